Context: an optimization exercise on an open-source flow, tuned for small area. The choices shown serve that exercise and are no tape-out recipe. RTL that was checked went through simulation tests only; none was proved equivalent to the original. Runs are listed by start time; runs that overlapped did not see each other's results, and the first one shown may already differ from the original design. Not every run is shown, and edits may drop behaviour that the tests do not exercise. No functional check of the RTL was part of runs 8 and 15. No activity file was given, so power comes from the tool's default toggle rates.

==> flow/design.v <==
`timescale 1ns / 1ps
module filter (i_clk, i_rst_n, i_data, o_data);
	parameter INPUT_WIDTH = 18;
	input i_clk, i_rst_n;
	input  	   signed [INPUT_WIDTH - 1 : 0] i_data;
	output reg signed [INPUT_WIDTH - 1 : 0] o_data;
	reg [3 : 0] counter_r;
	reg 		ctrl_comp;
	reg signed [INPUT_WIDTH - 1 : 0] pipeline_r [0 : 10];
	reg signed [INPUT_WIDTH + 4 - 1 : 0] mux_out, term;
	reg signed [INPUT_WIDTH + 7 - 1 : 0] acc_r;
	wire sync_reset;
	integer i;
assign  sync_reset = (counter_r == 4'b1111) ? 1'b0 : 1'b1;
always @(posedge i_clk, negedge i_rst_n)
	if(!i_rst_n)
		counter_r <= 4'b0;
	else
		counter_r <= counter_r + 1'b1;
always @(posedge i_clk, negedge i_rst_n)
    if(!i_rst_n)
		for(i = 0 ; i < 11; i = i + 1)
			pipeline_r[i] <= {INPUT_WIDTH{1'b0}};
    else if (!sync_reset) 
		begin
			pipeline_r[0] <= i_data;
			for(i = 0 ; i < 10; i = i + 1)
				pipeline_r [i + 1] <= pipeline_r[i];
	        end
always @(*) begin
    case (counter_r)
        4'd0  : 
                begin
                    mux_out = pipeline_r[0];
                    ctrl_comp = 1'b1;
                end
        4'd1  : 
                begin
                    mux_out = pipeline_r[0] << 1;
                    ctrl_comp = 1'b1;
                end
        4'd2  : 
                begin
                    mux_out = pipeline_r[1] << 3;
                    ctrl_comp = 1'b1;
                end
        4'd3  : 
                begin
                    mux_out = pipeline_r[2] << 3;
                    ctrl_comp = 1'b1;
                end
        4'd4  : 
                begin
                    mux_out = pipeline_r[4] << 3;
                    ctrl_comp = 1'b0;
                end
        4'd5  : 
                begin
                    mux_out = pipeline_r[4] << 1;
                    ctrl_comp = 1'b0;
                end
        4'd6  : 
                begin 
                    mux_out = pipeline_r[4];
                    ctrl_comp = 1'b0;
                end
        4'd7  : 
                begin
                    mux_out = pipeline_r[5] << 4;
                    ctrl_comp = 1'b0;
                end
        4'd8  :
                begin 
                    mux_out = pipeline_r[6] << 3;
                    ctrl_comp = 1'b0;
                end
        4'd9  : 
                begin
                    mux_out = pipeline_r[6] << 1;
                    ctrl_comp = 1'b0;
                end
        4'd10 : 
                begin
                    mux_out = pipeline_r[6];
                    ctrl_comp = 1'b0;
                end
        4'd11 :
                begin 
                    mux_out = pipeline_r[8] << 3;
                    ctrl_comp = 1'b1;
                end
        4'd12 : 
                begin
                mux_out = pipeline_r[9] << 3;
                ctrl_comp = 1'b1;
                end
        4'd13 : 
                begin
                    mux_out = pipeline_r[10];
                    ctrl_comp = 1'b1;
                end                                      
        4'd14 : 
                begin
                    mux_out = pipeline_r[10] << 1;
                    ctrl_comp = 1'b1;
                end
	default:
		begin
		    mux_out = {INPUT_WIDTH + 4 {1'b0}};
		    ctrl_comp = 1'b0;
		end
    endcase
end
always @(*)
	if (ctrl_comp)
		term = ~ mux_out + 1'b1; 
	else
		term = mux_out;
always @(posedge i_clk, negedge i_rst_n)
	if (!i_rst_n)
		acc_r <= {(INPUT_WIDTH + 7){1'b0}};
	else if (!sync_reset)
		acc_r <= {(INPUT_WIDTH + 7){1'b0}};
	else
		acc_r <= term + acc_r;
always @(posedge i_clk, negedge i_rst_n)
	if(!i_rst_n)
		o_data <= {(INPUT_WIDTH){1'b0}};
	else if(sync_reset == 1'b0)
		if(((~(|acc_r[24:22])) || (&acc_r[24:22])) && !((acc_r[22:5] == 18'h1FFFF) && acc_r[4]))
			o_data <= acc_r[22:5] + {acc_r[4]&&(|acc_r[3:0]||acc_r[5])};
		else if(acc_r[24]) 
			o_data <= 18'h20000;
		else 
			o_data <= 18'h1FFFF;
endmodule
==> flow/run.sh <==
#!/bin/bash
# synth_recipe.tcl (not shown) runs the flow's synth.tcl, then flattens the netlist and writes it again
# the make line also repeats each setting of config.mk as NAME=value (left out here)
make -C /OpenROAD-flow-scripts/flow DESIGN_CONFIG=/design/flow/config.mk WORK_HOME=/design/flow/orfs CLKGATE_MAP_FILE= SYNTH_SCRIPT=/design/flow/synth_recipe.tcl finish
==> flow/config.mk <==
export PLATFORM = sky130hd
export DESIGN_NAME = filter
export DESIGN_NICKNAME = filter
export VERILOG_FILES = /design/flow/design.v
export SDC_FILE = /design/flow/constraint.sdc
export NUM_CORES = 4
export LEC_CHECK = 0
export CAP_MARGIN = 20
export CORE_MARGIN = 2
export CORE_UTILIZATION = 40
export SLEW_MARGIN = 20
==> flow/constraint.sdc <==
create_clock -name core_clock -period 6.0 [get_ports {i_clk}]
set_input_delay 1.2000 -clock core_clock [delete_from_list [all_inputs] [get_ports {i_clk}]]
set_output_delay 1.2000 -clock core_clock [all_outputs]
set_load 0.01 [all_outputs]
==> results of run 1 <==
==> power groups by stage <==
stage | Combinational [mW] | Clock, mW | Sequential (mW)
detailed placement | 0.497 | 0 | 1.85
floorplan | 0.250 | 0 | 1.86
global placement | 0.489 | 0 | 1.84
finish | 0.493 | 1.66 | 1.82
CTS | 0.498 | 1.69 | 1.82
global route | 0.557 | 1.75 | 1.83
==> cells in the final DEF, fill, tap and decap left out, types with 12 or more instances in the layout <==
cell type / instances
nor2_1: 67
and3_1: 14
xnor2_1: 24
o21ai_0: 34
mux2i_1: 21
o22a_1: 17
buf_4: 18
a21o_1: 17
a221oi_1: 14
inv_1: 16
dfrtp_1: 243
xor2_1: 29
clkdlybuf4s50_1: 36
a22oi_1: 35
nand3_1: 33
a31oi_1: 12
ha_1: 28
nand2_1: 638
a21oi_1: 53
a222oi_1: 17
nor2b_1: 14
clkbuf_16: 27
==> cell type report <==
| cell class | count | area share |
|---|---|---|
| clock inverter | 12 | 0.00905 |
| inverter | 18 | 0.00457 |
| tap | 442 | 0.0374 |
| timing repair buffer | 58 | 0.0386 |
| sequential | 245 | 0.415 |
| clock buffer | 35 | 0.0504 |
| multi-input combinational | 1200 | 0.445 |
==> flip-flops by register name (all words and copies together) (netlist names) <==
name	count
acc_r	25
pipeline_r	198
counter_r	4
o_data	18
==> critical path, stage by stage, from the launching register on <==
cell,delay [ns]
dfrtp_1,0.39
inv_1,0.10
ha_2,0.38
buf_4,0.32
nor3_1,0.27
nor3_1,0.10
nor2_1,0.47
buf_4,0.26
nor2_1,0.05
a21oi_1,0.17
inv_1,0.09
fa_1,0.41
nor2b_1,0.19
o31ai_1,0.12
a21oi_1,0.23
a31oi_1,0.17
o21ai_0,0.52
a31oi_1,0.24
o21ai_0,0.24
xnor3_1,0.24
nor2_1,0.08
==> synthesized netlist by cell type, types with 5 or more instances <==
master / count / area [um^2]
a221oi_1: 14 / 123
mux2_2: 10 / 113
nand2_1: 638 / 2390
inv_1: 16 / 60.1
o2bb2ai_1: 6 / 52.6
nand2b_1: 11 / 68.8
a21o_1: 17 / 128
o22a_1: 17 / 149
and2_1: 6 / 37.5
o21a_1: 5 / 37.5
a21oi_1: 53 / 265
a31oi_1: 12 / 75.1
o22ai_1: 6 / 37.5
and3_1: 15 / 93.8
nand3_1: 34 / 170
dfrtp_1: 245 / 6130
xnor2_1: 24 / 210
buf_2: 17 / 85.1
a222oi_1: 17 / 170
a211oi_1: 6 / 45.0
o21ai_0: 34 / 170
buf_6: 13 / 146
mux2i_1: 21 / 210
a22oi_1: 35 / 263
nor3_1: 11 / 55.1
buf_1: 8 / 30.0
nor2_1: 67 / 251
ha_1: 31 / 388
clkbuf_1: 56 / 210
xor2_1: 29 / 254
nor2b_1: 14 / 87.6
==> per-stage QoR <==
stage	worst slack, ns	instance area, um^2	std cells	hold WS (ns)
floorplan	1.51	13300	1562	0.439
global placement	1.07	13900	1963	0.446
detailed placement	0.965	13900	1963	0.450
CTS	0.947	14800	2010	0.465
global route	0.320	14800	2010	0.488
finish	0.894	14800	2010	0.458
==> kinds of logic after synthesis <==
family | count (synthesis)
fa+ha+maj | 32
flops | 245
compound gates | 257
mux | 37
buf+inv | 117
simple gates | 820
xor+xnor | 54
==> path summary, 6_finish.rpt <==
| kind | startpoint | to | slack (ns) | cells past startpoint |
|---|---|---|---|---|
| setup / recovery | counter_r[0] | acc_r[24] | 0.89 | 20 |
| hold / removal | pipeline_r[7][3] | pipeline_r[8][3] | 0.46 | 2 |
| setup reg to reg | counter_r[0] | acc_r[24] | 0.89 | 20 |
| hold reg to reg | pipeline_r[7][3] | pipeline_r[8][3] | 0.46 | 2 |
| max in group asynchronous | i_rst_n | pipeline_r[0][11] | 4.15 | 2 |
| min in group asynchronous | i_rst_n | pipeline_r[0][0] | 0.71 | 1 |
==> metal layers <==
| layer | wire [um] | share of wire | vias to the layer above |
|---|---|---|---|
| li1 | - | - | 5249 |
| met1 | 16700 | 0.49 | 5180 |
| met2 | 14700 | 0.43 | 281 |
| met3 | 1650 | 0.049 | 59 |
| met4 | 901 | 0.027 | 0 |
| met5 | 0 | 0 | - |
==> reports/metrics.csv, run 1 <==
metric;value;unit
H-tree Lvls;1;
worst-skew pair later-pin latency;0.54;ns
vias in the first global route;10300;
synth unique cells;78;
GR Overflow Total;0;
Critical Path RT;6.47;ns
post_cts resized;0;
vias per cell;5.36;
nets;1602;
Worst Setup Path Type;reg2reg;
first-pass GRT wire length;55500;um
max_cap viols;0;
multiplexer area fraction after synthesis;0.0345;
largest family of logic cells by synthesized area;simple AND/OR/NAND/NOR gates;
Ports;38;
Worst Tran Pin Value;0.800;ns
critical path data arrival time;5.57;ns
Max clock buf depth;3;
total track usage;0.200;
clock share of power;0.418;
initial antenna violation count;0;
sequential share of power;0.458;
critical path startpoint category;flip-flop;
P&R area growth vs syn;11.3;%
Syn Inst Count;1562;
Internal Pwr Total;2.98;mW
fill count;3196;
largest net degree at the start of global routing;149;
WL final;33900;um
Synth Register Bits;245;
xor and xnor fraction of the mapped netlist area;0.0366;
die width;186;um
leakage;6.98;nW
Hold Fails Final Rpt;0;
clk_skew;0.00929;ns
clk root buf;clkbuf_16;
clock-pin transition on the worst setup and hold timing paths;0.06;ns
hold_buf cts;0;
Mapped Area;0.0133;mm^2
Synthesis Warnings;2;
Setup-failing EPs final;0;
Syn Nets;1614;
Max FO, Critical Path;30;
Fin Setup TNS;0;ns
Sw Share;0.249;
met3 GRT Util;0.0247;
Sink Count;245;
Sequential Area;0.00614;mm^2
Synth Area in Adders;0.0307;
area of the multi-input gates;0.00659;mm^2
Max Slew Vio Count;0;
Buffers on Ports;37;
Pwr Total;3.97;mW
cts bufs inserted;27;
Switch Pwr;988;uW
DRC;0;
worst vdd ir;204;uV
Layout Utilization;0.454;
fraction of registers with async set/reset;1.00;
outcome;finished clean;
gpl congestion;0.857;
PwrDens;268;mW/mm^2
Simple-Gate Fraction of Synth Area;0.254;
Compound-Gate Fraction of Synth Area;0.138;
RSZ-0062 raised after global routing;false;
Initial Utilization;0.407;
combinational share of power;0.124;
M1 GR Usage;0.296;
antenna-violating nets left;0;
crit end category;flip-flop;
main flop type after synthesis;dfrtp_1;
die area;0.0347;mm^2
initial drt markers;951;
row cnt;66;
busiest grt layer;met2;
sequential-to-total area share from yosys stat;0.461;
Tmin final;5.11;ns
layout cell share with drive strength beyond 1;0.0619;
Post-synth EDFFs;0;
hpwl dp;22700;um
met2 Resource Use GR;0.306;
wire per inst;16.9;um
routed vias;10800;
DIE HEIGHT;186;um
CTS tree;done;
Hold Crit Class;reg2reg;
CORE AREA;0.0326;mm^2
syn avg cell area;8.51;um^2
Antenna Cells;0;
Setup Buffers After CTS;0;
DRT Pass-1 Iters;9;
Slew headroom;0.467;
maximum clock frequency;196;MHz
fin crit share;0.851;
==> run 2: changes to the inputs <==
==> flow/design.v (replaced) <==
`timescale 1ns / 1ps
module filter (i_clk, i_rst_n, i_data, o_data);
	input i_clk, i_rst_n;
	input  signed [17:0] i_data;
	output reg signed [17:0] o_data;
	reg [3:0] cnt;
	reg started;
	reg [197:0] ring;
	reg [24:0] acc;
	wire ins = (cnt == 4'd15);
	wire [17:0] r10 = ring[197:180];
	wire [17:0] rd0 = ring[71:54];
	wire [17:0] rd1 = ring[143:126];
	wire [17:0] rd2 = ring[161:144];
	reg [2:0] sel;
	reg neg, dbl;
	always @(*) begin
		sel = 3'd0; neg = 1'b0; dbl = 1'b0;
		case (cnt)
			4'd15: begin sel[1] = 1'b1; end
			4'd0: begin sel[0] = 1'b1; end
			4'd1: begin sel[2] = 1'b1; neg = 1'b1; dbl = 1'b1; end
			4'd2: begin sel[0] = 1'b1; neg = 1'b1; end
			4'd3: begin sel[2] = 1'b1; neg = 1'b1; end
			4'd4: begin sel[0] = 1'b1; neg = 1'b1; end
			4'd5: begin sel[0] = 1'b1; end
			4'd6: begin sel[0] = 1'b1; neg = 1'b1; dbl = 1'b1; end
			4'd7: begin sel[1] = 1'b1; neg = 1'b1; end
			4'd8: begin sel[0] = 1'b1; neg = 1'b1; end
			4'd9: begin sel[1] = 1'b1; dbl = 1'b1; end
			4'd10: begin sel[2] = 1'b1; dbl = 1'b1; end
			4'd11: begin sel[2] = 1'b1; neg = 1'b1; end
			4'd13: begin sel[2] = 1'b1; end
			4'd14: begin sel[0] = 1'b1; end
			default: ;
		endcase
	end
	wire [17:0] word = ({18{sel[0]}} & rd0) | ({18{sel[1]}} & rd1) | ({18{sel[2]}} & rd2);
	wire [24:0] term = {{7{word[17]}}, word} ^ {25{neg}};
	wire [24:0] base = ins ? 25'd1 : (dbl ? {acc[23:0], 1'b0} : acc);
	wire [24:0] acc_nx = base + term + {24'd0, neg};
	wire ovf = ~((acc[24] == acc[23]) && (acc[24] == acc[22]));
	wire tie = ~|acc[4:0];
	wire [17:0] y = ovf ? {acc[24], {17{~acc[24]}}} : {acc[22:6], acc[5] & ~tie};
	always @(posedge i_clk, negedge i_rst_n)
		if (!i_rst_n) begin
			cnt <= 4'd0;
			started <= 1'b0;
			o_data <= 18'd0;
		end else begin
			cnt <= cnt + 4'd1;
			if (ins) started <= 1'b1;
			if (ins && started) o_data <= y;
		end
	always @(posedge i_clk) begin
		ring <= {ring[179:0], ins ? i_data : (started ? r10 : 18'd0)};
		acc <= acc_nx;
	end
endmodule
==> reports/metrics.csv, run 2 <==
metric;value;unit;change
sequential-to-total area share from yosys stat;0.624;;+0.163
cts bufs inserted;25;;-7.4%
P&R area growth vs syn;16.9;%;
Synthesis Warnings;1;;-1
critical path startpoint category;flip-flop;;
CORE AREA;0.0197;mm^2;-40%
routed vias;5138;;-52%
Max FO, Critical Path;18;;-40%
GR Overflow Total;0;;unchanged
share of the synthesized area in the top cell type;0.553;;+0.0916
die width;146;um;-22%
fin crit share;0.792;;-0.0589
Setup-failing EPs final;0;;unchanged
die area;0.0213;mm^2;-39%
Layout Utilization;0.480;;+0.0265
critical path data arrival time;5.21;ns;-0.36 ns
largest cells by area after synthesis;dfxtp_1 (55%), dfrtp_1 (7.1%), nand2_1 (6.9%), ha_1 (4.8%), o21ai_0 (3.8%);;
largest net degree at the start of global routing;37;;-75%
Max clock buf depth;3;;unchanged
setup slack after layout;1.25;ns;+0.354 ns
post-place setup slack;1.25;ns;+0.290 ns
post_cts resized;0;;unchanged
clk root buf;clkbuf_16;;
fraction of registers with async set/reset;0.0935;;-0.907
initial antenna violation count;0;;unchanged
antenna-violating nets left;0;;unchanged
Hold Crit Class;reg2reg;;
DIE HEIGHT;146;um;-22%
PwrDens;359;mW/mm^2;+34%
WL final;14500;um;-57%
Post-synth EDFFs;0;;unchanged
Fin Setup TNS;0;ns;unchanged
wire per inst;13.4;um;-20%
Antenna Cells;0;;unchanged
hold_buf cts;0;;unchanged
Syn Nets;822;;-49%
RSZ-0062 raised after global routing;false;;
Worst Setup Path Type;reg2reg;;
Slew headroom;0.318;;-0.149
Biggest register;ring;;
main flop type after synthesis;dfxtp_1;;
total track usage;0.138;;-0.0615
Initial Utilization;0.411;;+0.00341
Tmin final;4.75;ns;-0.354 ns
clock-pin transition on the worst setup and hold timing paths;0.06;ns;about the same
max FFs per register;198;;unchanged
gpl congestion;0.841;;-1.9%
vias in the first global route;4873;;-53%
vias per cell;4.74;;-11%
Mapped Area;0.00807;mm^2;-39%
nets;856;;-47%
first-pass GRT wire length;24500;um;-56%
Setup Buffers After CTS;0;;unchanged
Syn Inst Count;770;;-51%
most frequent cells after synthesis;dfxtp_1 (223), nand2_1 (148), o21ai_0 (62);;
maximum clock frequency;210;MHz;+7.4%
layout cell share with drive strength beyond 1;0.0697;;+0.00782
worst-skew pair later-pin latency;0.53;ns;about the same
clk_skew;0.0218;ns;+0.0125 ns
DRC;0;;unchanged
DRT Pass-1 Iters;5;;-4
Max Slew Vio Count;0;;unchanged
most instantiated library cell after synthesis;dfxtp_1;;
syn avg cell area;10.5;um^2;+23%
crit end category;flip-flop;;
Buffers on Ports;37;;unchanged
Hold Fails Final Rpt;0;;unchanged
max_cap viols;0;;unchanged
most common cell after layout, fill and taps aside;dfxtp_1;;
cell accounting for the most synthesized area;dfxtp_1;;
Ports;38;;unchanged
H-tree Lvls;1;;unchanged
most frequent cells in the layout;dfxtp_1 (222), nand2_1 (148), o21ai_0 (62);;
initial drt markers;325;;-66%
CTS tree;done;;
Sink Count;246;;+0.41%
outcome;finished clean;;
row cnt;51;;-23%
leakage;3.82;nW;-45%
Worst Tran Pin Value;1.02;ns;+0.222 ns
Critical Path RT;6.46;ns;about the same
synth unique cells;49;;-37%
Synth Register Bits;246;;+0.41%
worst vdd ir;192;uV;-5.5%
hpwl dp;9780;um;-57%
Regs by FF count;ring (198), acc (25), o_data (18);;
## run 2: report_power, final
| group | leakage [nW] | switching, mW | internal [mW] | total (mW) |
|---|---|---|---|---|
| Combinational | 1.34 | 0.0793 | 0.132 | 0.211 |
| Sequential | 2.11 | 0.0326 | 1.72 | 1.75 |
| Clock | 0.372 | 0.612 | 0.820 | 1.43 |
| Total | 3.82 | 0.724 | 2.67 | 3.39 |
## run 2: final timing paths
check / slack [ns] / depth (start not counted) / startpoint / end
worst max register to register: 1.25 / 14 / cnt[0] / acc[24]
min in group asynchronous: 0.65 / 1 / i_rst_n / cnt[3]
max in group asynchronous: 4.98 / 1 / i_rst_n / o_data[16]
worst min-delay path: 0.31 / 0 / ring[116] / ring[134]
worst min register to register: 0.31 / 0 / ring[116] / ring[134]
worst max-delay path: 1.25 / 14 / cnt[0] / acc[24]
## run 2: layer usage
metal	GRT usage	up-vias	part of all wire
met5	0	-	0
met4	0.0359	0	0.023
met3	0.0281	27	0.046
met2	0.206	103	0.41
met1	0.205	2322	0.52
li1	-	2686	-
## run 2: through the flow
stage	instance area (um^2)	hold WS, ns	power, mW	cells
final	9440	0.309	3.39	1083
after floorplan	8070	0.310	1.85	770
after global placement	8690	0.310	1.99	1042
after global routing	9440	0.326	3.54	1083
after detailed placement	8690	0.312	2.00	1042
after CTS	9440	0.316	3.44	1083
## run 2: logic make-up (layout without fill, tap and decap cells)
family / count (synthesis) / after routing / share of synthesized area
XOR/XNOR: 40 / 40 / 0.0434
AO/OA/AOI/OAI: 170 / 170 / 0.133
flip-flops: 246 / 246 / 0.624
multiplexers: 9 / 9 / 0.0133
buffers and inverters: 45 / 93 / 0.0211
AND/OR/NAND/NOR: 228 / 228 / 0.115
adder cells (fa/ha/maj): 32 / 32 / 0.0505
## run 2: area by class of cell
class                      count  area [um^2]
fill                        1855        10200
sequential                   246         5040
multi-input combinational    479         2870
clock buffer                  30          654
timing repair buffer          43          410
tap                          265          332
clock inverter                11          100
inverter                       9         33.8
## run 2: critical path: stages, from the launching register on
cell and delay (ns):
dfrtp_1 0.48, inv_2 0.10, ha_1 0.22, mux4_2 0.68, a222oi_1 0.69, mux2i_1 0.24
fa_1 0.46, a211oi_1 0.27, o21bai_1 0.18, a2111o_1 0.45, a31oi_1 0.21, nand3_1 0.14
a31o_2 0.25, a21oi_1 0.16, xor2_1 0.14
==> run 3: changes to the inputs <==
==> flow/design.v (replaced) <==
`timescale 1ns / 1ps
module filter (i_clk, i_rst_n, i_data, o_data);
	input i_clk, i_rst_n;
	input  signed [17:0] i_data;
	output reg signed [17:0] o_data;
	reg [3:0] cnt;           
	reg started;             
	reg [197:0] ring;        
	reg [9:0] lo;            
	reg [10:0] hi;            
	reg cy;                  
	reg z;                   
	wire ins = (cnt == 4'd15);
	wire keep = ~ins & started;
	wire [17:0] r10 = ring[197:180];
	wire [17:0] rd0 = ring[35:18];
	wire [17:0] rd1 = ring[107:90];
	wire [17:0] rd2 = ring[161:144];
	reg [2:0] sel_d;
	reg neg_d, sh_d;
	always @(*) begin
		sel_d = 3'd0; neg_d = 1'b0; sh_d = 1'b0;
		case (cnt + 4'd1)
			4'd15: begin sel_d[2] = 1'b1; end
			4'd0: begin sel_d[2] = 1'b1; end
			4'd1: begin sel_d[0] = 1'b1; neg_d = 1'b1; end
			4'd2: begin sel_d[2] = 1'b1; end
			4'd3: begin sel_d[0] = 1'b1; sh_d = 1'b1; end
			4'd4: begin sel_d[0] = 1'b1; end
			4'd5: begin sel_d[1] = 1'b1; neg_d = 1'b1; end
			4'd6: begin sel_d[0] = 1'b1; neg_d = 1'b1; sh_d = 1'b1; end
			4'd7: begin sel_d[2] = 1'b1; neg_d = 1'b1; sh_d = 1'b1; end
			4'd8: begin sel_d[1] = 1'b1; end
			4'd9: begin sel_d[2] = 1'b1; neg_d = 1'b1; end
			4'd10: begin sel_d[2] = 1'b1; end
			4'd11: begin sel_d[1] = 1'b1; neg_d = 1'b1; end
			4'd12: begin sel_d[2] = 1'b1; neg_d = 1'b1; end
			4'd13: begin sel_d[1] = 1'b1; sh_d = 1'b1; end
			default: ;
		endcase
	end
	reg [2:0] sel;
	reg neg, sh;
	always @(posedge i_clk) begin
		sel <= sel_d; neg <= neg_d; sh <= sh_d;
	end
	wire [17:0] word = ({18{sel[0]}} & rd0) | ({18{sel[1]}} & rd1) | ({18{sel[2]}} & rd2);
	wire [17:0] tw = word ^ {18{neg}};    
	wire ld = ins;
	wire hs = ~ins & sh;
	wire hp = ~ins & ~sh;
	wire [9:0] lo_b = ({10{hs}} & {hi[0] ^ cy, lo[9:1]}) | ({10{hp}} & lo) | {5'd0, ld, 4'd0};
	wire [10:0] hi_b = ({11{hs}} & {hi[10], hi[10:1]}) | ({11{hp}} & hi);
	wire hi_ci = (hs & hi[0] & cy) | (hp & cy);
	wire [9:0] lo_t = tw[9:0];
	wire [10:0] hi_t = {{3{tw[17]}}, tw[17:10]};
	wire [10:0] la_c;
	wire [9:0] la_s;
	assign la_c[0] = neg;
	genvar la_i;
	generate for (la_i = 0; la_i < 10; la_i = la_i + 1) begin : la_g
		assign la_s[la_i] = lo_b[la_i] ^ lo_t[la_i] ^ la_c[la_i];
		assign la_c[la_i + 1] = (lo_b[la_i] & lo_t[la_i]) | (la_c[la_i] & (lo_b[la_i] ^ lo_t[la_i]));
	end endgenerate
	wire [11:0] ha_c;
	wire [10:0] ha_s;
	assign ha_c[0] = hi_ci;
	genvar ha_i;
	generate for (ha_i = 0; ha_i < 11; ha_i = ha_i + 1) begin : ha_g
		assign ha_s[ha_i] = hi_b[ha_i] ^ hi_t[ha_i] ^ ha_c[ha_i];
		assign ha_c[ha_i + 1] = (hi_b[ha_i] & hi_t[ha_i]) | (ha_c[ha_i] & (hi_b[ha_i] ^ hi_t[ha_i]));
	end endgenerate
	wire [20:0] acc = {hi, lo};
	wire ovf = ~((acc[20] == acc[19]) && (acc[20] == acc[18]));
	wire tie = z & ~acc[0];
	wire en = ins & started;
	wire en_v = en & ~ovf;
	wire en_p = en & ovf & ~acc[20];    
	wire en_n = en & ovf & acc[20];     
	wire [17:0] val = {acc[18:2], acc[1] & ~tie};
	wire [17:0] o_nx = ({18{en_v}} & val) | {en_n, {17{en_p}}} | ({18{~en}} & o_data);
	always @(posedge i_clk, negedge i_rst_n)
		if (!i_rst_n) begin
			cnt <= 4'd0;
			started <= 1'b0;
			o_data <= 18'd0;
		end else begin
			cnt <= cnt + 4'd1;
			started <= started | ins;
			o_data <= o_nx;
		end
	always @(posedge i_clk) begin
		ring <= {ring[179:0], ({18{ins}} & i_data) | ({18{keep}} & r10)};
		lo <= la_s;
		cy <= la_c[10];
		hi <= ha_s;
		z <= ld | (z & ~(hs & lo[0]));
	end
endmodule
--- a/flow/config.mk
+++ b/flow/config.mk
@@ -8,4 +8,6 @@
 export CAP_MARGIN = 20
 export CORE_MARGIN = 2
 export CORE_UTILIZATION = 40
+export CTS_CLUSTER_DIAMETER = 60
+export CTS_CLUSTER_SIZE = 30
 export SLEW_MARGIN = 20
==> reports/metrics.csv, run 3 <==
metric;value;unit;change
outcome;finished clean;;
clk_skew;0.0162;ns;-0.00556 ns
first-pass GRT wire length;19300;um;-21%
clock-pin transition on the worst setup and hold timing paths;0.10;ns;+0.04 ns
Setup-failing EPs final;0;;unchanged
worst-skew pair later-pin latency;0.48;ns;-0.05 ns
max_cap viols;0;;unchanged
Max clock buf depth;3;;unchanged
routed vias;3710;;-28%
total track usage;0.132;;-0.00636
wire per inst;14.7;um;+9.2%
Worst Setup Path Type;reg2reg;;
initial antenna violation count;0;;unchanged
RSZ-0062 raised after global routing;false;;
post_cts resized;0;;unchanged
vias per cell;4.57;;-3.6%
R2R setup slack;0.23;ns;-1.02 ns
layout cell share with drive strength beyond 1;0.0836;;+0.0139
Hold Fails Final Rpt;0;;unchanged
syn avg cell area;13.1;um^2;+25%
Max Slew Vio Count;0;;unchanged
CORE AREA;0.0174;mm^2;-12%
gpl congestion;0.802;;-4.6%
maximum clock frequency;173;MHz;-18%
Mapped Area;0.00711;mm^2;-12%
critical path startpoint category;flip-flop;;
row cnt;48;;-5.9%
critical path data arrival time;6.14;ns;+0.93 ns
cts bufs inserted;14;;-44%
nets;621;;-27%
R2R Path Start;cnt[1];;
cell mode on critical path;fa_1;;
Initial Utilization;0.409;;-0.00135
Syn Inst Count;543;;-29%
largest net degree at the start of global routing;36;;-2.7%
DRC;0;;unchanged
fill count;1516;;-18%
critical path, cell by cell;ha_2 -> and3_4 -> nor2_1 -> fa_1 -> fa_1 -> fa_1 -> fa_1 -> fa_2 -> fa_2 -> fa_2 -> fa_1 -> fa_1 -> fa_1 -> xor3_1;;
hpwl dp;7970;um;-19%
max FFs per register;198;;unchanged
Sequential Area;0.00510;mm^2;+1.2%
Syn Nets;585;;-29%
Worst path max stage delay;0.47;ns;-0.22 ns
Biggest register;ring;;
Tmin final;5.77;ns;+1.02 ns
Max FO, Critical Path;7;;-11
most frequent cells after synthesis;dfxtp_1 (226), nand2_1 (61), o21ai_0 (40);;
CTS tree;done;;
GR Overflow Total;0;;unchanged
Setup Buffers After CTS;0;;unchanged
PwrDens;378;mW/mm^2;+5.1%
die width;137;um;-6.0%
fraction of registers with async set/reset;0.0924;;-0.00113
leakage;3.29;nW;-14%
Regs by FF count;ring (198), o_data (18), hi (11);;
Synth Register Bits;249;;+1.2%
r2r worst-path depth;14;;unchanged
clk root buf;clkbuf_16;;
most frequent cells in the layout;dfxtp_1 (226), nand2_1 (61), o21ai_0 (40);;
Worst path slowest cell;dfrtp_1;;
share of the synthesized area in the top cell type;0.637;;+0.0837
area of the multi-input gates;0.00184;mm^2;-36%
hold_sp;ring[63];;
P&R area growth vs syn;16.0;%;
cell accounting for the most synthesized area;dfxtp_1;;
DIE HEIGHT;137;um;-6.0%
most common cell after layout, fill and taps aside;dfxtp_1;;
Critical Path RT;6.37;ns;-0.09 ns
DRT Pass-1 Iters;5;;unchanged
Fin Setup TNS;0;ns;unchanged
hold depth;0;;unchanged
worst hold endpoint;ring[81];;
Slew headroom;0.593;;+0.275
initial drt markers;280;;-14%
Hold Crit Class;reg2reg;;
Buffers on Ports;37;;unchanged
worst vdd ir;182;uV;-5.5%
most instantiated library cell after synthesis;dfxtp_1;;
main flop type after synthesis;dfxtp_1;;
Worst Tran Pin Value;0.611;ns;-0.412 ns
Fin Hold WS;0.327;ns;+0.0185 ns
synth unique cells;38;;-22%
Sink Count;249;;+1.2%
vias in the first global route;3752;;-23%
hold_buf cts;0;;unchanged
largest cells by area after synthesis;dfxtp_1 (64%), dfrtp_1 (8.1%), fa_1 (5.4%), nand2_1 (3.2%), mux2i_1 (2.8%);;
Post-synth EDFFs;0;;unchanged
crit end category;flip-flop;;
sequential-to-total area share from yosys stat;0.718;;+0.0934
antenna-violating nets left;0;;unchanged
Reg-to-Reg End;hi[10];;
Ports;38;;unchanged
fin crit share;0.962;;+0.170
WL final;11900;um;-18%
Antenna Cells;0;;unchanged
H-tree Lvls;1;;unchanged
die area;0.0188;mm^2;-12%
Synthesis Warnings;1;;unchanged
run 3: per-stage QoR:
stage | setup slack, ns | utilization | std cells | power [mW] | instance area, um^2
4_1_cts | 0.194 | 0.475 | 811 | 3.15 | 8250
6_report | 0.225 | 0.475 | 811 | 3.11 | 8240
2_1_floorplan | 0.0336 | - | 543 | 1.90 | 7140
3_3_place_gp | 0.254 | 0.446 | 788 | 2.05 | 7730
3_5_place_dp | 0.201 | 0.446 | 788 | 2.06 | 7730
5_1_grt | 0.0286 | 0.475 | 811 | 3.25 | 8240
run 3: per-layer routing:
metal  GRT usage  vias up  wire [um]  part of all wire
met1       0.184     1749       5840              0.49
met5           0        -          0                 0
met2       0.207       85       5250              0.44
met4      0.0418        0        226             0.019
li1            -     1863          -                 -
met3      0.0261       13        577             0.049
run 3: worst max-delay path by stage:
stage | slack [ns] | end | from | depth (start not counted)
2_1_floorplan | 0.03 | hi[10] | cnt[1] | 16
3_3_place_gp | 0.25 | hi[10] | cnt[1] | 14
4_1_cts | 0.19 | hi[10] | cnt[1] | 14
6_report | 0.23 | hi[10] | cnt[1] | 14
5_1_grt | 0.03 | hi[10] | cnt[1] | 14
3_5_place_dp | 0.20 | hi[10] | cnt[1] | 14
run 3: logic make-up (layout without fill, tap and decap cells):
group / after synthesis / count (layout) / synth area share
AOI/OAI and AO/OA: 88 / 88 / 0.0796
buffers and inverters: 43 / 86 / 0.0261
adders and majority gates: 22 / 22 / 0.0588
muxes: 23 / 23 / 0.0329
DFF: 249 / 249 / 0.718
xor gates and xnor gates: 23 / 23 / 0.0305
and+or+nand+nor: 95 / 95 / 0.0546
run 3: worst max-delay path: cells and delay by family, from the launching register on:
kind	cells	cell delay (ns)
xor+xnor	1	0.35
fa+ha+maj	11	4.60
simple gates	2	0.25
flops	1	0.47
run 3: power breakdown:
group	leakage (nW)	internal, mW	switching [mW]
logic	0.916	0.145	0.0923
registers	2.13	1.73	0.0383
clock network	0.246	0.545	0.556
total	3.29	2.43	0.687
run 3: final cells by class:
cell class,instances,area share
Clock buffer,16,0.0472
Timing Repair Buffer,50,0.0562
Multi-Input combinational cell,251,0.223
Inverter,13,0.00592
Tap cell,225,0.0342
Clock inverter,7,0.0147
Sequential cell,249,0.619
==> run 4: changes to the inputs <==
--- a/flow/config.mk
+++ b/flow/config.mk
@@ -8,6 +8,6 @@
 export CAP_MARGIN = 20
 export CORE_MARGIN = 2
 export CORE_UTILIZATION = 40
-export CTS_CLUSTER_DIAMETER = 60
-export CTS_CLUSTER_SIZE = 30
+export CTS_CLUSTER_DIAMETER = 50
+export CTS_CLUSTER_SIZE = 20
 export SLEW_MARGIN = 20
==> reports/metrics.csv, run 4 <==
metric;value;unit;change
Buffers on Ports;37;;unchanged
sequential share of power;0.556;;-0.014
critical path data arrival time;6.10;ns;-0.04 ns
Initial Utilization;0.409;;unchanged
Slew headroom;0.576;;-0.0169
Max clock buf depth;3;;unchanged
Max Slew Vio Count;0;;unchanged
gpl congestion;0.802;;unchanged
sequential-to-total area share from yosys stat;0.718;;unchanged
Syn Inst Count;543;;unchanged
wire per inst;14.6;um;-0.38%
nets;625;;+0.64%
Tmin final;5.74;ns;-0.0308 ns
RSZ-0062 raised after global routing;false;;
routed vias;3704;;-0.16%
fin crit share;0.957;;-0.00513
vias per cell;4.54;;-0.77%
top sig layer;met4;;
largest cells by area after synthesis;dfxtp_1 (64%), dfrtp_1 (8.1%), fa_1 (5.4%), nand2_1 (3.2%), mux2i_1 (2.8%);;
Synth Register Bits;249;;unchanged
fraction of registers with async set/reset;0.0924;;unchanged
R2R setup slack;0.26;ns;+0.03 ns
clk_skew;0.0106;ns;-0.00559 ns
Worst path top cell family by delay;adder cells;;
met2 WL;5320;um;+1.4%
cts bufs inserted;18;;+4
CORE AREA;0.0174;mm^2;unchanged
Worst path max stage delay;0.47;ns;about the same
met1 WL;5880;um;+0.58%
cell accounting for the most synthesized area;dfxtp_1;;
max_cap viols;0;;unchanged
Final Instance Count excl. Fillers;816;;+0.62%
WL final;11900;um;+0.24%
Antenna Cells;0;;unchanged
PwrDens;384;mW/mm^2;+1.6%
metal3 WL;500;um;-13%
die area;0.0188;mm^2;unchanged
H-tree Lvls;1;;unchanged
clock share of power;0.369;;+0.015
GR Overflow Total;0;;unchanged
Syn Nets;585;;unchanged
Worst Setup Path Type;reg2reg;;
Setup-failing EPs final;0;;unchanged
max FFs per register;198;;unchanged
maximum clock frequency;174;MHz;+0.54%
critical path startpoint category;flip-flop;;
Internal Pwr Total;2.51;mW;+3.4%
Biggest register;ring;;
DRT Pass-1 Iters;7;;+2
P&R area growth vs syn;16.8;%;
DIE HEIGHT;137;um;unchanged
Fin Setup TNS;0;ns;unchanged
critical path, cell by cell;a222oi_1 -> xnor2_1 -> fa_1 -> fa_1 -> fa_1 -> fa_1 -> fa_2 -> fa_2 -> fa_2 -> fa_1 -> fa_1 -> fa_1 -> xor3_1;;
Hold Crit Class;reg2reg;;
most frequent cells after synthesis;dfxtp_1 (226), nand2_1 (61), o21ai_0 (40);;
Synthesis Warnings;1;;unchanged
Regs by FF count;ring (198), o_data (18), hi (11);;
share of the synthesized area in the top cell type;0.637;;unchanged
main flop type after synthesis;dfxtp_1;;
most frequent cells in the layout;dfxtp_1 (226), nand2_1 (61), o21ai_0 (40);;
hold_buf cts;0;;unchanged
Buf/Inv on CP;0;;unchanged
DRC;0;;unchanged
Critical Path RT;6.36;ns;about the same
layout cell share with drive strength beyond 1;0.0931;;+0.00944
first-pass GRT wire length;19300;um;+0.39%
most common cell after layout, fill and taps aside;dfxtp_1;;
worst vdd ir;196;uV;+8.0%
CTS tree;done;;
Hold Fails Final Rpt;0;;unchanged
clk root buf;clkbuf_16;;
Worst Tran Pin Value;0.636;ns;+0.0253 ns
Post-synth EDFFs;0;;unchanged
Sw Share;0.213;;-0.00735
Worst path slowest cell;fa_1;;
initial antenna violation count;0;;unchanged
row cnt;48;;unchanged
Ports;38;;unchanged
vias in the first global route;3756;;+0.11%
combinational share of power;0.075;;about the same
Mapped Area;0.00711;mm^2;unchanged
cell mode on critical path;fa_1;;
worst-skew pair later-pin latency;0.48;ns;about the same
clock-pin transition on the worst setup and hold timing paths;0.08;ns;-0.02 ns
DP Cell Count;788;;unchanged
initial drt markers;296;;+5.7%
crit end category;flip-flop;;
most instantiated library cell after synthesis;dfxtp_1;;
largest net degree at the start of global routing;36;;unchanged
die width;137;um;unchanged
leakage;3.33;nW;+0.98%
hpwl dp;7970;um;unchanged
syn avg cell area;13.1;um^2;unchanged
Switch Pwr;680;uW;-1.0%
antenna-violating nets left;0;;unchanged
Max FO, Critical Path;2;;-5
synth unique cells;38;;unchanged
outcome;finished clean;;
Sink Count;249;;unchanged
total track usage;0.132;;+0.000547
[run 4: cell counts after synthesis]
Identical to the previous run, type by type.
[run 4: repair_timing]
item | CTS | global route
setup buffers | 0 | 0
resized for setup | 0 | 1
setup endpoints to repair | 0 | 1
endpoints found under the hold margin | 0 | 0
[run 4: kinds of logic (layout without fill, tap and decap cells)]
kind of cell,Yosys count,after routing,synth area share
multiplexers,23,23,0.0329
AND/OR/NAND/NOR,95,95,0.0546
flip-flops,249,249,0.718
buffers and inverters,43,91,0.0261
adder cells (fa/ha/maj),22,22,0.0588
XOR/XNOR,23,23,0.0305
AO/OA/AOI/OAI,88,88,0.0796
[run 4: cell type report]
type,count,area [um^2]
Sequential cell,249,5100
Multi-Input combinational cell,251,1840
Tap cell,225,282
Clock buffer,19,475
Fill cell,1515,9050
Clock inverter,9,95.1
Inverter,13,48.8
Timing Repair Buffer,50,463
[run 4: worst paths after layout]
kind,start,end,depth (start not counted)
worst max register to register,ring[28],hi[10],13
max in group asynchronous,i_rst_n,cnt[1],1
worst max-delay path,ring[28],hi[10],13
worst min-delay path,ring[116],ring[134],0
min in group asynchronous,i_rst_n,o_data[4],1
worst min register to register,ring[116],ring[134],0
[run 4: per-layer routing]
layer	vias to the layer above	track usage
li1	1877	-
met1	1730	0.188
met2	81	0.208
met3	16	0.0232
met4	0	0.0389
met5	-	0
[run 4: through the flow]
stage	utilization	hold slack [ns]	total power, mW	setup slack (ns)	area (um^2)
after global routing	0.478	0.319	3.33	0.0666	8300
after global placement	0.446	0.310	2.05	0.254	7730
after floorplan	-	0.310	1.90	0.0336	7140
after CTS	0.479	0.323	3.23	0.188	8310
final	0.478	0.322	3.19	0.256	8300
after detailed placement	0.446	0.312	2.06	0.201	7730
[run 4: power groups by stage]
stage / Combinational (mW) / Sequential (mW) / Clock (mW)
6_report: 0.238 / 1.77 / 1.18
5_1_grt: 0.268 / 1.78 / 1.28
4_1_cts: 0.242 / 1.78 / 1.21
3_5_place_dp: 0.242 / 1.81 / 0
3_3_place_gp: 0.240 / 1.81 / 0
2_1_floorplan: 0.0592 / 1.84 / 0
==> run 5: changes to the inputs <==
==> flow/flow/run.sh (new file) <==
#!/bin/bash
# Own layout flow: the standard flow (standard synthesis unchanged), with
#  - the smallest buffer (buf_1) on the ports instead of the default choice,
#  - clock tree sink clusters sized for this design, without dummy loads,
#  - power recovery (downsizing of cells off the critical paths) after global
#    routing.
# The make output goes to standard.log in this folder; ORFS's own per-step
# logs are under orfs/logs.
set -euo pipefail
bash standard.sh \
  "BUFFER_PORTS_ARGS=-buffer_cell sky130_fd_sc_hd__buf_1" \
  "CTS_ARGS=-sink_clustering_enable -repair_clock_nets -dont_use_dummy_load -sink_clustering_size 30 -sink_clustering_max_diameter 60" \
  "RECOVER_POWER=100" \
  finish > standard.log 2>&1
==> flow/standard.sh (new file) <==
#!/bin/bash
# synth_recipe.tcl (not shown) runs the flow's synth.tcl, then flattens the netlist and writes it again
# the make line also repeats each setting of config.mk as NAME=value (left out here)
make -C /OpenROAD-flow-scripts/flow DESIGN_CONFIG=/design/flow/config.mk WORK_HOME=/design/flow/orfs CLKGATE_MAP_FILE= SYNTH_SCRIPT=/design/flow/synth_recipe.tcl "${@:-finish}"
--- a/flow/config.mk
+++ b/flow/config.mk
@@ -8,6 +8,6 @@
 export CAP_MARGIN = 20
 export CORE_MARGIN = 2
 export CORE_UTILIZATION = 40
-export CTS_CLUSTER_DIAMETER = 50
-export CTS_CLUSTER_SIZE = 20
+export CTS_CLUSTER_DIAMETER = 60
+export CTS_CLUSTER_SIZE = 30
 export SLEW_MARGIN = 20
removed: flow/run.sh
==> reports/metrics.csv, run 5 <==
metric;value;unit;change
worst-skew pair later-pin latency;0.50;ns;+0.02 ns
largest net degree at the start of global routing;36;;unchanged
Fin Setup TNS;0;ns;unchanged
r2r worst-path depth;14;;+1
area of the multi-input gates;0.00184;mm^2;unchanged
Hold Crit Class;reg2reg;;
worst hold endpoint;ring[56];;
WL final;11900;um;about the same
vias in the first global route;3779;;+0.61%
Mapped Area;0.00711;mm^2;unchanged
initial antenna violation count;0;;unchanged
cell accounting for the most synthesized area;dfxtp_1;;
R2R Path Start;cnt[1];;
Regs by FF count;ring (198), o_data (18), hi (11);;
Max FO, Critical Path;7;;+5
clock-pin transition on the worst setup and hold timing paths;0.10;ns;+0.02 ns
leakage;3.13;nW;-6.0%
gpl congestion;0.864;;+7.7%
Max Slew Vio Count;0;;unchanged
Syn Nets;585;;unchanged
Sink Count;249;;unchanged
sequential share of power;0.621;;+0.065
hold_sp;ring[38];;
H-tree Lvls;1;;unchanged
sequential-to-total area share from yosys stat;0.718;;unchanged
total track usage;0.133;;+0.000622
Antenna Cells;0;;unchanged
Syn Inst Count;543;;unchanged
first-pass GRT wire length;19500;um;+0.97%
most frequent cells in the layout;dfxtp_1 (226), nand2_1 (61), o21ai_0 (40);;
outcome;finished clean;;
Post-synth EDFFs;0;;unchanged
syn avg cell area;13.1;um^2;unchanged
PwrDens;362;mW/mm^2;-5.6%
fin crit share;0.956;;-0.00159
Buffers on Ports;37;;unchanged
clock share of power;0.324;;-0.045
die area;0.0188;mm^2;unchanged
maximum clock frequency;174;MHz;+0.17%
most instantiated library cell after synthesis;dfxtp_1;;
Worst Tran Pin Value;1.32;ns;+0.688 ns
Sequential Area;0.00510;mm^2;about the same
Critical Path RT;6.34;ns;-0.02 ns
most common cell after layout, fill and taps aside;dfxtp_1;;
Synth Register Bits;249;;unchanged
die width;137;um;unchanged
DRT Pass-1 Iters;5;;-2
DRC;0;;unchanged
Hold Fails Final Rpt;0;;unchanged
wire per inst;14.8;um;+1.4%
hold_buf cts;0;;unchanged
Switch Pwr;612;uW;-10%
clk_skew;0.0728;ns;+0.0621 ns
Tmin final;5.73;ns;-0.00954 ns
Sw Share;0.214;;+0.000949
GR Overflow Total;0;;unchanged
CORE AREA;0.0174;mm^2;unchanged
Reg-to-Reg End;hi[10];;
Synthesis Warnings;1;;unchanged
worst vdd ir;158;uV;-20%
synth unique cells;38;;unchanged
nets;624;;-0.16%
fraction of registers with async set/reset;0.0924;;unchanged
Setup Buffers After CTS;0;;unchanged
most frequent cells after synthesis;dfxtp_1 (226), nand2_1 (61), o21ai_0 (40);;
RSZ-0062 raised after global routing;false;;
largest cells by area after synthesis;dfxtp_1 (64%), dfrtp_1 (8.1%), fa_1 (5.4%), nand2_1 (3.2%), mux2i_1 (2.8%);;
hpwl dp;8040;um;+0.95%
antenna-violating nets left;0;;unchanged
Worst Setup Path Type;reg2reg;;
Pwr Total;2.85;mW;-10%
Ports;38;;unchanged
fill count;1518;;+0.20%
row cnt;48;;unchanged
share of the synthesized area in the top cell type;0.637;;unchanged
vias per cell;4.63;;+2.1%
CTS tree;done;;
main flop type after synthesis;dfxtp_1;;
Biggest register;ring;;
max FFs per register;198;;unchanged
clk root buf;clkbuf_16;;
hold depth;0;;unchanged
cts bufs inserted;15;;-3
P&R area growth vs syn;10.9;%;
R2R setup slack;0.27;ns;about the same
layout cell share with drive strength beyond 1;0.0655;;-0.0275
Max clock buf depth;3;;unchanged
Setup-failing EPs final;0;;unchanged
crit end category;flip-flop;;
DIE HEIGHT;137;um;unchanged
Internal Pwr Total;2.24;mW;-11%
post_cts resized;0;;unchanged
combinational share of power;0.054;;-0.021
critical path startpoint category;flip-flop;;
max_cap viols;0;;unchanged
routed vias;3730;;+0.70%
Slew headroom;0.118;;-0.458
Initial Utilization;0.409;;unchanged
critical path data arrival time;6.08;ns;-0.02 ns
initial drt markers;234;;-21%
[run 5: cell count changes in the layout (fill, tap and decap cells not counted), sizes merged]
cell           delta
buf              +34
clkinvlp          -1
inv               -2
clkinv            -5
bufinv            -1
clkdlybuf4s50    -36
[run 5: layout make-up]
cell class | instances | share of cell area
sequential | 249 | 0.647
multi-input combinational | 251 | 0.233
tap | 225 | 0.0357
timing repair buffer | 52 | 0.0300
clock buffer | 15 | 0.0476
inverter | 13 | 0.00619
[run 5: how the worst max path moves through the flow]
stage                       from     end
after detailed placement  cnt[1]  hi[10]
final                     cnt[1]  hi[10]
after global routing      cnt[1]  hi[10]
after global placement    cnt[1]  hi[10]
after CTS                 cnt[1]  hi[10]
after floorplan           cnt[1]  hi[10]
[run 5: power groups by stage]
stage	clock network, mW	registers [mW]	logic (mW)
global placement	0	1.81	0.159
CTS	0.957	1.78	0.161
global route	1.01	1.78	0.185
finish	0.925	1.77	0.155
floorplan	0	1.84	0.0592
detailed placement	0	1.81	0.161
[run 5: per-stage QoR]
stage / setup WS (ns) / cells / hold WS [ns] / cell area (um^2) / util
2_1_floorplan: 0.0336 / 543 / 0.310 / 7140 / -
3_3_place_gp: 0.229 / 790 / 0.310 / 7520 / 0.433
3_5_place_dp: 0.177 / 790 / 0.312 / 7520 / 0.433
4_1_cts: 0.151 / 805 / 0.273 / 7890 / 0.455
5_1_grt: 0.0232 / 805 / 0.278 / 7880 / 0.454
6_report: 0.266 / 805 / 0.275 / 7880 / 0.454
[run 5: critical path, stage by stage (launching register included)]
cell and delay (ns):
dfrtp_1 0.45, ha_1 0.20, and3_4 0.21, nor2_1 0.07, fa_2 0.41, fa_1 0.45, fa_1 0.46, fa_1 0.46
fa_2 0.41, fa_2 0.40, fa_2 0.40, fa_1 0.45, fa_1 0.45, fa_1 0.42, xor3_1 0.35
[run 5: logic make-up after synthesis]
family / Yosys count / share of synthesized area
XOR/XNOR: 23 / 0.0305
AND/OR/NAND/NOR: 95 / 0.0546
buffers and inverters: 43 / 0.0261
multiplexers: 23 / 0.0329
AO/OA/AOI/OAI: 88 / 0.0796
flip-flops: 249 / 0.718
adder cells (fa/ha/maj): 22 / 0.0588
[run 5: routing by layer]
layer / global-route usage / part of all wire / vias to the layer above
li1: - / - / 1855
met4: 0.0435 / 0.017 / 0
met3: 0.0213 / 0.051 / 18
met1: 0.183 / 0.48 / 1773
met5: 0 / 0 / -
met2: 0.215 / 0.45 / 84
==> run 6: changes to the inputs <==
==> flow/flow/run.sh (replaced) <==
#!/bin/bash
# Own layout flow: the standard flow (standard synthesis unchanged), with
#  - the smallest buffer (buf_1) on the ports instead of the default choice,
#  - clock tree of clkbuf_8 with sink clusters sized for this design, without dummy loads,
#  - power recovery (downsizing of cells off the critical paths) after global
#    routing.
# The make output goes to standard.log in this folder; ORFS's own per-step
# logs are under orfs/logs.
set -euo pipefail
bash standard.sh \
  "BUFFER_PORTS_ARGS=-buffer_cell sky130_fd_sc_hd__buf_1" \
  "CTS_ARGS=-sink_clustering_enable -repair_clock_nets -dont_use_dummy_load -buf_list sky130_fd_sc_hd__clkbuf_8 -sink_clustering_size 20 -sink_clustering_max_diameter 60" \
  "RECOVER_POWER=100" \
  finish > standard.log 2>&1
==> reports/metrics.csv, run 6 <==
metric;value;unit;change
outcome;finished clean;;
fraction of registers with async set/reset;0.0924;;unchanged
gpl congestion;0.864;;unchanged
main flop type after synthesis;dfxtp_1;;
Slew headroom;0.148;;+0.0303
CTS tree;done;;
hold depth;0;;unchanged
fill count;1541;;+1.5%
max FFs per register;198;;unchanged
initial drt markers;231;;-1.3%
Buf/Inv on CP;0;;unchanged
Setup-failing EPs final;0;;unchanged
crit end category;flip-flop;;
share of the synthesized area in the top cell type;0.637;;unchanged
post-place setup slack;0.177;ns;unchanged
clk root buf;clkbuf_8;;
wire per inst;14.7;um;-0.54%
antenna-violating nets left;0;;unchanged
r2r worst-path depth;14;;unchanged
die area;0.0188;mm^2;unchanged
R2R setup slack;0.25;ns;about the same
Sw Share;0.222;;+0.00737
hold_buf cts;0;;unchanged
vias in the first global route;3801;;+0.58%
Biggest register;ring;;
most common cell after layout, fill and taps aside;dfxtp_1;;
hold_sp;ring[54];;
critical path startpoint category;flip-flop;;
syn avg cell area;13.1;um^2;unchanged
GR Overflow Total;0;;unchanged
Initial Utilization;0.409;;unchanged
hpwl dp;8040;um;unchanged
cell mode on critical path;fa_1;;
combinational share of power;0.059;;+0.005
Antenna Cells;0;;unchanged
Post-synth EDFFs;0;;unchanged
nets;626;;+0.32%
critical path, cell by cell;ha_1 -> and3_4 -> nor2_1 -> fa_1 -> fa_1 -> fa_1 -> fa_1 -> fa_2 -> fa_2 -> fa_2 -> fa_1 -> fa_1 -> fa_1 -> xor3_1;;
clk_skew;0.0457;ns;-0.0271 ns
RSZ-0062 raised after global routing;false;;
sequential share of power;0.672;;+0.051
vias per cell;4.58;;-1.1%
Worst path max stage delay;0.46;ns;about the same
Max clock buf depth;3;;unchanged
H-tree Lvls;1;;unchanged
fin crit share;0.958;;+0.00186
clock-pin transition on the worst setup and hold timing paths;0.12;ns;+0.02 ns
R2R Path Start;cnt[1];;
Critical Path RT;6.37;ns;+0.03 ns
Tmin final;5.75;ns;+0.0112 ns
leakage;3.06;nW;-2.0%
clock share of power;0.269;;-0.055
PwrDens;341;mW/mm^2;-5.9%
Syn Nets;585;;unchanged
Synth Register Bits;249;;unchanged
total track usage;0.133;;-0.000168
Worst path slowest cell;fa_1;;
Switch Pwr;584;uW;-4.4%
Hold Fails Final Rpt;0;;unchanged
max_cap viols;0;;unchanged
Synthesis Warnings;1;;unchanged
Syn Inst Count;543;;unchanged
Internal Pwr Total;2.05;mW;-8.5%
Buffers on Ports;37;;unchanged
WL final;11900;um;-0.29%
DRT Pass-1 Iters;5;;unchanged
Regs by FF count;ring (198), o_data (18), hi (11);;
Hold Crit Class;reg2reg;;
worst vdd ir;128;uV;-19%
maximum clock frequency;174;MHz;-0.19%
routed vias;3698;;-0.86%
Worst Setup Path Type;reg2reg;;
most frequent cells in the layout;dfxtp_1 (226), nand2_1 (61), o21ai_0 (40);;
initial antenna violation count;0;;unchanged
Fin Setup TNS;0;ns;unchanged
Fin Hold WS;0.299;ns;+0.0236 ns
Max Slew Vio Count;0;;unchanged
layout cell share with drive strength beyond 1;0.0687;;+0.00321
first-pass GRT wire length;19500;um;unchanged
Final Instance Count excl. Fillers;807;;+0.25%
synth unique cells;38;;unchanged
DRC;0;;unchanged
Worst Tran Pin Value;1.28;ns;-0.0454 ns
Reg-to-Reg End;hi[10];;
critical path data arrival time;6.12;ns;+0.04 ns
worst hold endpoint;ring[72];;
Max FO, Critical Path;7;;unchanged
cts bufs inserted;17;;+2
most instantiated library cell after synthesis;dfxtp_1;;
row cnt;48;;unchanged
most frequent cells after synthesis;dfxtp_1 (226), nand2_1 (61), o21ai_0 (40);;
Layout Utilization;0.446;;-0.00822
Worst path top cell family by delay;adder cells;;
Sink Count;249;;unchanged
largest net degree at the start of global routing;36;;unchanged
cell accounting for the most synthesized area;dfxtp_1;;
Ports;38;;unchanged
worst-skew pair later-pin latency;0.50;ns;about the same
DIE HEIGHT;137;um;unchanged
sequential-to-total area share from yosys stat;0.718;;unchanged
setup slack after layout;0.254;ns;-0.0112 ns
CORE AREA;0.0174;mm^2;unchanged
die width;137;um;unchanged
P&R area growth vs syn;8.86;%;
DP Cell Count;790;;unchanged
Mapped Area;0.00711;mm^2;unchanged
largest cells by area after synthesis;dfxtp_1 (64%), dfrtp_1 (8.1%), fa_1 (5.4%), nand2_1 (3.2%), mux2i_1 (2.8%);;
run 6: cell families (layout without fill, tap and decap cells):
logic type / after synthesis / after routing / synth area share
flops: 249 / 249 / 0.718
simple gates: 95 / 95 / 0.0546
compound gates: 88 / 88 / 0.0796
buf+inv: 43 / 82 / 0.0261
xor+xnor: 23 / 23 / 0.0305
mux: 23 / 23 / 0.0329
fa+ha+maj: 22 / 22 / 0.0588
run 6: worst max path at each step:
stage / to / slack, ns / startpoint / depth (start not counted)
floorplan: hi[10] / 0.03 / cnt[1] / 16
global placement: hi[10] / 0.23 / cnt[1] / 14
detailed placement: hi[10] / 0.18 / cnt[1] / 14
CTS: hi[10] / 0.14 / cnt[1] / 14
global route: hi[10] / 0.007 / sel[0] / 13
finish: hi[10] / 0.25 / cnt[1] / 14
run 6: power by group through the flow:
stage	clock network (mW)	logic, mW	registers [mW]
detailed placement	0	0.161	1.81
CTS	0.745	0.161	1.78
finish	0.709	0.155	1.77
floorplan	0	0.0592	1.84
global placement	0	0.159	1.81
global route	0.800	0.184	1.78
run 6: layout make-up:
cell class	count	area (um^2)	area share
flip-flops and latches	249	5100	0.659
multi-input cells	251	1830	0.237
well taps	225	282	0.0364
repair buffers	52	236	0.0306
clock buffers	17	234	0.0302
inverters	13	48.8	0.00631
run 6: layer usage:
| layer | up-vias | track usage | wire (um) |
|---|---|---|---|
| met4 | 0 | 0.0424 | 208 |
| met2 | 64 | 0.214 | 5390 |
| met1 | 1758 | 0.184 | 5790 |
| met3 | 16 | 0.0221 | 510 |
| met5 | - | 0 | 0 |
| li1 | 1860 | - | - |
run 6: worst register-to-register path, stage by stage, from the launching register on:
cell and delay, ns:
dfrtp_2 0.43, ha_1 0.18, and3_4 0.21, nor2_1 0.07, fa_1 0.46, fa_1 0.46
fa_1 0.46, fa_1 0.46, fa_2 0.41, fa_2 0.40, fa_2 0.40, fa_1 0.45
fa_1 0.45, fa_1 0.42, xor3_1 0.36
run 6: metrics by stage:
| stage | area (um^2) | total power [mW] |
|---|---|---|
| 6_report | 7740 | 2.64 |
| 3_3_place_gp | 7520 | 1.97 |
| 3_5_place_dp | 7520 | 1.97 |
| 4_1_cts | 7750 | 2.68 |
| 5_1_grt | 7740 | 2.77 |
| 2_1_floorplan | 7140 | 1.90 |
run 6: repair_timing:
action | in CTS | in global routing
buffers inserted | 0 | 0
setup endpoints to repair | 0 | 1
resized for setup | 0 | 1
==> run 7: changes to the inputs <==
==> flow/config.mk (replaced) <==
export PLATFORM = sky130hd
export DESIGN_NAME = filter
export DESIGN_NICKNAME = filter
export VERILOG_FILES = /design/flow/design.v
export SDC_FILE = /design/flow/constraint.sdc
export NUM_CORES = 4
export LEC_CHECK = 0
export CAP_MARGIN = 5
export CORE_MARGIN = 2
export CORE_UTILIZATION = 40
export CTS_CLUSTER_DIAMETER = 60
export CTS_CLUSTER_SIZE = 20
export SLEW_MARGIN = 5
==> reports/metrics.csv, run 7 <==
metric;value;unit;change
outcome;finished clean;;
Sw Share;0.222;;unchanged
Antenna Cells;0;;unchanged
design area;0.00774;mm^2;unchanged
share of the synthesized area in the top cell type;0.637;;unchanged
Internal Pwr Total;2.05;mW;unchanged
PwrDens;341;mW/mm^2;unchanged
die width;137;um;unchanged
DIE HEIGHT;137;um;unchanged
largest net degree at the start of global routing;36;;unchanged
Worst path top cell family by delay;adder cells;;
Syn Nets;585;;unchanged
Worst path slowest cell;fa_1;;
cell mode on critical path;fa_1;;
hold_buf cts;0;;unchanged
critical path data arrival time;6.12;ns;about the same
Buffers on Ports;37;;unchanged
Setup Buffers After CTS;0;;unchanged
Initial Utilization;0.409;;unchanged
H-tree Lvls;1;;unchanged
most common cell after layout, fill and taps aside;dfxtp_1;;
Worst path max stage delay;0.46;ns;about the same
nets;626;;unchanged
vias in the first global route;3801;;unchanged
DRC;0;;unchanged
fill count;1541;;unchanged
gpl congestion;0.864;;unchanged
Buf/Inv on CP;0;;unchanged
post_cts resized;0;;unchanged
WL final;11900;um;unchanged
Switch Pwr;584;uW;unchanged
hpwl dp;8040;um;unchanged
total track usage;0.133;;unchanged
combinational share of power;0.059;;about the same
DRT Pass-1 Iters;5;;unchanged
Sink Count;249;;unchanged
Mapped Area;0.00711;mm^2;unchanged
leakage;3.06;nW;unchanged
Critical Path RT;6.37;ns;about the same
antenna-violating nets left;0;;unchanged
GR Overflow Total;0;;unchanged
largest cells by area after synthesis;dfxtp_1 (64%), dfrtp_1 (8.1%), fa_1 (5.4%), nand2_1 (3.2%), mux2i_1 (2.8%);;
first-pass GRT wire length;19500;um;unchanged
vias per cell;4.58;;unchanged
worst-skew pair later-pin latency;0.50;ns;about the same
main flop type after synthesis;dfxtp_1;;
sequential share of power;0.672;;about the same
routed vias;3698;;unchanged
Worst Tran Pin Value;1.28;ns;unchanged
row cnt;48;;unchanged
Biggest register;ring;;
worst vdd ir;128;uV;unchanged
Fin Setup TNS;0;ns;unchanged
initial antenna violation count;0;;unchanged
sequential-to-total area share from yosys stat;0.718;;unchanged
initial drt markers;231;;unchanged
cell accounting for the most synthesized area;dfxtp_1;;
CORE AREA;0.0174;mm^2;unchanged
clock share of power;0.269;;about the same
max FFs per register;198;;unchanged
syn avg cell area;13.1;um^2;unchanged
Max clock buf depth;3;;unchanged
Max FO, Critical Path;7;;unchanged
Pwr Total;2.64;mW;unchanged
Post-DP Area;0.00752;mm^2;unchanged
Setup-failing EPs final;0;;unchanged
synth unique cells;38;;unchanged
clk_skew;0.0457;ns;unchanged
critical path startpoint category;flip-flop;;
fin crit share;0.958;;unchanged
Synthesis Warnings;1;;unchanged
Fin Hold WS;0.299;ns;unchanged
cts bufs inserted;17;;unchanged
Syn Inst Count;543;;unchanged
P&R area growth vs syn;8.86;%;unchanged
CTS tree;done;;
clk root buf;clkbuf_8;;
most instantiated library cell after synthesis;dfxtp_1;;
fraction of registers with async set/reset;0.0924;;unchanged
layout cell share with drive strength beyond 1;0.0687;;unchanged
Synth Register Bits;249;;unchanged
Ports;38;;unchanged
Post-synth EDFFs;0;;unchanged
crit end category;flip-flop;;
Tmin final;5.75;ns;unchanged
clock-pin transition on the worst setup and hold timing paths;0.12;ns;about the same
most frequent cells after synthesis;dfxtp_1 (226), nand2_1 (61), o21ai_0 (40);;
Max Slew Vio Count;0;;unchanged
critical path, cell by cell;ha_1 -> and3_4 -> nor2_1 -> fa_1 -> fa_1 -> fa_1 -> fa_1 -> fa_2 -> fa_2 -> fa_2 -> fa_1 -> fa_1 -> fa_1 -> xor3_1;;
maximum clock frequency;174;MHz;unchanged
most frequent cells in the layout;dfxtp_1 (226), nand2_1 (61), o21ai_0 (40);;
Slew headroom;0.148;;unchanged
Regs by FF count;ring (198), o_data (18), hi (11);;
Worst Setup Path Type;reg2reg;;
die area;0.0188;mm^2;unchanged
Hold Fails Final Rpt;0;;unchanged
RSZ-0062 raised after global routing;false;;
wire per inst;14.7;um;unchanged
Hold Crit Class;reg2reg;;
max_cap viols;0;;unchanged
==> run 7: cell counts after synthesis <==
No cell type changed its count.
==> run 7: final cells by class <==
cell class	count	area, um^2	share of cell area
flip-flops and latches	249	5100	0.659
clock buffers	17	234	0.0302
multi-input cells	251	1830	0.237
well taps	225	282	0.0364
inverters	13	48.8	0.00631
repair buffers	52	236	0.0306
==> run 7: cell families (layout without fill, tap and decap cells) <==
| family | count (synthesis) | count (layout) | share of synthesized area |
|---|---|---|---|
| flops | 249 | 249 | 0.718 |
| simple gates | 95 | 95 | 0.0546 |
| compound gates | 88 | 88 | 0.0796 |
| buf+inv | 43 | 82 | 0.0261 |
| xor+xnor | 23 | 23 | 0.0305 |
| mux | 23 | 23 | 0.0329 |
| fa+ha+maj | 22 | 22 | 0.0588 |
==> run 7: final timing paths <==
kind / end / slack (ns) / cells after the start / startpoint
max: hi[10] / 0.25 / 14 / cnt[1]
min: ring[72] / 0.30 / 0 / ring[54]
max reg2reg: hi[10] / 0.25 / 14 / cnt[1]
min reg2reg: ring[72] / 0.30 / 0 / ring[54]
max in group asynchronous: cnt[1] / 4.13 / 2 / i_rst_n
min in group asynchronous: started / 1.03 / 2 / i_rst_n
==> run 7: per-layer routing <==
metal,global-route usage,part of all wire,vias up
li1,-,-,1860
met5,0,0,-
met4,0.0424,0.017,0
met3,0.0221,0.043,16
met1,0.184,0.49,1758
met2,0.214,0.45,64
==> run 7: power groups by stage <==
| stage | logic, mW | clock network, mW | registers, mW |
|---|---|---|---|
| floorplan | 0.0592 | 0 | 1.84 |
| finish | 0.155 | 0.709 | 1.77 |
| CTS | 0.161 | 0.745 | 1.78 |
| detailed placement | 0.161 | 0 | 1.81 |
| global placement | 0.159 | 0 | 1.81 |
| global route | 0.184 | 0.800 | 1.78 |
==> run 7: worst register-to-register path: cells and delay by family, from the launching register on <==
kind	cells	cell delay [ns]
fa+ha+maj	11	4.55
flops	1	0.43
xor+xnor	1	0.36
simple gates	2	0.28
==> run 7: stage by stage <==
stage	instances	utilization	worst slack, ns
after floorplan	543	-	0.0336
after global placement	790	0.433	0.229
final	807	0.446	0.254
after global routing	807	0.446	0.00666
after detailed placement	790	0.433	0.177
after CTS	807	0.447	0.140
==> run 8: changes to the inputs <==
--- a/flow/design.v
+++ b/flow/design.v
@@ -6,8 +6,8 @@
 	reg [3:0] cnt;           
 	reg started;             
 	reg [197:0] ring;        
-	reg [9:0] lo;            
-	reg [10:0] hi;            
+	reg [10:0] lo;            
+	reg [9:0] hi;            
 	reg cy;                  
 	reg z;                   
 	wire ins = (cnt == 4'd15);
@@ -20,7 +20,7 @@
 	reg neg_d, sh_d;
 	always @(*) begin
 		sel_d = 3'd0; neg_d = 1'b0; sh_d = 1'b0;
-		case (cnt + 4'd1)
+		case (cnt)
 			4'd15: begin sel_d[2] = 1'b1; end
 			4'd0: begin sel_d[2] = 1'b1; end
 			4'd1: begin sel_d[0] = 1'b1; neg_d = 1'b1; end
@@ -39,34 +39,32 @@
 			default: ;
 		endcase
 	end
-	reg [2:0] sel;
-	reg neg, sh;
-	always @(posedge i_clk) begin
-		sel <= sel_d; neg <= neg_d; sh <= sh_d;
-	end
+	wire [2:0] sel = sel_d;
+	wire neg = neg_d;
+	wire sh = sh_d;
 	wire [17:0] word = ({18{sel[0]}} & rd0) | ({18{sel[1]}} & rd1) | ({18{sel[2]}} & rd2);
 	wire [17:0] tw = word ^ {18{neg}};    
 	wire ld = ins;
 	wire hs = ~ins & sh;
 	wire hp = ~ins & ~sh;
-	wire [9:0] lo_b = ({10{hs}} & {hi[0] ^ cy, lo[9:1]}) | ({10{hp}} & lo) | {5'd0, ld, 4'd0};
-	wire [10:0] hi_b = ({11{hs}} & {hi[10], hi[10:1]}) | ({11{hp}} & hi);
+	wire [10:0] lo_b = ({11{hs}} & {hi[0] ^ cy, lo[10:1]}) | ({11{hp}} & lo) | {6'd0, ld, 4'd0};
+	wire [9:0] hi_b = ({10{hs}} & {hi[9], hi[9:1]}) | ({10{hp}} & hi);
 	wire hi_ci = (hs & hi[0] & cy) | (hp & cy);
-	wire [9:0] lo_t = tw[9:0];
-	wire [10:0] hi_t = {{3{tw[17]}}, tw[17:10]};
-	wire [10:0] la_c;
-	wire [9:0] la_s;
+	wire [10:0] lo_t = tw[10:0];
+	wire [9:0] hi_t = {{3{tw[17]}}, tw[17:11]};
+	wire [11:0] la_c;
+	wire [10:0] la_s;
 	assign la_c[0] = neg;
 	genvar la_i;
-	generate for (la_i = 0; la_i < 10; la_i = la_i + 1) begin : la_g
+	generate for (la_i = 0; la_i < 11; la_i = la_i + 1) begin : la_g
 		assign la_s[la_i] = lo_b[la_i] ^ lo_t[la_i] ^ la_c[la_i];
 		assign la_c[la_i + 1] = (lo_b[la_i] & lo_t[la_i]) | (la_c[la_i] & (lo_b[la_i] ^ lo_t[la_i]));
 	end endgenerate
-	wire [11:0] ha_c;
-	wire [10:0] ha_s;
+	wire [10:0] ha_c;
+	wire [9:0] ha_s;
 	assign ha_c[0] = hi_ci;
 	genvar ha_i;
-	generate for (ha_i = 0; ha_i < 11; ha_i = ha_i + 1) begin : ha_g
+	generate for (ha_i = 0; ha_i < 10; ha_i = ha_i + 1) begin : ha_g
 		assign ha_s[ha_i] = hi_b[ha_i] ^ hi_t[ha_i] ^ ha_c[ha_i];
 		assign ha_c[ha_i + 1] = (hi_b[ha_i] & hi_t[ha_i]) | (ha_c[ha_i] & (hi_b[ha_i] ^ hi_t[ha_i]));
 	end endgenerate
@@ -92,7 +90,7 @@
 	always @(posedge i_clk) begin
 		ring <= {ring[179:0], ({18{ins}} & i_data) | ({18{keep}} & r10)};
 		lo <= la_s;
-		cy <= la_c[10];
+		cy <= la_c[11];
 		hi <= ha_s;
 		z <= ld | (z & ~(hs & lo[0]));
 	end
==> flow/config.mk (replaced) <==
export PLATFORM = sky130hd
export DESIGN_NAME = filter
export DESIGN_NICKNAME = filter
export VERILOG_FILES = /design/flow/design.v
export SDC_FILE = /design/flow/constraint.sdc
export NUM_CORES = 4
export LEC_CHECK = 0
export CAP_MARGIN = 20
export CORE_MARGIN = 2
export CORE_UTILIZATION = 40
export CTS_CLUSTER_DIAMETER = 60
export CTS_CLUSTER_SIZE = 30
export SLEW_MARGIN = 20
==> reports/metrics.csv, run 8 <==
metric;value;unit;change
DIE HEIGHT;135;um;-1.8%
Worst path max stage delay;0.54;ns;+0.08 ns
layout cell share with drive strength beyond 1;0.0919;;+0.0232
most frequent cells in the layout;dfxtp_1 (221), nand2_1 (60), buf_1 (37);;
Final Instance Count excl. Fillers;775;;-4.0%
Buf/Inv on CP;7;;+7
PwrDens;343;mW/mm^2;+0.70%
DP Cell Count;758;;-4.1%
hpwl dp;7520;um;-6.5%
clock-pin transition on the worst setup and hold timing paths;0.12;ns;about the same
total track usage;0.128;;-0.00444
Post-synth EDFFs;0;;unchanged
critical path data arrival time;6.21;ns;+0.09 ns
initial antenna violation count;0;;unchanged
Setup-failing EPs final;0;;unchanged
worst setup path start;cnt[0];;
syn avg cell area;13.5;um^2;+2.8%
max FFs per register;198;;unchanged
r2r worst-path depth;23;;+9
area of the multi-input gates;0.00174;mm^2;-5.0%
outcome;complete, but fails checks;;
clk root buf;clkbuf_8;;
SO Faults;capacitance limit, slew limit;;
Initial Utilization;0.412;;+0.00209
Worst path slowest cell;fa_1;;
nets;599;;-4.3%
largest cells by area after synthesis;dfxtp_1 (65%), dfrtp_1 (8.4%), fa_1 (5.6%), nand2_1 (3.3%), xnor2_1 (2.8%);;
worst vdd ir;129;uV;+1.1%
hold_buf cts;0;;unchanged
max_cap viols;1;;+1
Mapped Area;0.00685;mm^2;-3.6%
CTS tree;done;;
crit end category;flip-flop;;
Tmin final;5.74;ns;-0.00310 ns
die area;0.0182;mm^2;-3.5%
vias per cell;4.64;;+1.3%
WL final;11300;um;-4.6%
Hold Crit Class;reg2reg;;
CORE AREA;0.0166;mm^2;-4.1%
Worst Setup Path Type;reg2reg;;
critical path, cell by cell;inv_1 -> ha_1 -> nand2b_2 -> a21oi_4 -> a31oi_4 -> buf_6 -> a222oi_1 -> mux2_2 -> fa_1 -> fa_1 -> inv_1 -> fa_1 -> inv_1 -> fa_1 -> inv_1 -> fa_1 -> fa_2 -> fa_1 -> inv_1 -> fa_1 -> inv_1 -> fa_1 -> fa_1;;
vias in the first global route;3626;;-4.6%
design area;0.00753;mm^2;-2.6%
antenna-violating nets left;0;;unchanged
Regs by FF count;ring (198), o_data (18), lo (11);;
gpl congestion;0.728;;-16%
most instantiated library cell after synthesis;dfxtp_1;;
synth unique cells;38;;unchanged
setup slack after layout;0.258;ns;+0.00311 ns
Max clock buf depth;3;;unchanged
Biggest register;ring;;
Slew headroom;-0.201;;-0.348
R2R Path Start;cnt[0];;
R2R setup slack;0.26;ns;about the same
DRT Pass-1 Iters;6;;+1
die width;135;um;-1.8%
cell mode on critical path;fa_1;;
Critical Path RT;6.47;ns;+0.10 ns
hold depth;0;;unchanged
Worst Tran Pin Value;1.80;ns;+0.523 ns
Hold Fails Final Rpt;0;;unchanged
Fin Hold WS;0.316;ns;+0.0174 ns
main flop type after synthesis;dfxtp_1;;
GR Overflow Total;0;;unchanged
Sink Count;244;;-2.0%
Fin Setup TNS;0;ns;unchanged
Syn Inst Count;509;;-6.3%
fraction of registers with async set/reset;0.0943;;+0.00189
cell accounting for the most synthesized area;dfxtp_1;;
routed vias;3598;;-2.7%
P&R area growth vs syn;10.0;%;
Synth Register Bits;244;;-2.0%
Max FO, Critical Path;17;;+10
sequential-to-total area share from yosys stat;0.730;;+0.0124
hold_sp;ring[165];;
leakage;3.00;nW;-2.2%
Layout Utilization;0.453;;+0.00703
worst-skew pair later-pin latency;0.51;ns;about the same
critical path startpoint category;flip-flop;;
Reg-to-Reg End;lo[10];;
largest net degree at the start of global routing;42;;+17%
most frequent cells after synthesis;dfxtp_1 (221), nand2_1 (60), o21ai_0 (36);;
Antenna Cells;0;;unchanged
cts bufs inserted;16;;-1
share of the synthesized area in the top cell type;0.646;;+0.00934
Worst path top cell family by delay;adder cells;;
worst hold endpoint;ring[183];;
fin crit share;0.957;;about the same
H-tree Lvls;1;;unchanged
Pwr Total;2.59;mW;-1.9%
maximum clock frequency;174;MHz;about the same
post-place setup slack;0.0342;ns;-0.142 ns
DRC;0;;unchanged
Sequential Area;0.00500;mm^2;-2.0%
Max Slew Vio Count;42;;+42
Ports;38;;unchanged
initial drt markers;228;;-1.3%
wire per inst;14.6;um;-0.69%
most common cell after layout, fill and taps aside;dfxtp_1;;
fill count;1508;;-2.1%
first-pass GRT wire length;18600;um;-4.5%
clk_skew;0.0500;ns;+0.00435 ns
Post-DP Area;0.00729;mm^2;-3.1%
Syn Nets;551;;-5.8%
Synthesis Warnings;1;;unchanged
row cnt;47;;-2.1%
Buffers on Ports;37;;unchanged
-- run 8: cell count changes after synthesis, sizes merged, moves of 3 or more --
cell / delta
a22o: +13
o21ai: -3
buf: -4
a22oi: +3
clkbuf: -5
mux2i: -19
nor2: -14
xnor2: +5
dfxtp: -5
-- run 8: cell type report --
| type | count | area share |
|---|---|---|
| Inverter | 15 | 0.00747 |
| Clock buffer | 16 | 0.0292 |
| Multi-Input combinational cell | 229 | 0.231 |
| Tap cell | 220 | 0.0365 |
| Timing Repair Buffer | 51 | 0.0319 |
| Sequential cell | 244 | 0.664 |
-- run 8: what timing repair did --
action	in CTS	in global routing
gates resized for setup	0	9
setup buffers	0	1
setup endpoints to repair	0	3
-- run 8: metal layers --
metal / GRT usage / routed length (um) / share of wire
met5: 0 / 0 / 0
met4: 0.0456 / 246 / 0.022
met1: 0.183 / 5630 / 0.50
met3: 0.0248 / 441 / 0.039
met2: 0.196 / 5030 / 0.44
-- run 8: power breakdown --
part           leakage, nW  total, mW  switching [mW]  internal [mW]
registers             2.09       1.74          0.0362           1.70
logic                0.793      0.155          0.0939         0.0609
clock network        0.115      0.693           0.450          0.243
total                 3.00       2.59           0.581           2.01
-- run 8: cells by family after synthesis --
family,share of synthesized area
flip-flops,0.730
buffers and inverters,0.0228
AO/OA/AOI/OAI,0.100
adder cells (fa/ha/maj),0.0610
multiplexers,0.00475
XOR/XNOR,0.0320
AND/OR/NAND/NOR,0.0491
-- run 8: worst max-delay path by stage --
stage	endpoint	slack, ns	cells past startpoint
floorplan	hi[9]	0.02	19
global placement	hi[9]	0.12	19
detailed placement	hi[9]	0.03	19
CTS	hi[9]	0.03	19
global route	lo[10]	-0.05	23
finish	lo[10]	0.26	23
==> run 9: changes to the inputs <==
--- a/flow/design.v
+++ b/flow/design.v
@@ -6,8 +6,8 @@
 	reg [3:0] cnt;           
 	reg started;             
 	reg [197:0] ring;        
-	reg [10:0] lo;            
-	reg [9:0] hi;            
+	reg [9:0] lo;            
+	reg [10:0] hi;            
 	reg cy;                  
 	reg z;                   
 	wire ins = (cnt == 4'd15);
@@ -47,24 +47,24 @@
 	wire ld = ins;
 	wire hs = ~ins & sh;
 	wire hp = ~ins & ~sh;
-	wire [10:0] lo_b = ({11{hs}} & {hi[0] ^ cy, lo[10:1]}) | ({11{hp}} & lo) | {6'd0, ld, 4'd0};
-	wire [9:0] hi_b = ({10{hs}} & {hi[9], hi[9:1]}) | ({10{hp}} & hi);
+	wire [9:0] lo_b = ({10{hs}} & {hi[0] ^ cy, lo[9:1]}) | ({10{hp}} & lo) | {5'd0, ld, 4'd0};
+	wire [10:0] hi_b = ({11{hs}} & {hi[10], hi[10:1]}) | ({11{hp}} & hi);
 	wire hi_ci = (hs & hi[0] & cy) | (hp & cy);
-	wire [10:0] lo_t = tw[10:0];
-	wire [9:0] hi_t = {{3{tw[17]}}, tw[17:11]};
-	wire [11:0] la_c;
-	wire [10:0] la_s;
+	wire [9:0] lo_t = tw[9:0];
+	wire [10:0] hi_t = {{3{tw[17]}}, tw[17:10]};
+	wire [10:0] la_c;
+	wire [9:0] la_s;
 	assign la_c[0] = neg;
 	genvar la_i;
-	generate for (la_i = 0; la_i < 11; la_i = la_i + 1) begin : la_g
+	generate for (la_i = 0; la_i < 10; la_i = la_i + 1) begin : la_g
 		assign la_s[la_i] = lo_b[la_i] ^ lo_t[la_i] ^ la_c[la_i];
 		assign la_c[la_i + 1] = (lo_b[la_i] & lo_t[la_i]) | (la_c[la_i] & (lo_b[la_i] ^ lo_t[la_i]));
 	end endgenerate
-	wire [10:0] ha_c;
-	wire [9:0] ha_s;
+	wire [11:0] ha_c;
+	wire [10:0] ha_s;
 	assign ha_c[0] = hi_ci;
 	genvar ha_i;
-	generate for (ha_i = 0; ha_i < 10; ha_i = ha_i + 1) begin : ha_g
+	generate for (ha_i = 0; ha_i < 11; ha_i = ha_i + 1) begin : ha_g
 		assign ha_s[ha_i] = hi_b[ha_i] ^ hi_t[ha_i] ^ ha_c[ha_i];
 		assign ha_c[ha_i + 1] = (hi_b[ha_i] & hi_t[ha_i]) | (ha_c[ha_i] & (hi_b[ha_i] ^ hi_t[ha_i]));
 	end endgenerate
@@ -90,7 +90,7 @@
 	always @(posedge i_clk) begin
 		ring <= {ring[179:0], ({18{ins}} & i_data) | ({18{keep}} & r10)};
 		lo <= la_s;
-		cy <= la_c[11];
+		cy <= la_c[10];
 		hi <= ha_s;
 		z <= ld | (z & ~(hs & lo[0]));
 	end
==> reports/metrics.csv, run 9 <==
metric;value;unit;change
vias per cell;4.62;;-0.41%
Sequential Area;0.00500;mm^2;unchanged
critical path startpoint category;flip-flop;;
share of the synthesized area in the top cell type;0.646;;about the same
Hold Crit Class;reg2reg;;
gpl congestion;0.771;;+6.0%
Compound-Gate Fraction of Synth Area;0.0995;;-0.000767
Mapped Area;0.00685;mm^2;about the same
cell accounting for the most synthesized area;dfxtp_1;;
most instantiated library cell after synthesis;dfxtp_1;;
Slew headroom;0.353;;+0.553
clk_skew;0.0608;ns;+0.0108 ns
Max FO, Critical Path;6;;-11
Synth Area in Adders;0.0610;;about the same
DP Cell Count;753;;-0.66%
Worst Tran Pin Value;0.971;ns;-0.830 ns
max FFs per register;198;;unchanged
CTS tree;done;;
area of the multi-input gates;0.00175;mm^2;+0.72%
maximum clock frequency;172;MHz;-1.1%
Antenna Cells;0;;unchanged
cts bufs inserted;16;;unchanged
Syn Nets;550;;-0.18%
DRC;0;;unchanged
Regs by FF count;ring (198), o_data (18), hi (11);;
r2r worst-path depth;19;;-17%
vias in the first global route;3673;;+1.3%
die area;0.0182;mm^2;about the same
Post-synth EDFFs;0;;unchanged
critical path data arrival time;6.19;ns;-0.02 ns
first-pass GRT wire length;19100;um;+2.2%
main flop type after synthesis;dfxtp_1;;
hold_sp;ring[135];;
WL final;11600;um;+2.1%
largest cells by area after synthesis;dfxtp_1 (65%), dfrtp_1 (8.4%), fa_1 (5.6%), nand2_1 (3.3%), xnor2_1 (2.8%);;
row cnt;47;;unchanged
worst hold endpoint;ring[153];;
Worst Setup Path Type;reg2reg;;
sequential-to-total area share from yosys stat;0.730;;about the same
fraction of registers with async set/reset;0.0943;;unchanged
Max Slew Vio Count;0;;-100%
Simple-Gate Fraction of Synth Area;0.0497;;+0.000530
DIE HEIGHT;135;um;about the same
most frequent cells in the layout;dfxtp_1 (221), nand2_1 (60), buf_1 (37);;
Setup-failing EPs final;0;;unchanged
Fin Setup TNS;0;ns;unchanged
Critical Path RT;6.38;ns;-0.09 ns
fin crit share;0.968;;+0.0110
RSZ-0062 raised after global routing;true;;
initial antenna violation count;0;;unchanged
Biggest register;ring;;
synth unique cells;37;;-2.6%
Reg-to-Reg End;hi[10];;
max_cap viols;0;;-1
R2R setup slack;0.19;ns;-0.07 ns
Buffers on Ports;37;;unchanged
H-tree Lvls;1;;unchanged
worst vdd ir;156;uV;+21%
Post-DP Area;0.00728;mm^2;-0.12%
Synth Register Bits;244;;unchanged
fill count;1508;;unchanged
largest net degree at the start of global routing;42;;unchanged
wire per inst;15.0;um;+2.7%
Hold Fails Final Rpt;0;;unchanged
layout cell share with drive strength beyond 1;0.0927;;+0.000835
Synthesis Warnings;1;;unchanged
Sink Count;244;;unchanged
Initial Utilization;0.412;;about the same
Pwr Total;2.58;mW;-0.19%
hold depth;0;;unchanged
crit end category;flip-flop;;
outcome;finished clean;;
design area;0.00752;mm^2;-0.25%
R2R Path Start;cnt[0];;
DRT Pass-1 Iters;6;;unchanged
Max clock buf depth;3;;unchanged
die width;135;um;about the same
antenna-violating nets left;0;;unchanged
syn avg cell area;13.5;um^2;+0.23%
Ports;38;;unchanged
hpwl dp;7690;um;+2.3%
initial drt markers;227;;-0.44%
routed vias;3560;;-1.1%
multiplexer area fraction after synthesis;0.00694;;+0.00219
worst-skew pair later-pin latency;0.51;ns;about the same
Tmin final;5.81;ns;+0.0661 ns
Final Instance Count excl. Fillers;770;;-0.65%
clock-pin transition on the worst setup and hold timing paths;0.12;ns;about the same
Syn Inst Count;508;;-0.20%
P&R area growth vs syn;9.70;%;
most common cell after layout, fill and taps aside;dfxtp_1;;
PwrDens;343;mW/mm^2;about the same
leakage;2.98;nW;-0.59%
clk root buf;clkbuf_8;;
nets;594;;-0.83%
GR Overflow Total;0;;unchanged
total track usage;0.133;;+0.00485
CORE AREA;0.0166;mm^2;unchanged
xor and xnor fraction of the mapped netlist area;0.0320;;about the same
largest family of logic cells by synthesized area;compound AO/OA/AOI/OAI gates;;
most frequent cells after synthesis;dfxtp_1 (221), nand2_1 (60), o21ai_0 (36);;
run 9: changes by cell type in the layout (fill, tap and decap cells not counted), moves of 2 or more:
cell      change
inv_1         -4
nor2_1        +4
nor2_2        -3
clkbuf_1      -2
ha_1          -2
nand2b_1      -2
run 9: how the worst max path moves through the flow:
stage / from / to / slack, ns / depth (start not counted)
after detailed placement: cnt[0] / hi[10] / 0.04 / 19
after CTS: cnt[0] / hi[10] / 0.03 / 19
after global placement: cnt[0] / hi[10] / 0.13 / 19
after floorplan: cnt[0] / hi[10] / 0.03 / 20
final: cnt[0] / hi[10] / 0.19 / 19
after global routing: cnt[0] / hi[10] / -0.07 / 19
run 9: cell families (layout without fill, tap and decap cells):
logic type                 after synthesis  in the layout
xor gates and xnor gates                25             25
muxes                                    4              4
adders and majority gates               22             22
DFF                                    244            244
AOI/OAI and AO/OA                       99             99
buffers and inverters                   34             76
and+or+nand+nor                         80             80
run 9: repair_timing:
action	in CTS	in global routing
buffers inserted	0	1
hold buffers	0	0
setup endpoints to repair	0	3
resized for setup	0	5
run 9: power by group:
part / internal, mW / total (mW) / switching [mW]
sequential: 1.70 / 1.74 / 0.0380
combinational: 0.0611 / 0.154 / 0.0932
clock: 0.243 / 0.687 / 0.444
total: 2.01 / 2.58 / 0.575
run 9: metrics by stage:
| stage | setup slack (ns) | hold slack (ns) | utilization |
|---|---|---|---|
| global route | -0.0720 | 0.325 | 0.452 |
| floorplan | 0.0278 | 0.310 | - |
| CTS | 0.0287 | 0.317 | 0.450 |
| global placement | 0.126 | 0.310 | 0.437 |
| finish | 0.191 | 0.321 | 0.452 |
| detailed placement | 0.0421 | 0.312 | 0.437 |
run 9: worst max-delay path, cell delays in order (launching register included):
cell      delay (ns)
dfrtp_2         0.46
inv_4           0.07
ha_4            0.28
nor2b_4         0.04
mux2_4          0.27
a222oi_1        0.32
xnor2_1         0.13
fa_2            0.36
fa_2            0.36
fa_2            0.39
fa_2            0.36
fa_2            0.39
fa_2            0.35
fa_2            0.40
fa_2            0.35
fa_2            0.37
fa_2            0.38
xnor2_2         0.15
xnor2_1         0.14
xnor2_1         0.13
run 9: per-layer routing:
layer  vias to the layer above  GRT usage  routed length (um)
met5                         -          0                   0
met4                         0     0.0462                 283
met3                        20     0.0244                 482
met2                        69      0.214                5200
met1                      1700      0.182                5620
li1                       1771          -                   -
run 9: layout make-up:
class,instances,area share
multi-input cells,230,0.233
repair buffers,47,0.0285
clock buffers,16,0.0293
flip-flops and latches,244,0.665
well taps,220,0.0366
inverters,13,0.00683
==> run 10: changes to the inputs <==
==> flow/flow/run.sh (replaced) <==
#!/bin/bash
# Own layout flow: the standard flow (standard synthesis unchanged), with
#  - the smallest buffer (buf_1) on the ports instead of the default choice,
#  - clock tree of clkbuf_8 with sink clusters sized for this design, without dummy loads,
# The make output goes to standard.log in this folder; ORFS's own per-step
# logs are under orfs/logs.
set -euo pipefail
bash standard.sh \
  "BUFFER_PORTS_ARGS=-buffer_cell sky130_fd_sc_hd__buf_1" \
  "CTS_ARGS=-sink_clustering_enable -repair_clock_nets -dont_use_dummy_load -buf_list sky130_fd_sc_hd__clkbuf_8 -sink_clustering_size 20 -sink_clustering_max_diameter 60" \
  finish > standard.log 2>&1
==> reports/metrics.csv, run 10 <==
metric;value;unit;change
hold_buf cts;0;;unchanged
clk_skew;0.0608;ns;unchanged
layout cell share with drive strength beyond 1;0.0927;;unchanged
fraction of registers with async set/reset;0.0943;;unchanged
largest net degree at the start of global routing;42;;unchanged
CORE AREA;0.0166;mm^2;unchanged
synth unique cells;37;;unchanged
main flop type after synthesis;dfxtp_1;;
Final Instance Count excl. Fillers;770;;unchanged
H-tree Lvls;1;;unchanged
fill count;1508;;unchanged
fin crit share;0.968;;unchanged
Initial Utilization;0.412;;unchanged
DRT Pass-1 Iters;6;;unchanged
Worst Tran Pin Value;0.971;ns;+0.000152 ns
critical path, cell by cell;inv_4 -> ha_4 -> nor2b_4 -> mux2_4 -> a222oi_1 -> xnor2_1 -> fa_2 -> fa_2 -> fa_2 -> fa_2 -> fa_2 -> fa_2 -> fa_2 -> fa_2 -> fa_2 -> fa_2 -> xnor2_2 -> xnor2_1 -> xnor2_1;;
clk root buf;clkbuf_8;;
DIE HEIGHT;135;um;unchanged
Post-DP Area;0.00728;mm^2;unchanged
total track usage;0.133;;unchanged
die area;0.0182;mm^2;unchanged
critical path startpoint category;flip-flop;;
DP Cell Count;753;;unchanged
Ports;38;;unchanged
cts bufs inserted;16;;unchanged
outcome;finished clean;;
met2 WL;5190;um;about the same
CTS tree;done;;
Synth Register Bits;244;;unchanged
P&R area growth vs syn;9.70;%;unchanged
Setup-failing EPs final;0;;unchanged
Critical Path RT;6.38;ns;about the same
Syn Inst Count;508;;unchanged
Biggest register;ring;;
Worst path top cell family by delay;adder cells;;
most frequent cells in the layout;dfxtp_1 (221), nand2_1 (60), buf_1 (37);;
top sig layer;met4;;
largest cells by area after synthesis;dfxtp_1 (65%), dfrtp_1 (8.4%), fa_1 (5.6%), nand2_1 (3.3%), xnor2_1 (2.8%);;
maximum clock frequency;172;MHz;unchanged
routed vias;3559;;-0.028%
initial drt markers;227;;unchanged
Synthesis Warnings;1;;unchanged
antenna-violating nets left;0;;unchanged
most instantiated library cell after synthesis;dfxtp_1;;
Mapped Area;0.00685;mm^2;unchanged
Syn Nets;550;;unchanged
cell accounting for the most synthesized area;dfxtp_1;;
GR Overflow Total;0;;unchanged
vias in the first global route;3673;;unchanged
most common cell after layout, fill and taps aside;dfxtp_1;;
nets;594;;unchanged
max_cap viols;0;;unchanged
syn avg cell area;13.5;um^2;unchanged
most frequent cells after synthesis;dfxtp_1 (221), nand2_1 (60), o21ai_0 (36);;
Max FO, Critical Path;6;;unchanged
Hold Crit Class;reg2reg;;
Fin Hold WS;0.321;ns;+0.0000450 ns
critical path data arrival time;6.19;ns;about the same
post-place setup slack;0.0421;ns;unchanged
leakage;2.98;nW;unchanged
max FFs per register;198;;unchanged
DRC;0;;unchanged
Sink Count;244;;unchanged
worst-skew pair later-pin latency;0.51;ns;about the same
share of the synthesized area in the top cell type;0.646;;unchanged
worst vdd ir;156;uV;unchanged
Worst path max stage delay;0.46;ns;about the same
design area;0.00752;mm^2;unchanged
metal3 WL;482;um;unchanged
Buf/Inv on CP;1;;unchanged
vias per cell;4.62;;about the same
clock-pin transition on the worst setup and hold timing paths;0.12;ns;about the same
met1 WL;5620;um;unchanged
hpwl dp;7690;um;unchanged
die width;135;um;unchanged
WL final;11600;um;about the same
initial antenna violation count;0;;unchanged
sequential-to-total area share from yosys stat;0.730;;unchanged
cell mode on critical path;fa_2;;
Hold Fails Final Rpt;0;;unchanged
row cnt;47;;unchanged
Tmin final;5.81;ns;unchanged
Worst Setup Path Type;reg2reg;;
Regs by FF count;ring (198), o_data (18), hi (11);;
Antenna Cells;0;;unchanged
wire per inst;15.0;um;about the same
Slew headroom;0.353;;about the same
RSZ-0062 raised after global routing;true;;
setup slack after layout;0.191;ns;unchanged
Buffers on Ports;37;;unchanged
Layout Utilization;0.452;;unchanged
Max clock buf depth;3;;unchanged
Post-synth EDFFs;0;;unchanged
Worst path slowest cell;dfrtp_2;;
PwrDens;343;mW/mm^2;about the same
first-pass GRT wire length;19100;um;unchanged
crit end category;flip-flop;;
Max Slew Vio Count;0;;unchanged
gpl congestion;0.771;;unchanged
-- run 10: final cells by class --
type	count	area, um^2	area share
repair buffers	47	214	0.0285
flip-flops and latches	244	5000	0.665
well taps	220	275	0.0366
inverters	13	51.3	0.00683
clock buffers	16	220	0.0293
multi-input cells	230	1750	0.233
-- run 10: path summary, 6_finish.rpt --
check / depth (start not counted) / from / end / slack, ns
min: 0 / ring[135] / ring[153] / 0.32
max in group asynchronous: 2 / i_rst_n / o_data[6] / 5.06
min reg2reg: 0 / ring[135] / ring[153] / 0.32
max: 19 / cnt[0] / hi[10] / 0.19
min in group asynchronous: 2 / i_rst_n / o_data[5] / 0.64
max reg2reg: 19 / cnt[0] / hi[10] / 0.19
-- run 10: metal layers --
metal	GRT usage	up-vias
met3	0.0244	20
met5	0	-
met4	0.0462	0
met1	0.182	1699
li1	-	1771
met2	0.214	69
-- run 10: worst register-to-register path, stage by stage (launching register included) --
cell,delay [ns]
dfrtp_2,0.46
inv_4,0.07
ha_4,0.28
nor2b_4,0.04
mux2_4,0.27
a222oi_1,0.32
xnor2_1,0.14
fa_2,0.36
fa_2,0.36
fa_2,0.39
fa_2,0.36
fa_2,0.39
fa_2,0.35
fa_2,0.40
fa_2,0.36
fa_2,0.37
fa_2,0.38
xnor2_2,0.15
xnor2_1,0.14
xnor2_1,0.13
-- run 10: power by group --
part / internal, mW / leakage [nW] / switching (mW)
combinational: 0.0611 / 0.775 / 0.0932
sequential: 1.70 / 2.09 / 0.0380
clock: 0.243 / 0.115 / 0.444
-- run 10: what timing repair did --
item,CTS,global route
gates resized for setup,0,5
hold endpoints to repair,0,0
setup endpoints to repair,0,3
setup buffers,0,1
-- run 10: kinds of logic after synthesis --
kind of cell	Yosys count	share of synthesized area
DFF	244	0.730
AOI/OAI and AO/OA	99	0.0995
and+or+nand+nor	80	0.0497
buffers and inverters	34	0.0212
xor gates and xnor gates	25	0.0320
adders and majority gates	22	0.0610
muxes	4	0.00694
-- run 10: metrics by stage --
stage	total power, mW	TNS [ns]
CTS	2.61	0
detailed placement	1.94	0
finish	2.58	0
global placement	1.93	0
global route	2.71	-0.0720
floorplan	1.86	0
==> run 11: changes to the inputs <==
--- a/flow/config.mk
+++ b/flow/config.mk
@@ -7,7 +7,8 @@
 export LEC_CHECK = 0
 export CAP_MARGIN = 20
 export CORE_MARGIN = 2
-export CORE_UTILIZATION = 40
+export CORE_UTILIZATION = 60
 export CTS_CLUSTER_DIAMETER = 60
-export CTS_CLUSTER_SIZE = 30
+export CTS_CLUSTER_SIZE = 20
+export PLACE_DENSITY = 0.7
 export SLEW_MARGIN = 20
==> reports/metrics.csv, run 11 <==
metric;value;unit;change
cts bufs inserted;16;;unchanged
synth unique cells;37;;unchanged
Tmin final;5.78;ns;-0.0322 ns
initial drt markers;231;;+1.8%
nets;595;;+0.17%
CTS tree;done;;
most frequent cells after synthesis;dfxtp_1 (221), nand2_1 (60), o21ai_0 (36);;
DRC;0;;unchanged
Syn Nets;550;;unchanged
total track usage;0.182;;+0.0484
antenna-violating nets left;0;;unchanged
hpwl dp;7090;um;-7.9%
max FFs per register;198;;unchanged
RSZ-0062 raised after global routing;true;;
Syn Inst Count;508;;unchanged
critical path startpoint category;flip-flop;;
DIE HEIGHT;111;um;-18%
routed vias;3525;;-0.96%
worst-skew pair later-pin latency;0.51;ns;about the same
sequential-to-total area share from yosys stat;0.730;;unchanged
Mapped Area;0.00685;mm^2;unchanged
Post-synth EDFFs;0;;unchanged
vias in the first global route;3515;;-4.3%
DP Cell Count;677;;-10%
row cnt;39;;-17%
Setup-failing EPs final;0;;unchanged
CORE AREA;0.0113;mm^2;-32%
GR Overflow Total;0;;unchanged
share of the synthesized area in the top cell type;0.646;;unchanged
Buffers on Ports;37;;unchanged
Initial Utilization;0.608;;+0.196
vias per cell;5.08;;+9.9%
Synth Register Bits;244;;unchanged
worst vdd ir;291;uV;+87%
clock-pin transition on the worst setup and hold timing paths;0.12;ns;about the same
layout cell share with drive strength beyond 1;0.0962;;+0.00346
maximum clock frequency;173;MHz;+0.56%
gpl congestion;0.840;;+8.9%
fin crit share;0.963;;-0.00537
outcome;finished clean;;
critical path data arrival time;6.17;ns;-0.02 ns
syn avg cell area;13.5;um^2;unchanged
largest cells by area after synthesis;dfxtp_1 (65%), dfrtp_1 (8.4%), fa_1 (5.6%), nand2_1 (3.3%), xnor2_1 (2.8%);;
P&R area growth vs syn;8.38;%;
die area;0.0123;mm^2;-32%
leakage;2.99;nW;+0.22%
Hold Crit Class;reg2reg;;
wire per inst;15.5;um;+2.9%
most instantiated library cell after synthesis;dfxtp_1;;
Ports;38;;unchanged
main flop type after synthesis;dfxtp_1;;
largest net degree at the start of global routing;42;;unchanged
design area;0.00743;mm^2;-1.2%
Sink Count;244;;unchanged
fraction of registers with async set/reset;0.0943;;unchanged
Pwr Total;2.57;mW;-0.48%
Layout Utilization;0.659;;+0.207
Post-DP Area;0.00719;mm^2;-1.2%
Synthesis Warnings;1;;unchanged
Worst Setup Path Type;reg2reg;;
Fin Hold WS;0.280;ns;-0.0412 ns
Slew headroom;0.338;;-0.0149
Antenna Cells;0;;unchanged
crit end category;flip-flop;;
Max clock buf depth;3;;unchanged
DRT Pass-1 Iters;8;;+2
Max FO, Critical Path;6;;unchanged
initial antenna violation count;0;;unchanged
Final Instance Count excl. Fillers;694;;-9.9%
most frequent cells in the layout;dfxtp_1 (221), nand2_1 (60), buf_1 (36);;
first-pass GRT wire length;17900;um;-6.0%
max_cap viols;0;;unchanged
Worst Tran Pin Value;0.990;ns;+0.0187 ns
PwrDens;346;mW/mm^2;+0.73%
Hold Fails Final Rpt;0;;unchanged
Regs by FF count;ring (198), o_data (18), hi (11);;
die width;111;um;-18%
Max Slew Vio Count;0;;unchanged
clk root buf;clkbuf_8;;
WL final;10700;um;-7.2%
H-tree Lvls;1;;unchanged
Critical Path RT;6.39;ns;about the same
clk_skew;0.0533;ns;-0.00756 ns
cell accounting for the most synthesized area;dfxtp_1;;
Biggest register;ring;;
fill count;821;;-46%
most common cell after layout, fill and taps aside;dfxtp_1;;
run 11: cell counts after synthesis:
No cell type changed its count.
run 11: logic make-up (layout without fill, tap and decap cells):
kind of cell | after synthesis | in the layout | share of synthesized area
multiplexers | 4 | 4 | 0.00694
AND/OR/NAND/NOR | 80 | 80 | 0.0497
AO/OA/AOI/OAI | 99 | 99 | 0.0995
XOR/XNOR | 25 | 25 | 0.0320
adder cells (fa/ha/maj) | 22 | 22 | 0.0610
flip-flops | 244 | 244 | 0.730
buffers and inverters | 34 | 77 | 0.0212
run 11: report_power, final:
| group | internal [mW] | leakage [nW] | switching, mW |
|---|---|---|---|
| clock | 0.242 | 0.115 | 0.433 |
| sequential | 1.70 | 2.09 | 0.0373 |
| combinational | 0.0613 | 0.784 | 0.0931 |
run 11: cell type report:
cell class                      instances  area, um^2  area share
Inverter                               13        51.3     0.00691
Multi-Input combinational cell        230        1750       0.235
Tap cell                              143         179      0.0241
Timing Repair Buffer                   48         226      0.0305
Sequential cell                       244        5000       0.674
Clock buffer                           16         220      0.0297
run 11: critical path: stages (launching register included):
cell and delay [ns]:
dfrtp_2 0.45, inv_4 0.07, ha_4 0.28, nor2b_4 0.04
mux2_4 0.28, a222oi_1 0.32, xnor2_1 0.13, fa_2 0.35
fa_2 0.35, fa_2 0.41, fa_2 0.36, fa_2 0.39
fa_2 0.35, fa_2 0.39, fa_2 0.35, fa_2 0.37
fa_2 0.39, xnor2_1 0.14, xnor2_1 0.14, xnor2_1 0.13
run 11: metal layers:
| metal | vias up | routed length, um | global-route usage |
|---|---|---|---|
| met1 | 1671 | 5460 | 0.276 |
| met5 | - | 0 | 0 |
| met3 | 18 | 399 | 0.0279 |
| met2 | 64 | 4630 | 0.270 |
| met4 | 0 | 256 | 0.0600 |
| li1 | 1772 | - | - |
run 11: timing repair:
| action | CTS | global route |
|---|---|---|
| setup endpoints to repair | 0 | 3 |
| resized for setup | 0 | 6 |
| setup buffers | 0 | 1 |
| hold buffers | 0 | 0 |
| hold endpoints to repair | 0 | 0 |
run 11: worst paths after layout:
kind | start | end | slack, ns | depth (start not counted)
max | cnt[0] | hi[10] | 0.22 | 19
min | ring[66] | ring[84] | 0.28 | 0
max reg2reg | cnt[0] | hi[10] | 0.22 | 19
min reg2reg | ring[66] | ring[84] | 0.28 | 0
max in group asynchronous | i_rst_n | cnt[0] | 4.96 | 1
min in group asynchronous | i_rst_n | o_data[17] | 0.68 | 1
run 11: through the flow:
stage,TNS [ns],setup WS (ns)
after floorplan,0,0.0278
after global placement,0,0.125
after detailed placement,0,0.0517
after CTS,0,0.0708
after global routing,-0.0707,-0.0579
final,0,0.224
==> run 12: changes to the inputs <==
==> flow/flow/run.sh (replaced) <==
#!/bin/bash
# Own layout flow: the standard flow, with
#  - the standard synthesis, then its combinational logic re-mapped for area
#    by ABC (remap.ys; registers and adder cells kept, with their names),
#  - the smallest buffer (buf_1) on the ports instead of the default choice,
#  - a clock tree of clkbuf_8 with sink clusters sized for this design and
#    no dummy loads.
# Each tool's output goes to a log in this folder (synth.log, remap.log,
# standard.log); ORFS's own per-step logs are under orfs/logs.
set -euo pipefail
ARGS=(
  "BUFFER_PORTS_ARGS=-buffer_cell sky130_fd_sc_hd__buf_1"
  "CTS_ARGS=-sink_clustering_enable -repair_clock_nets -dont_use_dummy_load -buf_list sky130_fd_sc_hd__clkbuf_8 -sink_clustering_size 20 -sink_clustering_max_diameter 60"
)
bash standard.sh "${ARGS[@]}" synth > synth.log 2>&1
R=orfs/results/sky130hd/filter/base
cp $R/1_2_yosys.v $R/1_2_yosys_standard.v
LIB=$FLOW_HOME/platforms/sky130hd/lib/sky130_fd_sc_hd__tt_025C_1v80.lib
DU=""
for c in probe_p_8 probec_p_8 lpflow_bleeder_1 lpflow_clkbufkapwr_1 lpflow_clkbufkapwr_16 lpflow_clkbufkapwr_2 lpflow_clkbufkapwr_4 lpflow_clkbufkapwr_8 lpflow_clkinvkapwr_1 lpflow_clkinvkapwr_16 lpflow_clkinvkapwr_2 lpflow_clkinvkapwr_4 lpflow_clkinvkapwr_8 lpflow_decapkapwr_12 lpflow_decapkapwr_3 lpflow_decapkapwr_4 lpflow_decapkapwr_6 lpflow_decapkapwr_8 lpflow_inputiso0n_1 lpflow_inputiso0p_1 lpflow_inputiso1n_1 lpflow_inputiso1p_1 lpflow_inputisolatch_1 lpflow_isobufsrc_1 lpflow_isobufsrc_16 lpflow_isobufsrc_2 lpflow_isobufsrc_4 lpflow_isobufsrc_8 lpflow_isobufsrckapwr_16 lpflow_lsbuf_lh_hl_isowell_tap_1 lpflow_lsbuf_lh_hl_isowell_tap_2 lpflow_lsbuf_lh_hl_isowell_tap_4 lpflow_lsbuf_lh_isowell_4 lpflow_lsbuf_lh_isowell_tap_1 lpflow_lsbuf_lh_isowell_tap_2 lpflow_lsbuf_lh_isowell_tap_4; do DU="$DU -dont_use sky130_fd_sc_hd__$c"; done
SCRIPT="strash;dch,-f;amap;topo;stime,-c"
sed "s#@LIB@#$LIB#g; s#@IN@#$R/1_2_yosys_standard.v#; s#@OUT@#$R/1_2_yosys.v#; s#@DONTUSE@#$DU#; s#@SCRIPT@#$SCRIPT#" flow/remap.ys > remap_run.ys
yosys -l remap.log remap_run.ys > /dev/null 2>&1
rm -f $R/1_synth.odb $R/1_synth.sdc
bash standard.sh "${ARGS[@]}" finish > standard.log 2>&1
==> flow/flow/remap.ys (new file) <==
# Re-map the combinational logic of the standard synthesis for area.
# Registers (and full/half adder cells) are kept as they are, with their names.
read_liberty -ignore_miss_func @LIB@
blackbox sky130_fd_sc_hd__df* sky130_fd_sc_hd__sdf* sky130_fd_sc_hd__edf* sky130_fd_sc_hd__dl* sky130_fd_sc_hd__fa_* sky130_fd_sc_hd__ha_* sky130_fd_sc_hd__conb_*
read_verilog @IN@
hierarchy -top filter
flatten
opt -purge
abc -liberty @LIB@ @DONTUSE@ -script +@SCRIPT@
opt_clean -purge
hilomap -singleton -hicell sky130_fd_sc_hd__conb_1 HI -locell sky130_fd_sc_hd__conb_1 LO
insbuf -buf sky130_fd_sc_hd__buf_4 A X
splitnets
opt_clean -purge
stat -liberty @LIB@
write_verilog -noattr -nohex -nodec @OUT@
==> reports/metrics.csv, run 12 <==
metric;value;unit;change
Worst Tran Pin Value;0.862;ns;-0.127 ns
PwrDens;338;mW/mm^2;-2.2%
Ports;38;;unchanged
DIE HEIGHT;111;um;-0.24%
setup slack after layout;-0.0640;ns;-0.288 ns
Max FO, Critical Path;6;;unchanged
Worst Setup Path Type;reg2reg;;
cts bufs inserted;16;;unchanged
clk_skew;0.0577;ns;+0.00438 ns
Hold Crit Class;reg2reg;;
Tmin final;6.06;ns;+0.288 ns
Synthesis Warnings;1;;unchanged
row cnt;38;;-2.6%
CTS tree;done;;
routed vias;3901;;+11%
initial drt markers;258;;+12%
Sw Share;0.221;;+0.00179
Hold Fails Final Rpt;0;;unchanged
Fin Hold WS;0.264;ns;-0.0158 ns
nets;631;;+6.1%
Switch Pwr;567;uW;+0.70%
DRT Pass-1 Iters;5;;-3
DRC;0;;unchanged
layout cell share with drive strength beyond 1;0.145;;+0.0486
Setup-failing EPs final;1;;+1
Layout Utilization;0.691;;+0.0318
leakage;3.02;nW;+1.2%
critical path data arrival time;6.48;ns;+0.31 ns
Regs by FF count;ring (198), o_data (18), hi (11);;
Pwr Total;2.57;mW;-0.11%
GR Overflow Total;0;;unchanged
Antenna Cells;0;;unchanged
DP Cell Count;705;;+4.1%
Worst path max stage delay;0.40;ns;-0.05 ns
Worst path slowest cell;fa_2;;
fin crit share;1.01;;+0.0479
Mapped Area;0.00682;mm^2;-0.49%
Slew headroom;0.425;;+0.0874
total track usage;0.203;;+0.0210
Biggest register;ring;;
cell mode on critical path;fa_2;;
Final Instance Count excl. Fillers;727;;+4.8%
largest net degree at the start of global routing;24;;-43%
gpl congestion;0.924;;+10%
wire per inst;16.7;um;+8.0%
H-tree Lvls;1;;unchanged
clock share of power;0.265;;+0.002
max_cap viols;0;;unchanged
Max Slew Vio Count;0;;unchanged
Sink Count;244;;unchanged
maximum clock frequency;165;MHz;-4.7%
antenna-violating nets left;0;;unchanged
critical path startpoint category;flip-flop;;
CORE AREA;0.0110;mm^2;-2.6%
P&R area growth vs syn;11.2;%;
Max clock buf depth;3;;unchanged
first-pass GRT wire length;19900;um;+11%
worst-skew pair later-pin latency;0.50;ns;about the same
worst vdd ir;245;uV;-16%
max FFs per register;198;;unchanged
vias per cell;5.37;;+5.6%
Fin Setup TNS;-0.0640;ns;-0.0640 ns
Internal Pwr Total;2.00;mW;-0.34%
Syn Inst Count;524;;+3.1%
most common cell after layout, fill and taps aside;dfxtp_1;;
Initial Utilization;0.621;;+0.0129
SO Faults;setup timing;;
die width;111;um;-0.24%
sequential share of power;0.676;;about the same
syn avg cell area;13.0;um^2;-3.5%
vias in the first global route;3924;;+12%
Critical Path RT;6.42;ns;+0.03 ns
initial antenna violation count;0;;unchanged
Syn Nets;566;;+2.9%
combinational share of power;0.059;;about the same
WL final;12100;um;+13%
RSZ-0062 raised after global routing;true;;
clk root buf;clkbuf_8;;
Buffers on Ports;37;;unchanged
outcome;complete, but fails checks;;
hpwl dp;8130;um;+15%
crit end category;flip-flop;;
most frequent cells in the layout;dfxtp_1 (221), nand2_1 (42), buf_1 (37);;
die area;0.0122;mm^2;-0.48%
clock-pin transition on the worst setup and hold timing paths;0.11;ns;about the same
hold_buf cts;0;;unchanged
run 12: layout make-up:
cell class / count / area [um^2]
clock buffers: 16 / 220
flip-flops and latches: 244 / 5000
fillers: 797 / 3400
well taps: 140 / 175
multi-input cells: 221 / 1660
inverters: 41 / 175
repair buffers: 65 / 353
run 12: power groups by stage:
stage	combinational, mW	clock [mW]	sequential (mW)
after floorplan	0.171	0	1.76
after global placement	0.148	0	1.77
after detailed placement	0.152	0	1.77
after CTS	0.153	0.705	1.74
after global routing	0.173	0.765	1.75
final	0.150	0.681	1.74
run 12: worst paths after layout:
kind                           from         to  slack [ns]  cells past startpoint
hold / removal             ring[76]   ring[94]        0.26                      0
max in group asynchronous   i_rst_n     cnt[0]        5.06                      2
setup / recovery             cnt[1]     hi[10]       -0.06                     26
setup reg to reg             cnt[1]     hi[10]       -0.06                     26
hold reg to reg            ring[76]   ring[94]        0.26                      0
min in group asynchronous   i_rst_n  o_data[3]        0.66                      2
run 12: per-layer routing:
layer	GRT usage	share of wire	up-vias	wire length, um
met2	0.318	0.45	101	5520
li1	-	-	1889	-
met1	0.293	0.47	1890	5720
met5	0	0	-	0
met3	0.0329	0.051	21	616
met4	0.0625	0.024	0	291
run 12: repair_timing:
item                                    CTS  global route
resized for setup                         2            10
setup buffers                             2             4
endpoints found under the setup margin    2             3
pin swaps                                 2             6
run 12: critical path: cells and delay by family (launching register included):
kind                       cells  cell delay [ns]
adders and majority gates     11             3.98
AOI/OAI and AO/OA              6             0.68
and+or+nand+nor                5             0.54
buffers and inverters          4             0.41
DFF                            1             0.39
run 12: stage by stage:
step	worst slack, ns	area, um^2
finish	-0.0640	7580
global placement	0.0351	7290
CTS	-0.0462	7530
floorplan	0.0214	6950
global route	-0.382	7580
detailed placement	-0.0654	7290
==> run 13: changes to the inputs <==
==> flow/flow/run.sh (replaced) <==
#!/bin/bash
# Own layout flow: the standard flow (standard synthesis unchanged), with
#  - the smallest buffer (buf_1) on the ports instead of the default choice,
#  - clock tree of clkbuf_8 with sink clusters sized for this design, without dummy loads,
# The make output goes to standard.log in this folder; ORFS's own per-step
# logs are under orfs/logs.
set -euo pipefail
bash standard.sh \
  "BUFFER_PORTS_ARGS=-buffer_cell sky130_fd_sc_hd__buf_1" \
  "CTS_ARGS=-sink_clustering_enable -repair_clock_nets -dont_use_dummy_load -buf_list sky130_fd_sc_hd__clkbuf_8 -sink_clustering_size 20 -sink_clustering_max_diameter 60" \
  finish > standard.log 2>&1
--- a/flow/config.mk
+++ b/flow/config.mk
@@ -10,5 +10,6 @@
 export CORE_UTILIZATION = 60
 export CTS_CLUSTER_DIAMETER = 60
 export CTS_CLUSTER_SIZE = 20
+export GPL_TIMING_DRIVEN = 0
 export PLACE_DENSITY = 0.7
 export SLEW_MARGIN = 20
removed: flow/flow/remap.ys
==> reports/metrics.csv, run 13 <==
metric;value;unit;change
outcome;finished clean;;
most frequent cells after synthesis;dfxtp_1 (221), nand2_1 (60), o21ai_0 (36);;
most common cell after layout, fill and taps aside;dfxtp_1;;
Slew headroom;0.539;;+0.114
nets;618;;-2.1%
worst-skew pair later-pin latency;0.49;ns;about the same
Max Slew Vio Count;0;;unchanged
Ports;38;;unchanged
DRC;0;;unchanged
max_cap viols;0;;unchanged
row cnt;39;;+2.6%
xor and xnor fraction of the mapped netlist area;0.0320;;
Hold Fails Final Rpt;0;;unchanged
wire per inst;16.6;um;-0.93%
Synth Area in Adders;0.0610;;
fin crit share;0.990;;-0.0204
initial antenna violation count;0;;unchanged
gpl congestion;0.864;;-6.5%
initial drt markers;318;;+23%
hold_buf cts;0;;unchanged
RSZ-0062 raised after global routing;true;;
Biggest register;ring;;
Max FO, Critical Path;4;;-2
synth unique cells;37;;
crit end category;flip-flop;;
Post-synth EDFFs;0;;
CTS tree;done;;
Tmin final;5.94;ns;-0.122 ns
worst vdd ir;263;uV;+7.1%
WL final;11900;um;-2.3%
critical path data arrival time;6.31;ns;-0.17 ns
DP Cell Count;688;;-2.4%
cell accounting for the most synthesized area;dfxtp_1;;
largest cells by area after synthesis;dfxtp_1 (65%), dfrtp_1 (8.4%), fa_1 (5.6%), nand2_1 (3.3%), xnor2_1 (2.8%);;
Antenna Cells;0;;unchanged
Final Instance Count excl. Fillers;717;;-1.4%
Simple-Gate Fraction of Synth Area;0.0497;;
die width;111;um;+0.24%
Worst Setup Path Type;reg2reg;;
setup slack after layout;0.0584;ns;+0.122 ns
clk root buf;clkbuf_8;;
Worst Tran Pin Value;0.692;ns;-0.170 ns
largest net degree at the start of global routing;24;;unchanged
Hold Crit Class;reg2reg;;
critical path, cell by cell;inv_4 -> ha_4 -> nor2b_4 -> o21bai_4 -> o21ai_4 -> buf_6 -> a222oi_1 -> xnor2_1 -> fa_2 -> fa_2 -> fa_2 -> fa_2 -> fa_2 -> fa_2 -> fa_2 -> fa_2 -> fa_2 -> fa_2 -> xnor2_1 -> xnor2_1 -> xnor2_1;;
Mapped Area;0.00685;mm^2;+0.50%
clock-pin transition on the worst setup and hold timing paths;0.11;ns;about the same
GR Overflow Total;0;;unchanged
Worst path slowest cell;dfrtp_2;;
Max clock buf depth;3;;unchanged
leakage;3.07;nW;+1.4%
max FFs per register;198;;unchanged
P&R area growth vs syn;11.1;%;
Initial Utilization;0.608;;-0.0129
multiplexer area fraction after synthesis;0.00694;;
Synthesis Warnings;1;;unchanged
DIE HEIGHT;111;um;+0.24%
cts bufs inserted;16;;unchanged
Buffers on Ports;37;;unchanged
clk_skew;0.0529;ns;-0.00478 ns
Worst path max stage delay;0.48;ns;+0.08 ns
Syn Nets;550;;-2.8%
CORE AREA;0.0113;mm^2;+2.6%
vias per cell;5.22;;-2.8%
fraction of registers with async set/reset;0.0943;;
H-tree Lvls;1;;unchanged
post-place setup slack;-0.459;ns;-0.393 ns
die area;0.0123;mm^2;+0.48%
Sink Count;244;;unchanged
PwrDens;339;mW/mm^2;+0.30%
Pwr Total;2.58;mW;+0.63%
largest family of logic cells by synthesized area;compound AO/OA/AOI/OAI gates;;
share of the synthesized area in the top cell type;0.646;;
Syn Inst Count;508;;-3.1%
DRT Pass-1 Iters;6;;+1
Critical Path RT;6.37;ns;-0.05 ns
most frequent cells in the layout;dfxtp_1 (221), nand2_1 (60), buf_1 (37);;
layout cell share with drive strength beyond 1;0.125;;-0.0194
Regs by FF count;ring (198), o_data (18), hi (11);;
sequential-to-total area share from yosys stat;0.730;;
first-pass GRT wire length;19300;um;-2.9%
Fin Hold WS;0.315;ns;+0.0502 ns
Setup-failing EPs final;0;;-1
cell mode on critical path;fa_2;;
Synth Register Bits;244;;
total track usage;0.198;;-0.00494
main flop type after synthesis;dfxtp_1;;
syn avg cell area;13.5;um^2;+3.7%
antenna-violating nets left;0;;unchanged
Compound-Gate Fraction of Synth Area;0.0995;;
critical path startpoint category;flip-flop;;
routed vias;3740;;-4.1%
vias in the first global route;3767;;-4.0%
most instantiated library cell after synthesis;dfxtp_1;;
maximum clock frequency;168;MHz;+2.1%
hpwl dp;7910;um;-2.8%
[run 13: repair_timing]
item                       CTS  global route
gates resized for setup     18             5
setup buffers               11             3
setup endpoints to repair    3             3
pin swaps                   12            12
[run 13: final cells by class]
cell class / count / area, um^2
sequential: 244 / 5000
fill: 815 / 3660
multi-input combinational: 230 / 1810
timing repair buffer: 51 / 249
clock buffer: 16 / 220
tap: 143 / 179
buffer: 20 / 101
inverter: 13 / 51.3
[run 13: report_power, final]
part | switching (mW) | internal, mW | leakage (nW)
clock | 0.441 | 0.243 | 0.115
combinational | 0.0986 | 0.0621 | 0.864
sequential | 0.0368 | 1.70 | 2.09
total | 0.576 | 2.01 | 3.07
[run 13: metal layers]
layer | wire length, um | GRT usage | vias up
met1 | 5650 | 0.296 | 1790
li1 | - | - | 1821
met3 | 667 | 0.0290 | 22
met2 | 5280 | 0.300 | 107
met5 | 0 | 0 | -
met4 | 275 | 0.0633 | 0
[run 13: worst max-delay path, delay by kind of cell, from the launching register on]
kind	cells	cell delay, ns
adders and majority gates	11	3.83
AOI/OAI and AO/OA	3	0.58
buffers and inverters	2	0.21
xor gates and xnor gates	4	0.61
DFF	1	0.48
and+or+nand+nor	1	0.14
[run 13: per-stage QoR]
stage                     utilization  instance area, um^2  setup TNS [ns]
after global placement          0.640                 7210          -0.553
after CTS                       0.672                 7570         -0.0538
after detailed placement        0.640                 7210          -0.591
after floorplan                     -                 6890               0
final                           0.675                 7610               0
after global routing            0.675                 7610          -0.212
[run 13: path summary, 6_finish.rpt]
kind                            slack (ns)    endpoint     start  cells after the start
worst max-delay path                  0.06      hi[10]    cnt[0]                     21
worst min-delay path                  0.31   ring[101]  ring[83]                      0
worst max register to register        0.06      hi[10]    cnt[0]                     21
worst min register to register        0.31   ring[101]  ring[83]                      0
max in group asynchronous             4.96  o_data[11]   i_rst_n                      1
min in group asynchronous             0.65   o_data[1]   i_rst_n                      1
[run 13: kinds of logic (layout without fill, tap and decap cells)]
logic type      count (synthesis)  in the layout
fa+ha+maj                      22             22
xor+xnor                       25             25
simple gates                   80             80
buf+inv                        34            100
compound gates                 99             99
flops                         244            244
mux                             4              4
==> run 14: changes to the inputs <==
--- a/flow/config.mk
+++ b/flow/config.mk
@@ -7,9 +7,8 @@
 export LEC_CHECK = 0
 export CAP_MARGIN = 20
 export CORE_MARGIN = 2
-export CORE_UTILIZATION = 60
+export CORE_UTILIZATION = 70
 export CTS_CLUSTER_DIAMETER = 60
 export CTS_CLUSTER_SIZE = 20
-export GPL_TIMING_DRIVEN = 0
-export PLACE_DENSITY = 0.7
+export PLACE_DENSITY = 0.8
 export SLEW_MARGIN = 20
==> reports/metrics.csv, run 14 <==
metric;value;unit;change
most common cell after layout, fill and taps aside;dfxtp_1;;
Worst Tran Pin Value;0.974;ns;+0.282 ns
Fin Hold WS;0.307;ns;-0.00782 ns
gpl congestion;0.827;;-4.4%
Post-synth EDFFs;0;;unchanged
r2r worst-path depth;19;;-9.5%
Tmin final;5.90;ns;-0.0411 ns
Mapped Area;0.00685;mm^2;unchanged
antenna-violating nets left;0;;unchanged
Regs by FF count;ring (198), o_data (18), hi (11);;
Setup-failing EPs final;0;;unchanged
DRT Pass-1 Iters;5;;-1
Hold Crit Class;reg2reg;;
RSZ-0062 raised after global routing;true;;
worst vdd ir;240;uV;-8.5%
hpwl dp;7330;um;-7.3%
synth unique cells;37;;unchanged
GR Overflow Total;0;;unchanged
most instantiated library cell after synthesis;dfxtp_1;;
layout cell share with drive strength beyond 1;0.0964;;-0.0291
CORE AREA;0.00964;mm^2;-14%
Ports;38;;unchanged
DP Cell Count;666;;-3.2%
Hold Fails Final Rpt;0;;unchanged
Buffers on Ports;37;;unchanged
fin crit share;0.983;;-0.00685
post-place setup slack;-0.0544;ns;+0.404 ns
worst setup path start;cnt[1];;
Synthesis Warnings;1;;unchanged
R2R Path Start;cnt[1];;
critical path startpoint category;flip-flop;;
R2R setup slack;0.1;ns;+0.04 ns
Synth Area in Adders;0.0610;;unchanged
wire per inst;16.1;um;-2.6%
syn avg cell area;13.5;um^2;unchanged
maximum clock frequency;169;MHz;+0.70%
routed vias;3644;;-2.6%
DIE HEIGHT;103;um;-7.1%
Worst Setup Path Type;reg2reg;;
Critical Path End;hi[10];;
Synth Register Bits;244;;unchanged
Pwr Total;2.57;mW;-0.42%
worst-skew pair later-pin latency;0.51;ns;+0.02 ns
cts bufs inserted;16;;unchanged
clk_skew;0.0766;ns;+0.0237 ns
Max Slew Vio Count;0;;unchanged
first-pass GRT wire length;17700;um;-8.2%
DRC;0;;unchanged
largest family of logic cells by synthesized area;compound AO/OA/AOI/OAI gates;;
largest cells by area after synthesis;dfxtp_1 (65%), dfrtp_1 (8.4%), fa_1 (5.6%), nand2_1 (3.3%), xnor2_1 (2.8%);;
xor and xnor fraction of the mapped netlist area;0.0320;;unchanged
clock-pin transition on the worst setup and hold timing paths;0.12;ns;about the same
Slew headroom;0.348;;-0.190
main flop type after synthesis;dfxtp_1;;
total track usage;0.218;;+0.0200
Compound-Gate Fraction of Synth Area;0.0995;;unchanged
initial antenna violation count;0;;unchanged
Fin Setup TNS;0;ns;unchanged
Antenna Cells;0;;unchanged
Syn Inst Count;508;;unchanged
cell accounting for the most synthesized area;dfxtp_1;;
die width;103;um;-7.1%
WL final;11000;um;-7.2%
outcome;finished clean;;
Biggest register;ring;;
leakage;2.99;nW;-2.6%
clk root buf;clkbuf_8;;
sequential-to-total area share from yosys stat;0.730;;unchanged
CTS tree;done;;
initial drt markers;201;;-37%
Final Instance Count excl. Fillers;683;;-4.7%
fill count;626;;-23%
H-tree Lvls;1;;unchanged
share of the synthesized area in the top cell type;0.646;;unchanged
Max clock buf depth;3;;unchanged
die area;0.0106;mm^2;-14%
Sink Count;244;;unchanged
PwrDens;347;mW/mm^2;+2.2%
Max FO, Critical Path;5;;+1
fraction of registers with async set/reset;0.0943;;unchanged
vias in the first global route;3547;;-5.8%
setup slack after layout;0.0996;ns;+0.0411 ns
Initial Utilization;0.711;;+0.103
critical path data arrival time;6.29;ns;-0.02 ns
crit end category;flip-flop;;
Syn Nets;550;;unchanged
row cnt;36;;-7.7%
P&R area growth vs syn;8.24;%;
Reg-to-Reg End;hi[10];;
hold_buf cts;0;;unchanged
max_cap viols;0;;unchanged
most frequent cells after synthesis;dfxtp_1 (221), nand2_1 (60), o21ai_0 (36);;
multiplexer area fraction after synthesis;0.00694;;unchanged
most frequent cells in the layout;dfxtp_1 (221), nand2_1 (60), buf_1 (36);;
Simple-Gate Fraction of Synth Area;0.0497;;unchanged
Critical Path RT;6.39;ns;+0.02 ns
vias per cell;5.34;;+2.3%
max FFs per register;198;;unchanged
largest net degree at the start of global routing;42;;+75%
nets;594;;-3.9%
run 14: cell counts after synthesis:
Identical to the previous run, type by type.
run 14: cell families after synthesis:
group	count (synthesis)
AO/OA/AOI/OAI	99
XOR/XNOR	25
adder cells (fa/ha/maj)	22
buffers and inverters	34
flip-flops	244
multiplexers	4
AND/OR/NAND/NOR	80
run 14: what timing repair did:
item | 4_1_cts | 5_1_grt
pin swaps | 0 | 6
resized for setup | 1 | 5
buffers inserted | 0 | 1
endpoints found under the setup margin | 1 | 1
run 14: critical path, cell delays in order, from the launching register on:
cell	delay, ns
dfrtp_1	0.45
inv_2	0.08
ha_4	0.29
nor2b_4	0.04
mux2_4	0.27
a222oi_1	0.36
xnor2_1	0.15
fa_2	0.36
fa_2	0.34
fa_2	0.35
fa_2	0.39
fa_2	0.35
fa_2	0.41
fa_2	0.41
fa_2	0.35
fa_2	0.37
fa_2	0.40
xnor2_2	0.16
xnor2_2	0.15
xnor2_1	0.13
run 14: worst min-delay path by stage:
stage | startpoint | endpoint | slack (ns) | cells past startpoint
CTS | ring[164] | ring[182] | 0.30 | 0
finish | ring[60] | ring[78] | 0.31 | 0
detailed placement | ring[82] | ring[100] | 0.31 | 0
global route | ring[9] | ring[27] | 0.31 | 0
global placement | ring[14] | ring[32] | 0.31 | 0
floorplan | ring[82] | ring[100] | 0.31 | 0
run 14: cell type report:
cell class / count / area (um^2) / area share
Tap cell: 133 / 166 / 0.0224
Multi-Input combinational cell: 230 / 1760 / 0.238
Sequential cell: 244 / 5000 / 0.674
Inverter: 13 / 51.3 / 0.00692
Timing Repair Buffer: 47 / 215 / 0.0290
Clock buffer: 16 / 220 / 0.0297
run 14: metrics by stage:
| stage | instance area [um^2] | util |
|---|---|---|
| floorplan | 6890 | - |
| global placement | 7170 | 0.744 |
| detailed placement | 7170 | 0.744 |
| CTS | 7390 | 0.767 |
| global route | 7420 | 0.769 |
| finish | 7420 | 0.769 |
run 14: per-layer routing:
metal	GRT usage	routed length [um]	vias up
met5	0	0	-
met4	0.0516	223	0
met3	0.0359	511	18
met2	0.340	5020	95
met1	0.324	5250	1767
li1	-	-	1764
run 14: where the power goes:
part / total (mW) / internal, mW / switching [mW]
sequential: 1.74 / 1.70 / 0.0361
combinational: 0.154 / 0.0610 / 0.0932
clock: 0.679 / 0.242 / 0.437
total: 2.57 / 2.01 / 0.566
==> run 15: changes to the inputs <==
--- a/flow/design.v
+++ b/flow/design.v
@@ -76,7 +76,7 @@
 	wire en_p = en & ovf & ~acc[20];    
 	wire en_n = en & ovf & acc[20];     
 	wire [17:0] val = {acc[18:2], acc[1] & ~tie};
-	wire [17:0] o_nx = ({18{en_v}} & val) | {en_n, {17{en_p}}} | ({18{~en}} & o_data);
+	wire [17:0] o_nx = en ? (ovf ? {acc[20], {17{~acc[20]}}} : val) : o_data;
 	always @(posedge i_clk, negedge i_rst_n)
 		if (!i_rst_n) begin
 			cnt <= 4'd0;
--- a/flow/config.mk
+++ b/flow/config.mk
@@ -7,8 +7,8 @@
 export LEC_CHECK = 0
 export CAP_MARGIN = 20
 export CORE_MARGIN = 2
-export CORE_UTILIZATION = 70
+export CORE_UTILIZATION = 60
 export CTS_CLUSTER_DIAMETER = 60
 export CTS_CLUSTER_SIZE = 20
-export PLACE_DENSITY = 0.8
+export PLACE_DENSITY = 0.7
 export SLEW_MARGIN = 20
==> reports/metrics.csv, run 15 <==
metric;value;unit;change
Ports;38;;unchanged
fill count;792;;+27%
clk_skew;0.0335;ns;-0.0431 ns
most common cell after layout, fill and taps aside;dfxtp_1;;
Layout Utilization;0.677;;-0.0920
layout cell share with drive strength beyond 1;0.0993;;+0.00291
cts bufs inserted;16;;unchanged
Tmin final;5.74;ns;-0.162 ns
Syn Nets;549;;-0.18%
PwrDens;346;mW/mm^2;-0.28%
R2R setup slack;0.26;ns;+0.16 ns
total track usage;0.179;;-0.0391
DRT Pass-1 Iters;5;;unchanged
most instantiated library cell after synthesis;dfxtp_1;;
max_cap viols;0;;unchanged
fin crit share;0.956;;-0.0269
clock-pin transition on the worst setup and hold timing paths;0.11;ns;about the same
max FFs per register;198;;unchanged
Worst Setup Path Type;reg2reg;;
r2r worst-path depth;21;;+2
Mapped Area;0.00684;mm^2;-0.20%
Reg-to-Reg End;lo[9];;
R2R Path Start;cnt[1];;
Pwr Total;2.57;mW;about the same
worst-skew pair later-pin latency;0.50;ns;about the same
critical path startpoint category;flip-flop;;
Initial Utilization;0.623;;-0.0882
share of the synthesized area in the top cell type;0.647;;+0.00130
Sink Count;244;;unchanged
row cnt;38;;+5.6%
worst vdd ir;228;uV;-5.2%
Max Slew Vio Count;0;;unchanged
WL final;10700;um;-2.8%
synth unique cells;39;;+5.4%
Post-synth EDFFs;0;;unchanged
initial antenna violation count;0;;unchanged
largest cells by area after synthesis;dfxtp_1 (65%), dfrtp_1 (8.4%), fa_1 (5.6%), nand2_1 (3.2%), xnor2_1 (2.8%);;
hold_buf cts;0;;unchanged
die area;0.0123;mm^2;+16%
main flop type after synthesis;dfxtp_1;;
Regs by FF count;ring (198), o_data (18), hi (11);;
Slew headroom;0.428;;+0.0794
Hold Fails Final Rpt;0;;unchanged
Synthesis Warnings;1;;unchanged
P&R area growth vs syn;8.80;%;
Biggest register;ring;;
wire per inst;15.4;um;-4.3%
nets;598;;+0.67%
Critical Path RT;6.46;ns;+0.07 ns
initial drt markers;274;;+36%
GR Overflow Total;0;;unchanged
Worst Tran Pin Value;0.856;ns;-0.118 ns
worst hold endpoint;ring[54];;
sequential-to-total area share from yosys stat;0.731;;+0.00147
Antenna Cells;0;;unchanged
most frequent cells after synthesis;dfxtp_1 (221), nand2_1 (59), o21ai_0 (36);;
antenna-violating nets left;0;;unchanged
Fin Hold WS;0.309;ns;+0.00230 ns
setup slack after layout;0.261;ns;+0.162 ns
DIE HEIGHT;111;um;+7.6%
vias per cell;5.19;;-2.6%
Max clock buf depth;3;;unchanged
vias in the first global route;3513;;-0.96%
outcome;finished clean;;
critical path data arrival time;6.19;ns;-0.10 ns
leakage;3.00;nW;+0.58%
CTS tree;done;;
clk root buf;clkbuf_8;;
die width;111;um;+7.6%
routed vias;3605;;-1.1%
Buffers on Ports;37;;unchanged
Buf/Inv on CP;7;;+6
post-place setup slack;-0.0852;ns;-0.0308 ns
maximum clock frequency;174;MHz;+2.8%
syn avg cell area;13.5;um^2;about the same
Worst path top cell family by delay;adder cells;;
cell mode on critical path;fa_1;;
Setup-failing EPs final;0;;unchanged
Max FO, Critical Path;17;;+12
most frequent cells in the layout;dfxtp_1 (221), nand2_1 (59), buf_1 (37);;
Syn Inst Count;507;;-0.20%
DRC;0;;unchanged
first-pass GRT wire length;17900;um;+0.82%
Synth Register Bits;244;;unchanged
H-tree Lvls;1;;unchanged
critical path, cell by cell;inv_2 -> ha_4 -> nor2b_4 -> mux2_4 -> buf_4 -> a222oi_1 -> mux2_2 -> fa_1 -> inv_1 -> fa_1 -> fa_1 -> inv_1 -> fa_1 -> inv_1 -> fa_1 -> fa_1 -> fa_1 -> inv_1 -> fa_1 -> inv_1 -> fa_1;;
crit end category;flip-flop;;
hpwl dp;7020;um;-4.2%
Hold Crit Class;reg2reg;;
Worst path max stage delay;0.52;ns;+0.07 ns
cell accounting for the most synthesized area;dfxtp_1;;
CORE AREA;0.0110;mm^2;+14%
hold_sp;ring[36];;
gpl congestion;0.785;;-5.0%
hold depth;0;;unchanged
RSZ-0062 raised after global routing;false;;
largest net degree at the start of global routing;42;;unchanged
Worst path slowest cell;fa_1;;
fraction of registers with async set/reset;0.0943;;unchanged
## run 15: where the power goes
part / total (mW) / internal, mW / switching (mW) / leakage [nW]
logic: 0.153 / 0.0606 / 0.0926 / 0.801
clock network: 0.680 / 0.242 / 0.438 / 0.115
registers: 1.74 / 1.70 / 0.0372 / 2.09
## run 15: layout make-up
cell class,instances,area (um^2),share of cell area
Tap cell,140,175,0.0235
Timing Repair Buffer,52,251,0.0338
Sequential cell,244,5000,0.672
Inverter,14,52.6,0.00706
Clock buffer,16,220,0.0296
Multi-Input combinational cell,228,1740,0.234
## run 15: stage by stage
stage	cell area (um^2)	instances	TNS, ns
2_1_floorplan	6870	507	0
3_3_place_gp	7190	677	0
3_5_place_dp	7190	677	-0.0852
4_1_cts	7430	694	0
5_1_grt	7440	694	0
6_report	7440	694	0
## run 15: cells by family after synthesis
| group | count (synthesis) | share of synthesized area |
|---|---|---|
| adders and majority gates | 22 | 0.0611 |
| buffers and inverters | 35 | 0.0214 |
| xor gates and xnor gates | 25 | 0.0320 |
| and+or+nand+nor | 77 | 0.0479 |
| DFF | 244 | 0.731 |
| muxes | 4 | 0.00695 |
| AOI/OAI and AO/OA | 100 | 0.0994 |
## run 15: layer usage
metal  share of wire  global-route usage  routed length (um)
met1            0.51               0.277                5500
met4           0.018              0.0508                 192
met5               0                   0                   0
met2            0.43               0.261                4560
met3           0.042              0.0301                 448
## run 15: what timing repair did
item / CTS / global route
hold endpoints to repair: 0 / 0
resized for setup: 3 / 2
setup endpoints to repair: 1 / 1
setup buffers: 1 / 0
pin swaps: 2 / 14
## run 15: worst max-delay path by stage
stage                start      to  cells past startpoint  slack [ns]
floorplan           cnt[1]  hi[10]                     19        0.02
global placement    cnt[0]  hi[10]                     19        0.02
detailed placement  cnt[1]  hi[10]                     19       -0.09
CTS                 cnt[1]  hi[10]                     19        0.03
global route        cnt[1]   lo[9]                     21       0.006
finish              cnt[1]   lo[9]                     21        0.26

re-timing with driven ports:
No port has a modelled driver above. Below, the same layouts with a new extraction and two added sets of constraints.
Step 1 assumes that a clkbuf_16 drives the clock port and a buf_2 every other input.
Step 2 moves the port delays by t, midway between the first and last clock arrival at a register: inputs arrive t later, outputs are due t later. That takes back most of the time a late clock gives input paths.
a / b / c = no drivers / after step 1 / after step 2; a / b = the first two.
| run | t (ns) | slack for setup (ns) | worst hold slack (ns) | clock arrival spread, ns |
|---|---|---|---|---|
| run 1 | 0.588 | 0.894 / 0.894 / 0.894 | 0.458 / 0.458 / 0.458 | 0.010 / 0.010 |
| run 2 | 0.567 | 1.248 / 1.248 / 1.248 | 0.309 / 0.309 / 0.309 | 0.023 / 0.023 |
| run 3 | 0.510 | 0.225 / 0.225 / 0.225 | 0.327 / 0.327 / 0.327 | 0.016 / 0.016 |
| run 4 | 0.514 | 0.256 / 0.256 / 0.256 | 0.322 / 0.322 / 0.322 | 0.011 / 0.011 |
| run 5 | 0.507 | 0.266 / 0.266 / 0.266 | 0.275 / 0.275 / 0.275 | 0.073 / 0.074 |
| run 6 | 0.522 | 0.254 / 0.254 / 0.254 | 0.299 / 0.299 / 0.299 | 0.046 / 0.046 |
| run 7 | 0.522 | 0.254 / 0.254 / 0.254 | 0.299 / 0.299 / 0.299 | 0.046 / 0.046 |
| run 8 | 0.524 | 0.258 / 0.258 / 0.258 | 0.316 / 0.316 / 0.316 | 0.050 / 0.050 |
| run 9 | 0.510 | 0.191 / 0.191 / 0.191 | 0.321 / 0.321 / 0.321 | 0.061 / 0.061 |
| run 10 | 0.510 | 0.191 / 0.191 / 0.191 | 0.321 / 0.321 / 0.321 | 0.061 / 0.061 |
| run 11 | 0.516 | 0.224 / 0.224 / 0.224 | 0.280 / 0.280 / 0.280 | 0.053 / 0.053 |
| run 12 | 0.506 | -0.064 / -0.064 / -0.064 | 0.264 / 0.264 / 0.264 | 0.059 / 0.059 |
| run 13 | 0.502 | 0.058 / 0.058 / 0.058 | 0.315 / 0.315 / 0.315 | 0.053 / 0.053 |
| run 14 | 0.502 | 0.100 / 0.100 / 0.100 | 0.307 / 0.307 / 0.307 | 0.079 / 0.079 |
| run 15 | 0.518 | 0.261 / 0.261 / 0.261 | 0.309 / 0.309 / 0.309 | 0.034 / 0.035 |
